From an optimization exercise on the open Yosys and OpenROAD flow, aimed at small area, a short achievable clock period and few clock cycles per item; shortcuts taken in it are not production practice. Only simulation tests tie the RTL to the original design; equivalence was not proved. Order is by start time. A run may have started before the one above it ended, and the first run may already hold edits. Some runs may be left out. An edit can pass the tests and still lose a function that they never use.

$ cat flow/config.mk
export PLATFORM = sky130hd
export DESIGN_NAME = LCM
export DESIGN_NICKNAME = LCM
export VERILOG_FILES = /design/flow/design.v
export SDC_FILE = /design/flow/constraint.sdc
export NUM_CORES = 4
export LEC_CHECK = 0
export CAP_MARGIN = 20
export CORE_MARGIN = 2
export CORE_UTILIZATION = 40
export SLEW_MARGIN = 20
$ cat flow/constraint.sdc
create_clock -name core_clock -period 240.0 [get_ports {clk}]
set_input_delay 48.0000 -clock core_clock [delete_from_list [all_inputs] [get_ports {clk}]]
set_output_delay 48.0000 -clock core_clock [all_outputs]
set_load 0.01 [all_outputs]
$ cat flow/design.v
module DIV #(
    DATA_WIDTH  = 8                      
)(
    input  [DATA_WIDTH-1:0] numer,       
    input  [DATA_WIDTH-1:0] denom,       
    output [DATA_WIDTH-1:0] quotient,    
    output [DATA_WIDTH-1:0] remain       
);
    reg [DATA_WIDTH*2-1:0] numer_r;
    reg [DATA_WIDTH*2-1:0] denom_r;
    reg quotient_e [DATA_WIDTH];
    always_comb begin
        numer_r = {{DATA_WIDTH{1'b0}},numer};    
        denom_r = denom << DATA_WIDTH;           
    end
    reg [DATA_WIDTH*2-1:0] numer_e [DATA_WIDTH+1];
    reg [DATA_WIDTH*2-1:0] denom_e [DATA_WIDTH+1];
    assign numer_e[0] = numer_r;
    assign denom_e[0] = denom_r >> 1;
    generate
    genvar i;
    for(i=0;i<DATA_WIDTH;i++)
        begin:shift
            always_comb begin
                if( numer_e[i] >= denom_e[i])begin
                    quotient_e[DATA_WIDTH-1-i] = 1'b1;
                    numer_e[i+1] =  numer_e[i]-denom_e[i];
                    denom_e[i+1] = denom_e[i] >> 1;
                end
                else begin
                    quotient_e[DATA_WIDTH-1-i] = 1'b0;
                    numer_e[i+1] =numer_e[i];
                    denom_e[i+1] = denom_e[i] >> 1;
                end
            end
				assign quotient[i] = quotient_e[i];  
        end
    endgenerate
    assign remain = numer_e[DATA_WIDTH];     
endmodule
`timescale 1ns/1ns
module LCM #(
    parameter   DATA_WIDTH = 16          
)(
    input                       clk,     
    input                       rst_n,   
    input                       en,      
    input  [DATA_WIDTH-1:0]     a,       
    input  [DATA_WIDTH-1:0]     b,       
    output                      valid,   
    output [DATA_WIDTH*2-1:0]   gcd,     
    output [DATA_WIDTH*2-1:0]   lcm      
);
    reg en_r1,en_r2;
    always_ff @(posedge clk, negedge rst_n) begin
        if(!rst_n) begin
            en_r1 <= '0;
            en_r2 <= '0;
        end
        else begin
            en_r1 <= en;
            en_r2 <= en_r1;
        end
    end
    wire enable;
    assign enable = en_r1 && ~en_r2;
    reg  [DATA_WIDTH-1:0] numer,denom;
    wire [DATA_WIDTH-1:0]quotient,remain;
    DIV#(
        .DATA_WIDTH(DATA_WIDTH)                      
    )u_DIV(
        .numer,       
        .denom,       
        .quotient,    
        .remain       
    );
    reg [DATA_WIDTH*2-1:0]   gcd_r;
    always_ff @(posedge clk, negedge rst_n) begin
        if(!rst_n) begin
            numer <= '0;
            denom <= '0;   
		end
        else if(valid) begin
            numer <= '0;
            denom <= '0;
        end
        else if(enable) begin
            numer <= a;
            denom <= b;
        end
        else if(remain!='0)begin
            numer <= denom;
            denom <= remain;
        end
        else begin
            gcd_r <= denom;
        end
    end
    assign gcd = (valid)?gcd_r:'0;
    reg valid_r;
    always_ff @(posedge clk, negedge rst_n) begin
        if(!rst_n) begin
            valid_r <= '0;
        end
        else if((remain=='0)&&(denom!='0)&&(valid_r=='0)) begin
            valid_r <= '1;
        end
        else begin
            valid_r <= '0;
        end
    end
    assign valid = valid_r;
    wire [DATA_WIDTH*2-1:0]   lcm_r;
    wire [DATA_WIDTH*2-1:0]   product;
    assign product = a*b;
    DIV#(
        .DATA_WIDTH(DATA_WIDTH*2)                      
    )ulcm_DIV(
        .numer(product),       
        .denom(gcd),       
        .quotient(lcm_r),    
        .remain()       
    );
    assign lcm = (valid)?lcm_r:'0;
endmodule
$ cat flow/run.sh
#!/bin/bash
# synth_recipe.tcl (not shown) runs the flow's synth.tcl, then flattens the netlist and writes it again
# the make line also repeats each setting of config.mk as NAME=value (left out here)
make -C /OpenROAD-flow-scripts/flow DESIGN_CONFIG=/design/flow/config.mk WORK_HOME=/design/flow/orfs CLKGATE_MAP_FILE= SYNTH_SCRIPT=/design/flow/synth_recipe.tcl finish
==> results.json, run 1 <==
{
  "worst-path-buf-inv": 35,
  "cp.arrival_ps": 183630,
  "yosys_most_used_dff": "dfrtp_1",
  "synth_top_area_share_pct": 11.90,
  "crit_required_ps": 192000,
  "finalSetupViolations": 0,
  "ys_top_cells_by_area": "ha_1, xnor2_1, a21oi_1",
  "vias": 92336,
  "synthCells": 11845,
  "period_share_pct": 96.51,
  "finClkSkew_ps": 15.72,
  "worstHoldStart": "en_r1",
  "worstPathMaxFanout": 34,
  "overflow": 0,
  "wire_per_inst_um": 22.58,
  "min_to": "en_r2",
  "r2r_slack_ps": 175390,
  "cp-end-kind": "primary output",
  "die_area_sq_um": 225300,
  "io_buffer_count": 83,
  "endpoint": "lcm[0]",
  "drc": 0,
  "grt_pass1_wl_um": 510100,
  "die-width_um": 474.7,
  "slowest_delay_ps": 690,
  "core_sq_um": 219900,
  "post-place-ws_ps": -866.6,
  "antenna_left": 0,
  "hold_viol": 0,
  "numCtsBuffers": 5,
  "clk_latency_ps": 320,
  "startpoint": "b[12]",
  "status": "timing/DRC/antenna clean",
  "num_rows": 172,
  "r2r_cells": 300,
  "synth.distinct_cells": 225,
  "cp_num_cells": 689,
  "holdCritPathClass": "reg2reg",
  "maxSlewViolCount": 0,
  "h-tree-depth": 2,
  "start_util_pct": 40.29,
  "setup_ws_ps": 8365,
  "cts-hold-fix-buffers": 0,
  "place.gp.congestion": 0.9775,
  "cts_buffer_depth": 2,
  "max_freq_mhz": 4.317,
  "synth_top_area_cell": "ha_1",
  "cts_sinks": 51,
  "criticalPathCategory": "in2out",
  "fin_nets": 12909,
  "grtUsageTotal_pct": 27.92,
  "timing.max_cap.violations": 0,
  "root_buffer": "clkbuf_16",
  "path_clk_slew_ps": 80,
  "syn2layout_area_growth_pct": 4.350,
  "tritoncts": "built",
  "holdPathStages": 0,
  "yosys_warnings": 13,
  "timing.rr.start": "numer[0]",
  "die_h_um": 474.7,
  "synth_edf_count": 16,
  "slowest_stage": "clkdlybuf4s15_1",
  "dr.pass1.iters": 6,
  "cp-start-kind": "primary input",
  "path_common_cell": "a21o_1",
  "viasPerCell": 6.260,
  "drive_gt1_share_pct": 14.09,
  "drt_iter0_markers": 8088,
  "r2r-end": "gcd_r[10]",
  "multi_input_comb_area_sq_um": 81660,
  "cp_top_family": "compound AO/OA/AOI/OAI gates",
  "layout_common_cells": "nor2_1, a21oi_1, nand2_1",
  "layout_commonest_cell": "nor2_1",
  "yosysSeqAreaShare_pct": 1.531,
  "antenna_found_initial": 6,
  "num_antenna_cells": 0,
  "ys_async_sr_fraction_pct": 68.63,
  "worst_pin_slew_ps": 1208,
  "synth_area_sq_um": 88610,
  "relSlewSlack_pct": 18.75,
  "ios": 100,
  "grt_max_degree": 66,
  "grt_pass1_vias": 87485,
  "postSynthAreaPerCell_sq_um": 7.481,
  "finalWirelength_um": 333100,
  "num-fill-cells": 22832,
  "ys_ff_latch": 51,
  "seq_area_sq_um": 1358,
  "hpwl_um": 269000,
  "min_period_ps": 231630
}
==> what timing repair did <==
item,in CTS,in global routing
endpoints found under the setup margin,1,3
buffers inserted,1,97
pin swaps,3,30
gates resized for setup,20,144
cloned,2,14
endpoints found under the hold margin,0,0
==> metal layers <==
| layer | track usage [%] | share of wire, % | vias to the layer above | routed length (um) |
|---|---|---|---|---|
| met5 | 0 | 0.0081 | - | 27 |
| met4 | 8.157 | 3.3 | 4 | 11150 |
| met3 | 2.439 | 5.9 | 585 | 19760 |
| met2 | 46.62 | 46 | 3344 | 152700 |
| met1 | 37.97 | 45 | 44610 | 149500 |
| li1 | - | - | 43793 | - |
==> cell type report <==
cell class | instances | area share [%]
well taps | 2958 | 4.003
flip-flops and latches | 51 | 1.468
inverters | 675 | 2.750
clock inverters | 3 | 0.04871
multi-input cells | 10691 | 88.31
repair buffers | 368 | 3.285
clock buffers | 5 | 0.1353
==> cells by family (layout without fill, tap and decap cells) <==
group	after synthesis	after routing	synth area share, %
multiplexers	299	299	3.706
flip-flops	51	51	1.531
buffers and inverters	1134	1051	7.179
other	1	16	0.004232
XOR/XNOR	1213	1213	12.56
AND/OR/NAND/NOR	4444	4455	27.91
adder cells (fa/ha/maj)	1082	1082	17.30
AO/OA/AOI/OAI	3621	3626	29.81
==> through the flow <==
step | utilization (%) | area, sq um | cells | hold slack, ps | setup TNS, ps
detailed placement | 41.31 | 90870 | 14629 | 460.5 | -866.6
floorplan | - | 88670 | 11860 | 354.6 | 0
finish | 42.04 | 92470 | 14751 | 496.9 | 0
global route | 42.04 | 92470 | 14751 | 487.0 | -317.7
CTS | 41.41 | 91090 | 14640 | 497.7 | 0
global placement | 41.31 | 90860 | 14629 | 459.3 | 0
==> registers in the layout (all words and copies together), names as in the netlist <==
signal / cells
gcd_r: 16
denom: 16
numer: 16
en_r1: 1
en_r2: 1
valid_r: 1
==> cells in the mapped netlist, types with 35 or more instances <==
| library cell | n |
|---|---|
| a211oi_1 | 75 |
| a21boi_0 | 43 |
| a21o_1 | 620 |
| a21o_2 | 54 |
| a21oi_1 | 998 |
| a21oi_2 | 47 |
| a311oi_1 | 66 |
| a31oi_1 | 102 |
| and2_1 | 210 |
| and2_2 | 66 |
| and3_1 | 80 |
| and3_2 | 55 |
| and4_1 | 36 |
| buf_4 | 37 |
| buf_6 | 113 |
| clkbuf_1 | 174 |
| dfrtp_1 | 35 |
| fa_1 | 239 |
| ha_1 | 843 |
| inv_1 | 670 |
| mux2_2 | 161 |
| mux2i_1 | 114 |
| nand2_1 | 931 |
| nand2b_1 | 157 |
| nand3_1 | 313 |
| nand4_1 | 289 |
| nor2_1 | 1058 |
| nor2b_1 | 120 |
| nor3_1 | 226 |
| nor3b_1 | 37 |
| nor4_1 | 130 |
| o2111ai_1 | 55 |
| o211ai_1 | 74 |
| o21a_1 | 46 |
| o21ai_0 | 433 |
| o21ai_1 | 47 |
| o21bai_1 | 122 |
| o31ai_1 | 58 |
| or2_2 | 56 |
| or3_1 | 79 |
| or4_1 | 49 |
| xnor2_1 | 811 |
| xnor2_2 | 37 |
| xor2_1 | 344 |
Testbench counts, summed over its fixed seeds: cycles 18,210, items 1,600.
Power of run 1 is not shown: the default activity estimate is doubtful for this run.
==> inputs of run 2 (changes only) <==
==> flow/design.v (replaced) <==
module DIV #(
    parameter W  = 16,       
    parameter SH = 2         
)(
    input  [W-1:0]   m,
    input  [W-1:0]   x,
    input  [W-1:0]   y,
    input  [2*W-1:0] u,
    input  [2*W-1:0] v,
    output [W-1:0]   xn,
    output [W-1:0]   yn,
    output [2*W-1:0] un,
    output [2*W-1:0] vn
);
    wire xo = |(x & m);
    wire yo = |(y & m);
    wire [W-1:0] bx = ~(y & {W{xo}});      
    wire [W-1:0] by = ~(x & {W{yo}});      
    wire [W:0]   cx, cy;
    wire selx = ~xo | (yo & cx[W]);       
    wire both = xo & yo;
    wire [W-1:0] dx, dy;
    assign cx[0] = 1'b1;
    assign cy[0] = 1'b1;
    wire [2*W-1:0] ug = u & {2*W{both | ~selx}};
    wire [2*W-1:0] vg = v & {2*W{both | selx}};
    wire [2*W:0]   cs;
    wire [2*W-1:0] s;                     
    assign cs[0] = 1'b0;
    genvar i;
    generate
        for (i = 0; i < W; i++) begin : sub
            assign dx[i]   = x[i] ^ bx[i] ^ cx[i];
            assign cx[i+1] = (x[i] & bx[i]) | (cx[i] & (x[i] ^ bx[i]));
            assign dy[i]   = y[i] ^ by[i] ^ cy[i];
            assign cy[i+1] = (y[i] & by[i]) | (cy[i] & (y[i] ^ by[i]));
        end
        for (i = 0; i < 2*W; i++) begin : add
            assign s[i]    = ug[i] ^ vg[i] ^ cs[i];
            assign cs[i+1] = (ug[i] & vg[i]) | (cs[i] & (ug[i] ^ vg[i]));
        end
    endgenerate
    wire tx = (SH > 1) && ~|(dx & (m << 1));
    wire ty = (SH > 1) && ~|(dy & (m << 1));
    assign xn = selx ? (tx ? dx >> 2 : dx >> 1) : x;
    assign yn = selx ? y : (ty ? dy >> 2 : dy >> 1);
    assign un = selx ? (tx ? u << 2 : u << 1) : s;
    assign vn = selx ? s : (ty ? v << 2 : v << 1);
endmodule
module LCM #(
    parameter DATA_WIDTH = 16
)(
    input                       clk,
    input                       rst_n,
    input                       en,
    input  [DATA_WIDTH-1:0]     a,
    input  [DATA_WIDTH-1:0]     b,
    output                      valid,
    output [DATA_WIDTH*2-1:0]   gcd,
    output [DATA_WIDTH*2-1:0]   lcm
);
    localparam W  = DATA_WIDTH;
    localparam NS = 2;               
    reg en_q, busy;
    reg [W-1:0]   x, y;
    reg [2*W-1:0] u, v;
    wire start = en & ~en_q;
    always_ff @(posedge clk, negedge rst_n) begin
        if (!rst_n) begin
            en_q <= 1'b0;
            busy <= 1'b0;
        end else begin
            en_q <= en;
            if (start)      busy <= 1'b1;
            else if (valid) busy <= 1'b0;
        end
    end
    wire [W-1:0] o = x | y;
    wire [W-1:0] m;
    wire [W:0]   seen;               
    assign seen[0] = 1'b0;
    genvar j;
    generate
        for (j = 0; j < W; j++) begin : low
            assign m[j]      = o[j] & ~seen[j];
            assign seen[j+1] = o[j] | seen[j];
        end
    endgenerate
    wire [W-1:0]   xs [NS+1];
    wire [W-1:0]   ys [NS+1];
    wire [2*W-1:0] us [NS+1];
    wire [2*W-1:0] vs [NS+1];
    assign xs[0] = x;
    assign ys[0] = y;
    assign us[0] = u;
    assign vs[0] = v;
    genvar i;
    generate
        for (i = 0; i < NS; i++) begin : step
            DIV #(.W(W)) u_step (
                .m (m),
                .x (xs[i]), .y (ys[i]), .u (us[i]), .v (vs[i]),
                .xn(xs[i+1]), .yn(ys[i+1]), .un(us[i+1]), .vn(vs[i+1])
            );
        end
    endgenerate
    always_ff @(posedge clk) begin
        if (start) begin
            x <= a;
            y <= b;
            u <= {{W{1'b0}}, b};
            v <= '0;
        end else begin
            x <= xs[NS];
            y <= ys[NS];
            u <= us[NS];
            v <= vs[NS];
        end
    end
    assign valid = busy & (~|x | ~|y);
    assign gcd   = {{W{1'b0}}, x | y};
    assign lcm   = v;
endmodule
==> results.json, run 2 <==
{
  "worst_pin_slew_ps": 976.8,
  "num_antenna_cells": 0,
  "num-fill-cells": 2828,
  "die_area_sq_um": 30440,
  "cp.arrival_ps": 2660,
  "layout_commonest_cell": "nand2_1",
  "cp-start-kind": "flip-flop",
  "cp_top_family": "simple AND/OR/NAND/NOR gates",
  "wire_per_inst_um": 22.46,
  "holdCritPathClass": "reg2reg",
  "r2r_slack_ps": 213170,
  "placed_area_sq_um": 12630,
  "cts_resized": 0,
  "slowest_stage": "nor4_1",
  "grt_pass1_wl_um": 64320,
  "cp-end-kind": "primary output",
  "criticalPathCategory": "reg2out",
  "finalSetupViolations": 0,
  "tns_ps": 0,
  "period_share_pct": 21.11,
  "num_rows": 62,
  "cts_buffer_depth": 2,
  "clk_latency_ps": 360,
  "antenna_found_initial": 0,
  "relSlewSlack_pct": 34.52,
  "grtUsageTotal_pct": 26.83,
  "viasPerCell": 6.115,
  "syn2layout_area_growth_pct": 11.21,
  "tritoncts": "built",
  "crit_required_ps": 192000,
  "yosysMostFrequentCell": "nand2_1",
  "grt_pass1_vias": 11291,
  "ys_top_cells_by_area": "fa_1, dfxtp_1, mux2i_1",
  "min_period_ps": 50660,
  "place.gp.congestion": 0.9714,
  "drt_iter0_markers": 1159,
  "cp_cell_sequence": "nor4_1, nand2_1, o21ai_0, and2_1, clkdlybuf4s50_1",
  "numCtsBuffers": 9,
  "ios": 100,
  "finalWirelength_um": 40510,
  "yosys-top-cells-count": "nand2_1, o21ai_0, fa_1",
  "die_h_um": 174.5,
  "overflow": 0,
  "status": "timing/DRC/antenna clean",
  "fin_nets": 1571,
  "path_clk_slew_ps": 70,
  "final_area_sq_um": 12930,
  "hold_viol": 0,
  "worst-path-buf-inv": 1,
  "ys_async_sr_fraction_pct": 2.041,
  "timing.max_cap.violations": 0,
  "hpwl_um": 29940,
  "max_freq_mhz": 19.74,
  "die-width_um": 174.5,
  "hold_slack_ps": 539.0,
  "postSynthAreaPerCell_sq_um": 8.267,
  "synth_area_sq_um": 11620,
  "cts-hold-fix-buffers": 0,
  "synth.distinct_cells": 87,
  "finClkSkew_ps": 10.50,
  "antenna_left": 0,
  "cts_setup_buffers": 0,
  "vias": 11031,
  "maxSlewViolCount": 0,
  "yosys_warnings": 1,
  "synth_top_area_share_pct": 20.32,
  "slowest_delay_ps": 600,
  "core_sq_um": 28630,
  "h-tree-depth": 3,
  "rsz0062_at_grt": "false",
  "largestRegisters": "u: 32 flops, v: 32 flops",
  "cts_sinks": 98,
  "dr.pass1.iters": 6,
  "yosysSeqAreaShare_pct": 16.96,
  "layout_common_cells": "nand2_1, o21ai_0, fa_1",
  "drive_gt1_share_pct": 8.873,
  "synth_top_area_cell": "fa_1",
  "grt_max_degree": 71,
  "synthCells": 1406,
  "drc": 0,
  "root_buffer": "clkbuf_16",
  "yosys_most_used_dff": "dfxtp_1",
  "start_util_pct": 40.61,
  "worstPathMaxFanout": 9,
  "io_buffer_count": 83,
  "ys_ff_latch": 98,
  "synth_edf_count": 0
}
## run 2: cell types whose count changed after synthesis, moves of 284 or more
cell,delta
nand4_1,-284
nor2_1,-970
nand3_1,-300
inv_1,-637
a21o_1,-616
xnor2_1,-809
a21oi_1,-937
o21ai_0,-308
nand2_1,-715
xor2_1,-342
ha_1,-841
## run 2: layout make-up
| type | count | area, sq um | share of cell area (%) |
|---|---|---|---|
| flip-flops and latches | 98 | 1972 | 15.26 |
| well taps | 384 | 480.5 | 3.717 |
| clock buffers | 12 | 256.5 | 1.984 |
| clock inverters | 3 | 40.04 | 0.3097 |
| inverters | 36 | 135.1 | 1.045 |
| multi-input cells | 1170 | 9064 | 70.12 |
| repair buffers | 101 | 978.4 | 7.569 |
## run 2: cells by family after synthesis
family | share of synthesized area [%]
and+or+nand+nor | 21.92
AOI/OAI and AO/OA | 21.55
xor gates and xnor gates | 0.3015
muxes | 12.57
other | 0.06461
buffers and inverters | 6.093
DFF | 16.96
adders and majority gates | 20.54
## run 2: final timing paths
kind                          to   from  depth (start not counted)
max                        valid   x[1]                          5
min                         busy   busy                          2
max reg2reg                v[31]   y[5]                         65
min reg2reg                 busy   busy                          2
max in group asynchronous   busy  rst_n                          1
min in group asynchronous   en_q  rst_n                          1
## run 2: through the flow
step           instances  util, %  setup slack, ps
6_report            1804    45.16           189340
3_3_place_gp        1788    44.05           189500
3_5_place_dp        1789    44.12           189750
2_1_floorplan       1422        -           190700
4_1_cts             1804    45.16           189350
5_1_grt             1804    45.16           189310
## run 2: routing by layer
metal | vias up | track usage (%) | share of wire [%]
met3 | 102 | 2.647 | 6.5
li1 | 5000 | - | -
met2 | 490 | 45.62 | 48
met5 | - | 0 | 0
met4 | 0 | 11.94 | 4.3
met1 | 5439 | 34.56 | 41
## run 2: worst reg2reg max path, delay by kind of cell, from the launching register on
kind	cells	cell delay [ps]
compound gates	2	560
fa+ha+maj	44	19500
buf+inv	4	1280
flops	1	530
simple gates	13	3930
mux	2	920
Testbench counts for the RTL of run 2, summed over its fixed seeds: cycles 13,518, items 1,600.
Power of run 2 is left out: the tool's default activity adds up to more than one toggle a clock period on the data nets, which glitch-free logic cannot reach.
==> inputs of run 3 (changes only) <==
--- a/flow/design.v
+++ b/flow/design.v
@@ -12,21 +12,15 @@
     output [2*W-1:0] un,
     output [2*W-1:0] vn
 );
-    wire xo = |(x & m);
-    wire yo = |(y & m);
-    wire [W-1:0] bx = ~(y & {W{xo}});      
-    wire [W-1:0] by = ~(x & {W{yo}});      
+    wire xo   = |(x & m);
+    wire yo   = |(y & m);
+    wire both = xo & yo;
+    wire [W-1:0] bx = ~(y & {W{both}});
+    wire [W-1:0] by = ~(x & {W{both}});
     wire [W:0]   cx, cy;
-    wire selx = ~xo | (yo & cx[W]);       
-    wire both = xo & yo;
     wire [W-1:0] dx, dy;
     assign cx[0] = 1'b1;
     assign cy[0] = 1'b1;
-    wire [2*W-1:0] ug = u & {2*W{both | ~selx}};
-    wire [2*W-1:0] vg = v & {2*W{both | selx}};
-    wire [2*W:0]   cs;
-    wire [2*W-1:0] s;                     
-    assign cs[0] = 1'b0;
     genvar i;
     generate
         for (i = 0; i < W; i++) begin : sub
@@ -35,17 +29,24 @@
             assign dy[i]   = y[i] ^ by[i] ^ cy[i];
             assign cy[i+1] = (y[i] & by[i]) | (cy[i] & (y[i] ^ by[i]));
         end
+    endgenerate
+    wire swap = xo & (~yo | ~cx[W]);
+    wire [W-1:0]   d = swap ? dy : dx;       
+    wire [2*W-1:0] w = swap ? v : u;         
+    wire t = (SH > 1) && ~|(d & (m << 1));
+    assign xn = t ? d >> 2 : d >> 1;
+    assign un = t ? w << 2 : w << 1;
+    assign yn = swap ? x : y;
+    wire [2*W-1:0] va = v & {2*W{yo}};
+    wire [2*W-1:0] ua = u & {2*W{xo}};
+    wire [2*W:0]   cs;
+    assign cs[0] = 1'b0;
+    generate
         for (i = 0; i < 2*W; i++) begin : add
-            assign s[i]    = ug[i] ^ vg[i] ^ cs[i];
-            assign cs[i+1] = (ug[i] & vg[i]) | (cs[i] & (ug[i] ^ vg[i]));
+            assign vn[i]    = va[i] ^ ua[i] ^ cs[i];
+            assign cs[i+1] = (va[i] & ua[i]) | (cs[i] & (va[i] ^ ua[i]));
         end
     endgenerate
-    wire tx = (SH > 1) && ~|(dx & (m << 1));
-    wire ty = (SH > 1) && ~|(dy & (m << 1));
-    assign xn = selx ? (tx ? dx >> 2 : dx >> 1) : x;
-    assign yn = selx ? y : (ty ? dy >> 2 : dy >> 1);
-    assign un = selx ? (tx ? u << 2 : u << 1) : s;
-    assign vn = selx ? s : (ty ? v << 2 : v << 1);
 endmodule
 module LCM #(
     parameter DATA_WIDTH = 16
@@ -61,20 +62,11 @@
 );
     localparam W  = DATA_WIDTH;
     localparam NS = 2;               
-    reg en_q, busy;
+    reg en_q, busy, valid_r;
     reg [W-1:0]   x, y;
     reg [2*W-1:0] u, v;
     wire start = en & ~en_q;
-    always_ff @(posedge clk, negedge rst_n) begin
-        if (!rst_n) begin
-            en_q <= 1'b0;
-            busy <= 1'b0;
-        end else begin
-            en_q <= en;
-            if (start)      busy <= 1'b1;
-            else if (valid) busy <= 1'b0;
-        end
-    end
+    wire load  = ~busy | valid_r;
     wire [W-1:0] o = x | y;
     wire [W-1:0] m;
     wire [W:0]   seen;               
@@ -104,8 +96,19 @@
             );
         end
     endgenerate
+    always_ff @(posedge clk, negedge rst_n) begin
+        if (!rst_n) begin
+            en_q    <= 1'b0;
+            busy    <= 1'b0;
+            valid_r <= 1'b0;
+        end else begin
+            en_q    <= en;
+            busy    <= start | (busy & ~valid_r);
+            valid_r <= busy & ~valid_r & ~|xs[NS];
+        end
+    end
     always_ff @(posedge clk) begin
-        if (start) begin
+        if (load) begin
             x <= a;
             y <= b;
             u <= {{W{1'b0}}, b};
@@ -117,7 +120,7 @@
             v <= vs[NS];
         end
     end
-    assign valid = busy & (~|x | ~|y);
-    assign gcd   = {{W{1'b0}}, x | y};
+    assign valid = valid_r;
+    assign gcd   = {{W{1'b0}}, y};
     assign lcm   = v;
 endmodule
==> results.json, run 3 <==
{
  "die_area_sq_um": 27880,
  "synth_top_family_by_area": "simple AND/OR/NAND/NOR gates",
  "cts_buffer_depth": 2,
  "antenna_left": 0,
  "postSynthAreaPerCell_sq_um": 7.545,
  "largestRegisters": "u: 32 flops, v: 32 flops",
  "criticalPathCategory": "reg2out",
  "die_h_um": 167.0,
  "synth.distinct_cells": 76,
  "finalSetupViolations": 0,
  "cts_setup_buffers": 0,
  "finalWirelength_um": 34240,
  "worst-path-buf-inv": 1,
  "cts-hold-fix-buffers": 0,
  "ios": 100,
  "grt_pass1_vias": 9724,
  "core_sq_um": 26060,
  "ys_async_sr_fraction_pct": 3.030,
  "layout_common_cells": "nand2_1, nor2_1, fa_1",
  "layout_commonest_cell": "nand2_1",
  "crit_required_ps": 192000,
  "root_buffer": "clkbuf_16",
  "path_clk_slew_ps": 70,
  "endpoint": "gcd[3]",
  "slowest_delay_ps": 620,
  "relSlewSlack_pct": 23.93,
  "drt_iter0_markers": 1137,
  "yosys_most_used_dff": "dfxtp_1",
  "die-width_um": 167.0,
  "finClkSkew_ps": 13.52,
  "io_buffer_count": 83,
  "cts_sinks": 99,
  "max_freq_mhz": 20.18,
  "vias": 10116,
  "r2r-end": "v[31]",
  "hpwl_um": 24970,
  "r2r_cells": 67,
  "wirelength_met1_um": 15720,
  "status": "timing/DRC/antenna clean",
  "startpoint": "y[3]",
  "tns_ps": 0,
  "timing.max_cap.violations": 0,
  "ys_top_cells_by_area": "fa_1, dfxtp_1, nand2_1",
  "holdCritPathClass": "reg2reg",
  "yosysMostFrequentCell": "nand2_1",
  "place.gp.congestion": 0.9339,
  "cts_resized": 0,
  "clk_latency_ps": 370,
  "cp_top_family": "buffers and inverters",
  "syn2layout_area_growth_pct": 12.30,
  "period_share_pct": 20.65,
  "dr_wl_met3_um": 2558,
  "placed_area_sq_um": 11600,
  "synth_top_area_cell": "fa_1",
  "fin_nets": 1588,
  "dr.pass1.iters": 6,
  "synth_compound_area_share_pct": 11.45,
  "viasPerCell": 5.702,
  "multi_input_comb_area_sq_um": 8108,
  "met2_length_um": 15020,
  "num_antenna_cells": 0,
  "wire_per_inst_um": 19.30,
  "rsz0062_at_grt": "false",
  "synth_area_sq_um": 10620,
  "yosys_warnings": 1,
  "grtUsageTotal_pct": 24.54,
  "grt_max_degree": 85,
  "ys_ff_latch": 99,
  "numCtsBuffers": 9,
  "cp-end-kind": "primary output",
  "drc": 0,
  "synth_edf_count": 0,
  "highest_layer": "met4",
  "cp_num_cells": 1,
  "yosys-top-cells-count": "nand2_1, nor2_1, fa_1",
  "timing.rr.start": "y[5]",
  "synth_xor_area_share_pct": 0.4122,
  "worst_pin_slew_ps": 1141,
  "synth_top_area_share_pct": 21.86,
  "num-fill-cells": 2640,
  "yosysSeqAreaShare_pct": 18.80,
  "cp.arrival_ps": 1560,
  "cp-start-kind": "flip-flop",
  "tritoncts": "built",
  "final_area_sq_um": 11930,
  "seq_area_sq_um": 1997,
  "synthMuxAreaShare_pct": 9.329,
  "antenna_found_initial": 1,
  "grt_pass1_wl_um": 54290,
  "yosys.area_share.adder_pct": 22.21,
  "min_period_ps": 49560,
  "overflow": 0,
  "worstPathMaxFanout": 10,
  "hold_viol": 0,
  "start_util_pct": 40.76,
  "cp_cell_sequence": "clkdlybuf4s50_1",
  "num_rows": 59,
  "synthCells": 1408,
  "r2r_slack_ps": 214720,
  "maxSlewViolCount": 0,
  "slowest_stage": "clkdlybuf4s50_1",
  "drive_gt1_share_pct": 4.795,
  "yosys.area_share.simple_pct": 32.05,
  "h-tree-depth": 3
}
## run 3: layout make-up
class,instances,area share [%]
Clock inverter,6,0.6084
Inverter,34,1.070
Sequential cell,99,16.74
Multi-Input combinational cell,1192,67.97
Tap cell,335,3.514
Timing Repair Buffer,98,8.181
Clock buffer,10,1.919
## run 3: worst min path at each step
stage / startpoint / end / slack, ps / cells after the start
floorplan: en_q / busy / 400 / 1
global placement: en_q / busy / 410 / 1
detailed placement: en_q / busy / 440 / 1
CTS: en_q / busy / 460 / 1
global route: en_q / busy / 470 / 1
finish: en_q / busy / 450 / 1
## run 3: cell families after synthesis
logic type      after synthesis
compound gates              182
xor+xnor                      5
fa+ha+maj                   119
buf+inv                     134
flops                        99
mux                          96
other cells                   2
simple gates                771
## run 3: routing by layer
layer / global-route usage (%) / vias up
met4: 8.058 / 0
met2: 36.34 / 422
met1: 36.42 / 4920
met5: 0 / -
met3: 3.921 / 56
li1: - / 4718
## run 3: metrics by stage
step	hold WS (ps)	utilization (%)	setup WS, ps	cells
2_1_floorplan	399.6	-	191470	1425
3_3_place_gp	407.9	44.51	190870	1757
3_5_place_dp	442.8	44.51	190830	1757
4_1_cts	457.7	45.67	190440	1773
5_1_grt	470.1	45.78	190400	1774
6_report	448.2	45.78	190450	1774
Testbench counts for the RTL of run 3, summed over its fixed seeds: cycles 13,518, items 1,600.
Power of run 3 is left out for the same reason.
==> inputs of run 4 (changes only) <==
--- a/flow/design.v
+++ b/flow/design.v
@@ -3,6 +3,7 @@
     parameter SH = 2         
 )(
     input  [W-1:0]   m,
+    input            yo,     
     input  [W-1:0]   x,
     input  [W-1:0]   y,
     input  [2*W-1:0] u,
@@ -13,7 +14,6 @@
     output [2*W-1:0] vn
 );
     wire xo   = |(x & m);
-    wire yo   = |(y & m);
     wire both = xo & yo;
     wire [W-1:0] bx = ~(y & {W{both}});
     wire [W-1:0] by = ~(x & {W{both}});
@@ -37,14 +37,13 @@
     assign xn = t ? d >> 2 : d >> 1;
     assign un = t ? w << 2 : w << 1;
     assign yn = swap ? x : y;
-    wire [2*W-1:0] va = v & {2*W{yo}};
     wire [2*W-1:0] ua = u & {2*W{xo}};
     wire [2*W:0]   cs;
     assign cs[0] = 1'b0;
     generate
         for (i = 0; i < 2*W; i++) begin : add
-            assign vn[i]    = va[i] ^ ua[i] ^ cs[i];
-            assign cs[i+1] = (va[i] & ua[i]) | (cs[i] & (va[i] ^ ua[i]));
+            assign vn[i]    = v[i] ^ ua[i] ^ cs[i];
+            assign cs[i+1] = (v[i] & ua[i]) | (cs[i] & (v[i] ^ ua[i]));
         end
     endgenerate
 endmodule
@@ -91,6 +90,7 @@
         for (i = 0; i < NS; i++) begin : step
             DIV #(.W(W)) u_step (
                 .m (m),
+                .yo(i == 0 ? |(y & m) : 1'b1),
                 .x (xs[i]), .y (ys[i]), .u (us[i]), .v (vs[i]),
                 .xn(xs[i+1]), .yn(ys[i+1]), .un(us[i+1]), .vn(vs[i+1])
             );
--- a/flow/config.mk
+++ b/flow/config.mk
@@ -5,6 +5,7 @@
 export SDC_FILE = /design/flow/constraint.sdc
 export NUM_CORES = 4
 export LEC_CHECK = 0
+export ABC_AREA = 1
 export CAP_MARGIN = 20
 export CORE_MARGIN = 2
 export CORE_UTILIZATION = 40
==> results.json, run 4 <==
{
  "die_h_um": 160.7,
  "syn2layout_area_growth_pct": 12.77,
  "layout_commonest_cell": "nand2_1",
  "grt_pass1_vias": 8904,
  "crit_required_ps": 192000,
  "synth_area_sq_um": 9824,
  "num-fill-cells": 2505,
  "yosysSeqAreaShare_pct": 20.33,
  "cts-hold-fix-buffers": 0,
  "cts_sinks": 99,
  "tns_ps": 0,
  "fin_nets": 1589,
  "io_buffer_count": 83,
  "grtUsageTotal_pct": 22.89,
  "yosysMostFrequentCell": "nand2_1",
  "num_antenna_cells": 0,
  "drc": 0,
  "hold_viol": 0,
  "ios": 100,
  "cts_resized": 0,
  "hpwl_um": 21250,
  "path_clk_slew_ps": 70,
  "postSynthAreaPerCell_sq_um": 7.038,
  "cp_cell_sequence": "clkdlybuf4s50_1",
  "grt_pass1_wl_um": 46900,
  "antenna_found_initial": 0,
  "yosys_most_used_dff": "dfxtp_1",
  "ys_top_cells_by_area": "fa_1, dfxtp_1, nand2_1",
  "cp-start-kind": "flip-flop",
  "synth_top_area_share_pct": 23.64,
  "timing.max_cap.violations": 0,
  "placed_area_sq_um": 10770,
  "die_area_sq_um": 25830,
  "ys_async_sr_fraction_pct": 3.030,
  "dr.pass1.iters": 5,
  "slowest_delay_ps": 600,
  "numCtsBuffers": 9,
  "rsz0062_at_grt": "false",
  "worstPathMaxFanout": 6,
  "finClkSkew_ps": 9.331,
  "cts_setup_buffers": 0,
  "tritoncts": "built",
  "drt_iter0_markers": 667,
  "die-width_um": 160.7,
  "worst-path-buf-inv": 1,
  "maxSlewViolCount": 0,
  "slowest_stage": "clkdlybuf4s50_1",
  "holdCritPathClass": "reg2reg",
  "largestRegisters": "u: 32 flops, v: 32 flops",
  "synth_edf_count": 0,
  "worst_pin_slew_ps": 896.8,
  "max_freq_mhz": 20.22,
  "cp_top_family": "buffers and inverters",
  "cp-end-kind": "primary output",
  "root_buffer": "clkbuf_16",
  "viasPerCell": 5.043,
  "antenna_left": 0,
  "place.gp.congestion": 0.9288,
  "synth_top_area_cell": "fa_1",
  "synthCells": 1396,
  "final_area_sq_um": 11080,
  "status": "timing/DRC/antenna clean",
  "seq_area_sq_um": 1997,
  "num_rows": 57,
  "hold_slack_ps": 446.8,
  "min_period_ps": 49460,
  "synth.distinct_cells": 43,
  "start_util_pct": 40.52,
  "clk_latency_ps": 360,
  "wire_per_inst_um": 16.06,
  "layout_common_cells": "nand2_1, inv_1, nor2_1",
  "finalWirelength_um": 28330,
  "core_sq_um": 24250,
  "yosys_warnings": 1,
  "drive_gt1_share_pct": 5.208,
  "period_share_pct": 20.61,
  "yosys-top-cells-count": "nand2_1, inv_1, nor2_1",
  "criticalPathCategory": "reg2out",
  "h-tree-depth": 3,
  "ys_ff_latch": 99,
  "cts_buffer_depth": 2,
  "grt_max_degree": 78,
  "vias": 8895,
  "overflow": 0,
  "cp.arrival_ps": 1460,
  "finalSetupViolations": 0,
  "relSlewSlack_pct": 40.00,
  "multi_input_comb_area_sq_um": 6823
}
==> run 4: cell count changes in the layout (fill, tap and decap cells not counted), sizes merged, moves of 8 or more <==
cell / previous run / this run
inv: 37 / 168
nand2: 354 / 418
o21ai: 64 / 128
mux2i: 90 / 42
and2: 47 / 0
nor2: 212 / 165
nand3: 83 / 121
a21oi: 36 / 7
nor3: 26 / 5
a31oi: 12 / 0
nand3b: 0 / 9
a211oi: 9 / 1
o221ai: 8 / 0
==> run 4: layout make-up <==
type,instances,share of cell area [%]
inverter,169,5.726
clock buffer,12,2.315
timing repair buffer,93,8.176
sequential,99,18.02
multi-input combinational,1063,61.58
clock inverter,4,0.5195
tap,324,3.659
==> run 4: kinds of logic (layout without fill, tap and decap cells) <==
logic type / count (synthesis) / count (layout) / synth area share [%]
xor gates and xnor gates: 6 / 6 / 0.5349
adders and majority gates: 119 / 119 / 24.02
muxes: 42 / 42 / 4.279
DFF: 99 / 99 / 20.33
and+or+nand+nor: 732 / 732 / 32.03
other: 2 / 19 / 0.07644
AOI/OAI and AO/OA: 145 / 145 / 7.705
buffers and inverters: 251 / 278 / 11.03
==> run 4: metrics by stage <==
step	utilization, %	cells	setup WS (ps)
floorplan	-	1413	191520
global route	45.69	1764	190470
global placement	44.40	1748	190950
finish	45.69	1764	190540
CTS	45.69	1764	190530
detailed placement	44.40	1748	190930
==> run 4: worst paths after layout <==
kind                       start      to  slack [ps]  cells past startpoint
min                         en_q    busy         450                      1
min reg2reg                 en_q    busy         450                      1
max                         y[1]  gcd[1]      190540                      1
min in group asynchronous  rst_n    en_q       47820                      1
max in group asynchronous  rst_n    busy      192040                      1
max reg2reg                 y[2]   v[31]      213970                     79
==> run 4: per-layer routing <==
metal | routed length, um | up-vias | track usage [%]
li1 | - | 4375 | -
met1 | 12560 | 4186 | 30.96
met2 | 13090 | 288 | 37.13
met3 | 1771 | 46 | 3.796
met4 | 909 | 0 | 8.279
met5 | 0 | - | 0
Testbench counts for the RTL of run 4, summed over its fixed seeds: cycles 13,518, items 1,600.
Power of run 4 is left out for the same reason.
==> inputs of run 5 (changes only) <==
--- a/flow/design.v
+++ b/flow/design.v
@@ -60,7 +60,7 @@
     output [DATA_WIDTH*2-1:0]   lcm
 );
     localparam W  = DATA_WIDTH;
-    localparam NS = 2;               
+    localparam NS = 3;               
     reg en_q, busy, valid_r;
     reg [W-1:0]   x, y;
     reg [2*W-1:0] u, v;
==> results.json, run 5 <==
{
  "ys_top_cells_by_area": "fa_1, nand2_1, dfxtp_1",
  "antenna_left": 0,
  "dr.pass1.iters": 5,
  "cts-hold-fix-buffers": 0,
  "cts_sinks": 99,
  "die_h_um": 183.9,
  "die_area_sq_um": 33820,
  "cts_setup_buffers": 0,
  "ios": 100,
  "holdCritPathClass": "reg2reg",
  "syn2layout_area_growth_pct": 9.356,
  "r2r_slack_ps": 203890,
  "root_buffer": "clkbuf_16",
  "tns_ps": 0,
  "status": "timing/DRC/antenna clean",
  "viasPerCell": 5.168,
  "slowest_stage": "clkdlybuf4s50_1",
  "ys_ff_latch": 99,
  "layout_common_cells": "nand2_1, inv_1, nor2_1",
  "grt_max_degree": 75,
  "yosysSeqAreaShare_pct": 15.43,
  "maxSlewViolCount": 0,
  "worstPathMaxFanout": 6,
  "ys_async_sr_fraction_pct": 3.030,
  "cts_buffer_depth": 2,
  "synth_edf_count": 0,
  "clk_latency_ps": 380,
  "finalSetupViolations": 0,
  "fin_nets": 2152,
  "criticalPathCategory": "reg2out",
  "finalWirelength_um": 39640,
  "cp.arrival_ps": 1530,
  "relSlewSlack_pct": 37.00,
  "drive_gt1_share_pct": 4.990,
  "numCtsBuffers": 9,
  "cp_cell_sequence": "clkdlybuf4s50_1",
  "path_clk_slew_ps": 90,
  "synth_top_area_cell": "fa_1",
  "vias": 12129,
  "yosys_most_used_dff": "dfxtp_1",
  "drc": 0,
  "finClkSkew_ps": 15.51,
  "synthCells": 1923,
  "place.gp.congestion": 0.8701,
  "synth_area_sq_um": 12940,
  "num-fill-cells": 3328,
  "start_util_pct": 40.81,
  "h-tree-depth": 3,
  "grt_pass1_wl_um": 63970,
  "slowest_delay_ps": 610,
  "hpwl_um": 30150,
  "max_freq_mhz": 20.19,
  "num_rows": 65,
  "postSynthAreaPerCell_sq_um": 6.732,
  "grtUsageTotal_pct": 24.39,
  "cp-end-kind": "primary output",
  "cts_resized": 0,
  "synth_top_area_share_pct": 26.75,
  "cp_top_family": "buffers and inverters",
  "crit_required_ps": 192000,
  "layout_commonest_cell": "nand2_1",
  "worst-path-buf-inv": 1,
  "core_sq_um": 31720,
  "overflow": 0,
  "yosys-top-cells-count": "nand2_1, inv_1, nor2_1",
  "worst_pin_slew_ps": 937.7,
  "yosysMostFrequentCell": "nand2_1",
  "timing.max_cap.violations": 0,
  "wire_per_inst_um": 16.89,
  "rsz0062_at_grt": "false",
  "period_share_pct": 20.64,
  "yosys_warnings": 1,
  "die-width_um": 183.9,
  "hold_viol": 0,
  "drt_iter0_markers": 747,
  "io_buffer_count": 83,
  "min_period_ps": 49530,
  "largestRegisters": "u: 32 flops, v: 32 flops",
  "cp-start-kind": "flip-flop",
  "grt_pass1_vias": 11949,
  "antenna_found_initial": 1,
  "synth.distinct_cells": 41,
  "tritoncts": "built"
}
## run 5: cell types whose count changed after synthesis, sizes merged, moves of 10 or more
cell,delta
inv,+41
o21ai,+65
fa,+57
nand2,+229
nor2,+49
nand3,+49
mux2i,-13
buf,+13
clkbuf,+15
o21a,+10
## run 5: final cells by class
cell class                 instances  area [sq um]  share of cell area (%)
clock inverter                     6         47.55                  0.3359
multi-input combinational       1518          9624                   67.99
inverter                         213         799.5                   5.648
clock buffer                      10         239.0                   1.688
timing repair buffer              98         943.4                   6.664
antenna                            1         2.502                 0.01768
sequential                        99          1997                   14.11
tap                              402         503.0                   3.553
## run 5: kinds of logic after synthesis
family / share of synthesized area (%)
xor+xnor: 0.5412
buf+inv: 10.78
mux: 2.242
compound gates: 8.854
fa+ha+maj: 27.24
other cells: 0.05802
simple gates: 34.86
flops: 15.43
## run 5: through the flow
stage                     cell area (sq um)  hold slack (ps)  std cells  setup WS [ps]  utilization [%]
after floorplan                       13010            410.3       1940         191520                -
after global placement                13870            422.3       2330         190880            43.72
after detailed placement              13870            424.4       2330         190880            43.72
after CTS                             14150            434.9       2346         190450            44.62
after global routing                  14150            460.5       2346         190420            44.62
final                                 14160            430.9       2347         190470            44.63
## run 5: final timing paths
check,end,cells after the start,from
worst min-delay path,busy,1,en_q
max in group asynchronous,busy,1,rst_n
worst max-delay path,gcd[2],1,y[2]
worst max register to register,v[31],116,y[0]
worst min register to register,busy,1,en_q
min in group asynchronous,valid_r,1,rst_n
## run 5: per-layer routing
layer | track usage, % | up-vias | wire length [um]
met4 | 9.568 | 0 | 1335
met3 | 2.536 | 64 | 1648
met1 | 30.81 | 5783 | 17070
li1 | - | 5966 | -
met2 | 42.78 | 316 | 19580
met5 | 0 | - | 0
Testbench counts for the RTL of run 5, summed over its fixed seeds: cycles 9,814, items 1,600.
Power of run 5 is left out for the same reason.
==> inputs of run 6 (changes only) <==
--- a/flow/design.v
+++ b/flow/design.v
@@ -60,7 +60,7 @@
     output [DATA_WIDTH*2-1:0]   lcm
 );
     localparam W  = DATA_WIDTH;
-    localparam NS = 3;               
+    localparam NS = 4;               
     reg en_q, busy, valid_r;
     reg [W-1:0]   x, y;
     reg [2*W-1:0] u, v;
==> results.json, run 6 <==
{
  "yosys_most_used_dff": "dfxtp_1",
  "die_area_sq_um": 41420,
  "slowest_delay_ps": 640,
  "io_buffer_count": 83,
  "timing.rr.start": "x[0]",
  "setup_ws_ps": 190440,
  "yosys-top-cells-count": "nand2_1, nor2_1, o21ai_0",
  "synth_top_area_cell": "fa_1",
  "worst-path-buf-inv": 1,
  "h-tree-depth": 3,
  "fin_cells": 2959,
  "drc": 0,
  "r2r_slack_ps": 192450,
  "cts_setup_buffers": 0,
  "synth_area_sq_um": 15920,
  "drive_gt1_share_pct": 4.398,
  "postSynthAreaPerCell_sq_um": 6.553,
  "viasPerCell": 5.259,
  "finClkSkew_ps": 18.53,
  "grt_pass1_vias": 15174,
  "period_share_pct": 20.65,
  "min_period_ps": 49560,
  "layout_common_cells": "nand2_1, nor2_1, o21ai_0",
  "startpoint": "y[11]",
  "status": "timing/DRC/antenna clean",
  "worstPathMaxFanout": 6,
  "vias": 15562,
  "numCtsBuffers": 9,
  "synth_edf_count": 0,
  "die_h_um": 203.5,
  "timing.max_cap.violations": 0,
  "synthCells": 2430,
  "yosysSeqAreaShare_pct": 12.54,
  "yosys_warnings": 1,
  "wire_per_inst_um": 18.27,
  "ios": 100,
  "synth_top_area_share_pct": 28.92,
  "antenna_left": 0,
  "hold_viol": 0,
  "finalSetupViolations": 0,
  "cp_top_family": "buffers and inverters",
  "yosysMostFrequentCell": "nand2_1",
  "dr.pass1.iters": 6,
  "start_util_pct": 40.26,
  "grt_max_degree": 76,
  "num-fill-cells": 4194,
  "slowest_stage": "clkdlybuf4s50_1",
  "grtUsageTotal_pct": 27.06,
  "largestRegisters": "u: 32 flops, v: 32 flops",
  "cts-hold-fix-buffers": 0,
  "ys_top_cells_by_area": "fa_1, nand2_1, dfxtp_1",
  "worst_pin_slew_ps": 1044,
  "finalWirelength_um": 54070,
  "fin_nets": 2700,
  "maxSlewViolCount": 0,
  "dp.cells": 2941,
  "overflow": 0,
  "path_clk_slew_ps": 90,
  "core_sq_um": 39550,
  "cp-start-kind": "flip-flop",
  "cts_buffer_depth": 2,
  "ys_ff_latch": 99,
  "fin_util_pct": 43.85,
  "post-place-ws_ps": 190710,
  "hpwl_um": 43290,
  "cp.arrival_ps": 1560,
  "tritoncts": "built",
  "worstHoldStart": "en_q",
  "place.gp.congestion": 0.9774,
  "die-width_um": 203.5,
  "grt_pass1_wl_um": 86010,
  "cp-end-kind": "primary output",
  "holdCritPathClass": "reg2reg",
  "layout_commonest_cell": "nand2_1",
  "cp_cell_sequence": "clkdlybuf4s50_1",
  "syn2layout_area_growth_pct": 8.911,
  "cts_sinks": 99,
  "root_buffer": "clkbuf_16",
  "crit_required_ps": 192000,
  "drt_iter0_markers": 1317,
  "synth.distinct_cells": 41,
  "clk_latency_ps": 410,
  "antenna_found_initial": 2,
  "tns_ps": 0,
  "rsz0062_at_grt": "false",
  "criticalPathCategory": "reg2out",
  "ys_async_sr_fraction_pct": 3.030,
  "relSlewSlack_pct": 30.14,
  "num_rows": 73,
  "max_freq_mhz": 20.18,
  "cts_resized": 0
}
run 6: cell count changes after synthesis, moves of 17 or more:
cell / before / now
nand2_1: 633 / 823
o21ai_0: 177 / 234
nor2_1: 196 / 264
inv_1: 198 / 229
clkbuf_1: 57 / 74
fa_1: 173 / 230
nand3_1: 166 / 214
run 6: stage by stage:
| step | hold WS [ps] | cell area, sq um |
|---|---|---|
| after floorplan | 410.3 | 15990 |
| after global placement | 426.9 | 17000 |
| after detailed placement | 431.4 | 17000 |
| after CTS | 447.7 | 17320 |
| after global routing | 478.3 | 17340 |
| final | 442.3 | 17340 |
run 6: metal layers:
layer  share of wire [%]  global-route usage, %  up-vias  wire, um
li1                    -                      -     7531         -
met1                  43                  35.44     7497     23100
met2                  49                  46.38      460     26410
met3                 5.1                  3.196       74      2747
met4                 3.3                  9.072        0      1808
met5                   0                      0        -         0
run 6: cell families after synthesis:
logic type	after synthesis	synth area share, %
AO/OA/AOI/OAI	298	9.901
flip-flops	99	12.54
multiplexers	28	1.760
other	2	0.04717
AND/OR/NAND/NOR	1369	35.48
XOR/XNOR	12	0.6601
buffers and inverters	385	10.14
adder cells (fa/ha/maj)	237	29.47
run 6: cell type report:
cell class                 instances  area, sq um  share of cell area (%)
multi-input combinational       1963        12410                   71.54
sequential                        99         1997                   11.52
timing repair buffer             108         1031                   5.945
inverter                         247        927.1                   5.346
tap                              525        656.9                   3.788
clock buffer                       9        225.2                   1.299
clock inverter                     7        95.09                  0.5483
antenna                            1        2.502                 0.01443
run 6: worst paths after layout:
| path | to | depth (start not counted) |
|---|---|---|
| setup / recovery | gcd[11] | 1 |
| hold / removal | busy | 1 |
| setup reg to reg | v[31] | 146 |
| hold reg to reg | busy | 1 |
| max in group asynchronous | valid_r | 1 |
| min in group asynchronous | busy | 1 |
Testbench counts for the RTL of run 6, summed over its fixed seeds: cycles 7,949, items 1,600.
Power of run 6 is left out for the same reason.
==> inputs of run 7 (changes only) <==
--- a/flow/design.v
+++ b/flow/design.v
@@ -60,7 +60,7 @@
     output [DATA_WIDTH*2-1:0]   lcm
 );
     localparam W  = DATA_WIDTH;
-    localparam NS = 4;               
+    localparam NS = 3;               
     reg en_q, busy, valid_r;
     reg [W-1:0]   x, y;
     reg [2*W-1:0] u, v;
==> flow/flow/run.sh (new file) <==
#!/bin/bash
# Own layout flow: the standard synthesis, then ABC re-maps the
# combinational logic for area (registers and adder cells untouched), then
# the standard ORFS flow from floorplan to finish, with plain buf_1 port
# buffers. Each tool writes its full output to a log here.
set -euo pipefail
HERE=$(pwd)
R=$HERE/orfs/results/$FLOW_PLATFORM/LCM/base
LIB=$FLOW_HOME/platforms/$FLOW_PLATFORM/lib/sky130_fd_sc_hd__tt_025C_1v80.lib

bash standard.sh synth > log_synth.txt 2>&1

# combinational cells as logic, for ABC to map again
python3 flow/genmap.py "$LIB" comb_map.v > log_genmap.txt 2>&1
DU=$(make -s -C "$FLOW_HOME" DESIGN_CONFIG="$HERE/config.mk" WORK_HOME="$HERE/orfs" print-DONT_USE_CELLS 2>/dev/null | sed -n 's/^DONT_USE_CELLS: //p')
DUARGS=""
for c in $DU; do DUARGS="$DUARGS -dont_use $c"; done
cp "$R/1_2_yosys.v" "$HERE/std_synth.v"
cat > remap.ys <<E2
read_liberty -lib $LIB
read_verilog $HERE/std_synth.v
hierarchy -top $FLOW_TOP
techmap -map $HERE/comb_map.v
techmap
opt -fast
abc -script $HERE/flow/area.abc -liberty $LIB $DUARGS -D 240000
opt_clean -purge
hilomap -singleton -hicell sky130_fd_sc_hd__conb_1 HI -locell sky130_fd_sc_hd__conb_1 LO
splitnets
opt_clean -purge
tee -o $HERE/remap_stat.txt stat -liberty $LIB
check -assert -mapped
write_verilog -noattr -nohex -nodec $HERE/remap.v
E2
yosys -s remap.ys > log_remap.txt 2>&1
cp remap.v "$R/1_2_yosys.v"
touch "$R/1_2_yosys.v"

export BUFFER_PORTS_ARGS="-buffer_cell sky130_fd_sc_hd__buf_1"
bash standard.sh finish > log_finish.txt 2>&1
==> flow/flow/area.abc (new file) <==
strash
dch
map -a
mfs2
&get -n
&st
&dch
&nf -R 1000
&put
mfs2
&get -n
&st
&dch
&nf -R 1000
&put
topo
==> flow/flow/genmap.py (new file) <==
import re,sys
lib=open(sys.argv[1]).read()
# cells kept as they are: adders, tie cells and anything not for logic
keep=['sky130_fd_sc_hd__fa_','sky130_fd_sc_hd__ha_','sky130_fd_sc_hd__conb','sky130_fd_sc_hd__lpflow','sky130_fd_sc_hd__probe']
out=[]
starts=[m for m in re.finditer(r'\n\s*cell\s*\(\s*"?(sky130_fd_sc_hd__\w+)"?\s*\)',lib)]
for k,m in enumerate(starts):
    name=m.group(1)
    body=lib[m.end(): starts[k+1].start() if k+1<len(starts) else len(lib)]
    if re.search(r'\b(ff|latch|statetable)\s*\(',body): continue
    if any(name.startswith(p) for p in keep): continue
    pins=re.findall(r'pin\s*\(\s*"?(\w+)"?\s*\)\s*\{(.*?)\n\s{8}\}',body,re.S)
    ins=[];outs=[]
    for pn,pb in pins:
        d=re.search(r'direction\s*:\s*"?(\w+)',pb)
        if not d: continue
        if d.group(1)=='input': ins.append(pn)
        elif d.group(1)=='output':
            f=re.search(r'function\s*:\s*"([^"]*)"',pb)
            if not f: break
            outs.append((pn,f.group(1)))
    else:
        if not outs: continue
        ex=[]
        for pn,f in outs:
            f=f.replace('!','~').replace('+','|').replace('*','&')
            ex.append(f"  assign {pn} = {f};")
        out.append(f"module {name}({','.join(ins+[o for o,_ in outs])});\n"+''.join(f"  input {i};\n" for i in ins)+''.join(f"  output {o};\n" for o,_ in outs)+'\n'.join(ex)+"\nendmodule\n")
open(sys.argv[2],'w').write('\n'.join(out))
print(len(out))
==> flow/standard.sh (new file) <==
#!/bin/bash
# synth_recipe.tcl (not shown) runs the flow's synth.tcl, then flattens the netlist and writes it again
# the make line also repeats each setting of config.mk as NAME=value (left out here)
make -C /OpenROAD-flow-scripts/flow DESIGN_CONFIG=/design/flow/config.mk WORK_HOME=/design/flow/orfs CLKGATE_MAP_FILE= SYNTH_SCRIPT=/design/flow/synth_recipe.tcl "${@:-finish}"
--- a/flow/config.mk
+++ b/flow/config.mk
@@ -5,7 +5,6 @@
 export SDC_FILE = /design/flow/constraint.sdc
 export NUM_CORES = 4
 export LEC_CHECK = 0
-export ABC_AREA = 1
 export CAP_MARGIN = 20
 export CORE_MARGIN = 2
 export CORE_UTILIZATION = 40
removed: flow/run.sh
==> results.json, run 7 <==
{
  "num_rows": 65,
  "startpoint": "y[8]",
  "h-tree-depth": 3,
  "cp-start-kind": "flip-flop",
  "cp_top_family": "flip-flops",
  "synth_area_sq_um": 12680,
  "min_period_ps": 49210,
  "slowest_delay_ps": 640,
  "overflow": 0,
  "layout_common_cells": "nand2_1, nor2_1, fa_1",
  "dr.pass1.iters": 6,
  "crit_required_ps": 192000,
  "ios": 100,
  "cts_buffer_depth": 2,
  "hpwl_um": 36780,
  "timing.max_cap.violations": 0,
  "grt_pass1_vias": 13768,
  "die-width_um": 182.0,
  "timing.rr.start": "y[0]",
  "max_freq_mhz": 20.32,
  "layout_commonest_cell": "nand2_1",
  "period_share_pct": 20.51,
  "num_antenna_cells": 0,
  "holdPathStages": 1,
  "worstHoldStart": "en_q",
  "numCtsBuffers": 9,
  "drc": 0,
  "status": "timing/DRC/antenna clean",
  "holdCritPathClass": "reg2reg",
  "maxSlewViolCount": 0,
  "vias": 13782,
  "antenna_found_initial": 0,
  "syn2layout_area_growth_pct": 11.62,
  "cts_resized": 0,
  "path_clk_slew_ps": 70,
  "io_buffer_count": 83,
  "cp_num_cells": 1,
  "die_h_um": 182.0,
  "drive_gt1_share_pct": 3.268,
  "cp_cell_sequence": "buf_1",
  "wire_per_inst_um": 22.34,
  "worstPathMaxFanout": 9,
  "tritoncts": "built",
  "cts_sinks": 99,
  "fin_util_pct": 45.08,
  "die_area_sq_um": 33140,
  "cts_setup_buffers": 0,
  "finalSetupViolations": 0,
  "cp-end-kind": "primary output",
  "cts-hold-fix-buffers": 0,
  "criticalPathCategory": "reg2out",
  "relSlewSlack_pct": 28.91,
  "postSynthAreaPerCell_sq_um": 7.511,
  "yosys_warnings": 1,
  "worst_pin_slew_ps": 1055,
  "drt_iter0_markers": 1279,
  "slowest_stage": "dfxtp_1",
  "dp.cells": 2222,
  "synthCells": 1688,
  "grt_pass1_wl_um": 77100,
  "viasPerCell": 6.158,
  "rsz0062_at_grt": "false",
  "finClkSkew_ps": 16.25,
  "worst-path-buf-inv": 1,
  "hold_viol": 0,
  "place.gp.congestion": 0.9727,
  "fin_nets": 2044,
  "antenna_left": 0,
  "grtUsageTotal_pct": 30.21,
  "r2r_cells": 95,
  "finalWirelength_um": 50000,
  "fin_cells": 2238,
  "root_buffer": "clkbuf_16",
  "grt_max_degree": 105,
  "core_sq_um": 31390,
  "largestRegisters": "u: 32 flops, v: 32 flops",
  "tns_ps": 0,
  "cp.arrival_ps": 1210,
  "start_util_pct": 40.39,
  "clk_latency_ps": 370
}
run 7: per-stage QoR:
step | hold slack, ps | instance area [sq um] | setup slack (ps)
after floorplan | 410.3 | 12740 | 191520
after global placement | 417.5 | 13870 | 191200
after detailed placement | 430.8 | 13870 | 191190
after CTS | 440.7 | 14150 | 190800
after global routing | 446.9 | 14150 | 190760
final | 437.8 | 14150 | 190790
run 7: layout make-up:
class                   count  area [sq um]
repair buffers            115         551.8
flip-flops and latches     99          1997
clock inverters             5         37.54
clock buffers              11         242.7
well taps                 402         503.0
fillers                  3241         17240
multi-input cells        1485         10360
inverters                 121         454.2
run 7: per-layer routing:
metal / vias up / part of all wire, % / global-route usage [%]
met5: - / 0 / 0
met4: 0 / 4.9 / 14.19
met3: 150 / 7.5 / 4.011
met2: 677 / 48 / 51.37
met1: 6733 / 40 / 38.10
li1: 6222 / - / -
run 7: final timing paths:
kind	to	slack [ps]
setup / recovery	gcd[8]	190790
hold / removal	busy	440
setup reg to reg	v[31]	202720
hold reg to reg	busy	440
max in group asynchronous	valid_r	192380
min in group asynchronous	en_q	47440
Testbench counts for the RTL of run 7, summed over its fixed seeds: cycles 9,814, items 1,600.
Power of run 7 is left out for the same reason.
==> inputs of run 8 (changes only) <==
--- a/flow/design.v
+++ b/flow/design.v
@@ -60,7 +60,7 @@
     output [DATA_WIDTH*2-1:0]   lcm
 );
     localparam W  = DATA_WIDTH;
-    localparam NS = 3;               
+    localparam NS = 4;               
     reg en_q, busy, valid_r;
     reg [W-1:0]   x, y;
     reg [2*W-1:0] u, v;
--- a/flow/config.mk
+++ b/flow/config.mk
@@ -5,6 +5,7 @@
 export SDC_FILE = /design/flow/constraint.sdc
 export NUM_CORES = 4
 export LEC_CHECK = 0
+export ABC_AREA = 1
 export CAP_MARGIN = 20
 export CORE_MARGIN = 2
 export CORE_UTILIZATION = 40
==> results.json, run 8 <==
{
  "die-width_um": 189.0,
  "drt_iter0_markers": 954,
  "seq_area_sq_um": 1997,
  "vias": 12119,
  "finalWirelength_um": 44940,
  "cp-start-kind": "flip-flop",
  "tns_ps": 0,
  "path_clk_slew_ps": 80,
  "synthCells": 1553,
  "hold_viol": 0,
  "ios": 100,
  "syn2layout_area_growth_pct": 11.10,
  "min_period_ps": 50730,
  "synth_area_sq_um": 13680,
  "timing.rr.start": "y[0]",
  "die_h_um": 189.0,
  "crit_required_ps": 240310,
  "drc": 0,
  "core_sq_um": 33620,
  "num-fill-cells": 3363,
  "root_buffer": "clkbuf_16",
  "cts_setup_buffers": 0,
  "wire_per_inst_um": 20.98,
  "viasPerCell": 5.658,
  "start_util_pct": 40.71,
  "num_antenna_cells": 0,
  "multi_input_comb_area_sq_um": 11520,
  "criticalPathCategory": "reg2reg",
  "worst-path-buf-inv": 12,
  "fin_nets": 1961,
  "max_freq_mhz": 19.71,
  "holdCritPathClass": "reg2reg",
  "die_area_sq_um": 35710,
  "relSlewSlack_pct": 35.14,
  "layout_common_cells": "nand2_1, fa_1, nor2_1",
  "status": "timing/DRC/antenna clean",
  "grt_max_degree": 78,
  "cp-end-kind": "flip-flop",
  "finClkSkew_ps": 19.74,
  "cp_top_family": "adder cells",
  "cts_buffer_depth": 2,
  "cp.arrival_ps": 51050,
  "drive_gt1_share_pct": 3.070,
  "finalSetupViolations": 0,
  "io_buffer_count": 83,
  "rsz0062_at_grt": "false",
  "hpwl_um": 36630,
  "overflow": 0,
  "antenna_found_initial": 0,
  "dr.pass1.iters": 8,
  "grtUsageTotal_pct": 26.09,
  "cts_sinks": 99,
  "clk_latency_ps": 390,
  "worstPathMaxFanout": 59,
  "maxSlewViolCount": 0,
  "yosys_warnings": 1,
  "timing.max_cap.violations": 0,
  "worstHoldStart": "en_q",
  "num_rows": 67,
  "postSynthAreaPerCell_sq_um": 8.812,
  "period_share_pct": 21.14,
  "cts_resized": 0,
  "cts-hold-fix-buffers": 0,
  "largestRegisters": "u: 32 flops, v: 32 flops",
  "path_common_cell": "fa_1",
  "slowest_stage": "o21ai_0",
  "antenna_left": 0,
  "h-tree-depth": 3,
  "tritoncts": "built",
  "grt_pass1_vias": 12494,
  "startpoint": "y[0]",
  "worst_pin_slew_ps": 962.7,
  "slowest_delay_ps": 820,
  "place.gp.congestion": 1.008,
  "numCtsBuffers": 9,
  "layout_commonest_cell": "nand2_1",
  "grt_pass1_wl_um": 71790
}
## run 8: routing by layer
| metal | wire length [um] | GRT usage (%) | vias to the layer above |
|---|---|---|---|
| li1 | - | - | 5594 |
| met4 | 1652 | 9.075 | 0 |
| met2 | 21420 | 43.35 | 451 |
| met3 | 2931 | 5.042 | 96 |
| met5 | 0 | 0 | - |
| met1 | 18940 | 33.98 | 5978 |
## run 8: worst reg2reg max path, delay by kind of cell, from the launching register on
family / cells / cell delay (ps)
buffers and inverters: 12 / 3310
flip-flops: 1 / 340
XOR/XNOR: 5 / 810
AND/OR/NAND/NOR: 37 / 8480
multiplexers: 4 / 1410
AO/OA/AOI/OAI: 18 / 4430
adder cells (fa/ha/maj): 74 / 31890
## run 8: final cells by class
type,instances,share of cell area (%)
multi-input cells,1392,75.77
flip-flops and latches,99,13.13
well taps,448,3.687
repair buffers,108,3.366
inverters,79,1.950
clock buffers,11,1.662
clock inverters,5,0.4279
## run 8: final timing paths
path,end,slack [ps],depth (start not counted)
max,v[31],189270,150
min,busy,430,1
max reg2reg,v[31],189270,150
min reg2reg,busy,430,1
max in group asynchronous,busy,192360,1
min in group asynchronous,en_q,47440,1
## run 8: stage by stage
stage	utilization (%)	hold slack, ps	cells	setup slack, ps	cell area [sq um]
floorplan	-	399.6	1570	183820	13750
global placement	44.22	408.5	2125	190280	14870
detailed placement	44.22	423.8	2125	189420	14870
CTS	45.17	435.2	2141	189350	15180
global route	45.23	434.6	2142	186160	15200
finish	45.23	429.4	2142	189270	15200
Testbench counts for the RTL of run 8, summed over its fixed seeds: cycles 7,949, items 1,600.
Power of run 8 is left out for the same reason.
==> inputs of run 9 (changes only) <==
--- a/flow/design.v
+++ b/flow/design.v
@@ -60,7 +60,7 @@
     output [DATA_WIDTH*2-1:0]   lcm
 );
     localparam W  = DATA_WIDTH;
-    localparam NS = 4;               
+    localparam NS = 3;               
     reg en_q, busy, valid_r;
     reg [W-1:0]   x, y;
     reg [2*W-1:0] u, v;
==> results.json, run 9 <==
{
  "grt_pass1_vias": 11646,
  "postSynthAreaPerCell_sq_um": 7.635,
  "slowest_stage": "dfxtp_1",
  "dr.pass1.iters": 5,
  "status": "timing/DRC/antenna clean",
  "numCtsBuffers": 9,
  "layout_common_cells": "nand2_1, nor2_1, fa_1",
  "worst_pin_slew_ps": 1112,
  "slowest_delay_ps": 530,
  "die_area_sq_um": 31350,
  "crit_required_ps": 192000,
  "grt_pass1_wl_um": 64410,
  "drt_iter0_markers": 956,
  "r2r_cells": 104,
  "relSlewSlack_pct": 25.21,
  "cts_sinks": 99,
  "worstHoldStart": "en_q",
  "cts_buffer_depth": 2,
  "core_sq_um": 29560,
  "setup_ws_ps": 190900,
  "io_buffer_count": 83,
  "timing.max_cap.violations": 0,
  "finClkSkew_ps": 12.83,
  "timing.rr.start": "x[1]",
  "die-width_um": 177.1,
  "maxSlewViolCount": 0,
  "num-fill-cells": 3098,
  "grtUsageTotal_pct": 26.77,
  "worstPathMaxFanout": 8,
  "max_freq_mhz": 20.36,
  "cp_num_cells": 1,
  "hold_slack_ps": 450.2,
  "rsz0062_at_grt": "false",
  "worst-path-buf-inv": 1,
  "tns_ps": 0,
  "wire_per_inst_um": 19.05,
  "start_util_pct": 40.52,
  "cp_cell_sequence": "buf_1",
  "period_share_pct": 20.46,
  "num_antenna_cells": 0,
  "drive_gt1_share_pct": 3.444,
  "viasPerCell": 5.632,
  "r2r_slack_ps": 203620,
  "antenna_left": 0,
  "holdPathStages": 1,
  "die_h_um": 177.1,
  "holdCritPathClass": "reg2reg",
  "overflow": 0,
  "cp-end-kind": "primary output",
  "cts_resized": 0,
  "root_buffer": "clkbuf_16",
  "ios": 100,
  "layout_commonest_cell": "nand2_1",
  "min_period_ps": 49100,
  "finalWirelength_um": 40070,
  "hold_viol": 0,
  "place.gp.congestion": 0.9647,
  "post-place-ws_ps": 191290,
  "synth_area_sq_um": 11980,
  "cp-start-kind": "flip-flop",
  "synthCells": 1569,
  "r2r-end": "v[31]",
  "drc": 0,
  "vias": 11844,
  "h-tree-depth": 3,
  "fin_util_pct": 45.69,
  "num_rows": 63,
  "path_clk_slew_ps": 80,
  "antenna_found_initial": 1,
  "tritoncts": "built",
  "criticalPathCategory": "reg2out",
  "fin_nets": 1921,
  "cts_setup_buffers": 0,
  "cp.arrival_ps": 1100,
  "syn2layout_area_growth_pct": 12.74,
  "cts-hold-fix-buffers": 0,
  "cp_top_family": "flip-flops",
  "hpwl_um": 31260,
  "finalSetupViolations": 0,
  "largestRegisters": "u: 32 flops, v: 32 flops",
  "grt_max_degree": 84,
  "clk_latency_ps": 380,
  "yosys_warnings": 1,
  "min_to": "busy"
}
run 9: cell type report:
type                            count  area [sq um]  area share (%)
Clock buffer                       10         239.0           1.769
Clock inverter                      6         93.84          0.6948
Inverter                           95         356.6           2.640
Multi-Input combinational cell   1392          9809           72.63
Sequential cell                    99          1997           14.79
Tap cell                          390         488.0           3.613
Timing Repair Buffer              111         521.8           3.863
run 9: how the worst max path moves through the flow:
stage | from | end | slack [ps]
2_1_floorplan | y[4] | gcd[4] | 191500
4_1_cts | y[10] | gcd[10] | 190880
5_1_grt | y[4] | gcd[4] | 190840
3_5_place_dp | y[10] | gcd[10] | 191290
6_report | y[10] | gcd[10] | 190900
3_3_place_gp | y[10] | gcd[10] | 191310
run 9: through the flow:
step,cell area [sq um],std cells
3_5_place_dp,13160,2087
3_3_place_gp,13160,2087
2_1_floorplan,12040,1586
6_report,13510,2103
4_1_cts,13490,2103
5_1_grt,13510,2103
run 9: routing by layer:
layer | vias up | track usage, % | wire length (um)
met3 | 70 | 3.222 | 2307
met1 | 5756 | 35.36 | 17330
met2 | 429 | 45.20 | 19090
met5 | - | 0 | 0
met4 | 0 | 9.401 | 1333
li1 | 5589 | - | -
Testbench counts for the RTL of run 9, summed over its fixed seeds: cycles 9,814, items 1,600.
Power of run 9 is left out for the same reason.
==> inputs of run 10 (changes only) <==
--- a/flow/design.v
+++ b/flow/design.v
@@ -3,6 +3,7 @@
     parameter SH = 2         
 )(
     input  [W-1:0]   m,
+    input            xo,     
     input            yo,     
     input  [W-1:0]   x,
     input  [W-1:0]   y,
@@ -11,9 +12,9 @@
     output [W-1:0]   xn,
     output [W-1:0]   yn,
     output [2*W-1:0] un,
-    output [2*W-1:0] vn
+    output [2*W-1:0] vn,
+    output           xon     
 );
-    wire xo   = |(x & m);
     wire both = xo & yo;
     wire [W-1:0] bx = ~(y & {W{both}});
     wire [W-1:0] by = ~(x & {W{both}});
@@ -34,7 +35,8 @@
     wire [W-1:0]   d = swap ? dy : dx;       
     wire [2*W-1:0] w = swap ? v : u;         
     wire t = (SH > 1) && ~|(d & (m << 1));
-    assign xn = t ? d >> 2 : d >> 1;
+    assign xn  = t ? d >> 2 : d >> 1;
+    assign xon = (SH > 1) ? (~t | |(d & (m << 2))) : |(d & (m << 1));
     assign un = t ? w << 2 : w << 1;
     assign yn = swap ? x : y;
     wire [2*W-1:0] ua = u & {2*W{xo}};
@@ -60,7 +62,7 @@
     output [DATA_WIDTH*2-1:0]   lcm
 );
     localparam W  = DATA_WIDTH;
-    localparam NS = 3;               
+    localparam NS = 4;               
     reg en_q, busy, valid_r;
     reg [W-1:0]   x, y;
     reg [2*W-1:0] u, v;
@@ -81,18 +83,22 @@
     wire [W-1:0]   ys [NS+1];
     wire [2*W-1:0] us [NS+1];
     wire [2*W-1:0] vs [NS+1];
+    wire           xos[NS+1];
     assign xs[0] = x;
     assign ys[0] = y;
     assign us[0] = u;
     assign vs[0] = v;
+    assign xos[0] = |(x & m);
     genvar i;
     generate
         for (i = 0; i < NS; i++) begin : step
             DIV #(.W(W)) u_step (
                 .m (m),
+                .xo(xos[i]),
                 .yo(i == 0 ? |(y & m) : 1'b1),
                 .x (xs[i]), .y (ys[i]), .u (us[i]), .v (vs[i]),
-                .xn(xs[i+1]), .yn(ys[i+1]), .un(us[i+1]), .vn(vs[i+1])
+                .xn(xs[i+1]), .yn(ys[i+1]), .un(us[i+1]), .vn(vs[i+1]),
+                .xon(xos[i+1])
             );
         end
     endgenerate
==> flow/flow/run.sh (replaced) <==
#!/bin/bash
# Own layout flow: the standard synthesis, then ABC maps the
# combinational logic again for area with a few scripts (registers and
# adder cells untouched) and keeps the smallest result, then the standard
# ORFS flow from floorplan to finish, with buf_1 port buffers.
# Each tool writes its full output to a log file here.
set -euo pipefail
HERE=$(pwd)
R=$HERE/orfs/results/$FLOW_PLATFORM/LCM/base
LIB=$FLOW_HOME/platforms/$FLOW_PLATFORM/lib/sky130_fd_sc_hd__tt_025C_1v80.lib

bash standard.sh synth > log_synth.txt 2>&1
cp "$R/1_2_yosys.v" "$HERE/std_synth.v"

# combinational cells as logic, for ABC to map again
python3 flow/genmap.py "$LIB" comb_map.v > log_genmap.txt 2>&1
DU=$(make -s -C "$FLOW_HOME" DESIGN_CONFIG="$HERE/config.mk" WORK_HOME="$HERE/orfs" print-DONT_USE_CELLS 2>/dev/null | sed -n 's/^DONT_USE_CELLS: //p')
DUARGS=""
for c in $DU; do DUARGS="$DUARGS -dont_use $c"; done

remap() {  # remap SCRIPT: writes remap_SCRIPT.v and remap_SCRIPT.area
  local s=$1
  cat > remap_$s.ys <<E2
read_liberty -lib $LIB
read_verilog $HERE/std_synth.v
hierarchy -top $FLOW_TOP
techmap -map $HERE/comb_map.v
techmap
opt -fast
abc -script $HERE/flow/$s.abc -liberty $LIB $DUARGS -D 240000
opt_clean -purge
hilomap -singleton -hicell sky130_fd_sc_hd__conb_1 HI -locell sky130_fd_sc_hd__conb_1 LO
splitnets
opt_clean -purge
tee -o $HERE/remap_$s.stat stat -liberty $LIB
check -assert -mapped
write_verilog -noattr -nohex -nodec $HERE/remap_$s.v
E2
  if yosys -s remap_$s.ys > log_remap_$s.txt 2>&1; then
    sed -n "s/.*Chip area for module '.$FLOW_TOP': *//p" remap_$s.stat > remap_$s.area
  fi
}
for s in a4 b1 b3 c4 c5; do remap $s & done
wait
best=""; besta=""
for s in a4 b1 b3 c4 c5; do
  [[ -s remap_$s.area ]] || continue
  a=$(cat remap_$s.area)
  if [[ -z "$best" ]] || awk -v a="$a" -v b="$besta" 'BEGIN{exit !(a<b)}'; then best=$s; besta=$a; fi
done
echo "best remap: $best $besta" | tee log_remap_choice.txt
if [[ -n "$best" ]]; then
  cp remap_$best.v "$R/1_2_yosys.v"
  touch "$R/1_2_yosys.v"
fi

export BUFFER_PORTS_ARGS="-buffer_cell sky130_fd_sc_hd__buf_1"
bash standard.sh finish > log_finish.txt 2>&1
==> flow/flow/a4.abc (new file) <==
strash
dch
map -a
mfs2
&get -n
&st
&dch
&nf -R 1000
&put
mfs2
&get -n
&st
&dch
&nf -R 1000
&put
topo
==> flow/flow/b1.abc (new file) <==
strash
dch
map -a
mfs2
&get -n
&st
&dch
&nf -R 1000
&put
mfs2
&get -n
&st
&dch
&nf -R 1000
&put
mfs2
&get -n
&st
&dch
&nf -R 1000
&put
topo
==> flow/flow/b3.abc (new file) <==
strash
dc2
dch -f
map -a
mfs2 -a
strash
dch -f
map -a
mfs2 -a
&get -n
&st
&dch -f
&nf -R 1000
&put
topo
==> flow/flow/c3.abc (new file) <==
strash
&get -n
&st
&deepsyn -T 120
&put
dch
map -a
mfs2
&get -n
&st
&dch
&nf -R 1000
&put
mfs2
&get -n
&st
&dch
&nf -R 1000
&put
topo
==> flow/flow/c4.abc (new file) <==
strash
dch
amap
mfs2
&get -n
&st
&dch
&nf -R 1000
&put
mfs2
&get -n
&st
&dch
&nf -R 1000
&put
topo
==> flow/flow/c5.abc (new file) <==
strash
ifraig
dc2
dch
map -a
mfs2 -W 4 -M 5000
&get -n
&st
&dch
&nf -R 1000
&put
mfs2 -W 4 -M 5000
&get -n
&st
&dch
&nf -R 1000
&put
topo
removed: flow/flow/area.abc
==> results.json, run 10 <==
{
  "status": "timing/DRC/antenna clean",
  "cp.arrival_ps": 1160,
  "core_sq_um": 33620,
  "place.gp.congestion": 0.9513,
  "antenna_found_initial": 2,
  "hpwl_um": 32300,
  "cts_sinks": 99,
  "cp-start-kind": "flip-flop",
  "use_met3_pct": 4.153,
  "dr.pass1.iters": 5,
  "wire_per_inst_um": 19.51,
  "rsz0062_at_grt": "false",
  "tns_ps": 0,
  "maxSlewViolCount": 0,
  "cts-hold-fix-buffers": 0,
  "hold_viol": 0,
  "slowest_delay_ps": 580,
  "cts_buffer_depth": 2,
  "postSynthAreaPerCell_sq_um": 9.178,
  "synthCells": 1488,
  "die-width_um": 188.8,
  "relSlewSlack_pct": 23.76,
  "grt_max_degree": 69,
  "root_buffer": "clkbuf_16",
  "layout_common_cells": "fa_1, nand2_1, mux2i_1",
  "min_period_ps": 49160,
  "finClkSkew_ps": 9.669,
  "path_clk_slew_ps": 80,
  "gr-max-usage-layer": "met2",
  "cp_top_family": "flip-flops",
  "num_rows": 67,
  "cp_cell_sequence": "buf_1",
  "layout_commonest_cell": "fa_1",
  "setup_ws_ps": 190840,
  "cp-end-kind": "primary output",
  "drive_gt1_share_pct": 2.954,
  "grtUsageTotal_pct": 24.01,
  "fin_nets": 1892,
  "period_share_pct": 20.48,
  "largestRegisters": "u: 32 flops, v: 32 flops",
  "h-tree-depth": 3,
  "cts_setup_buffers": 0,
  "worstPathMaxFanout": 8,
  "numCtsBuffers": 9,
  "post-place-ws_ps": 191240,
  "synth_area_sq_um": 13660,
  "max_freq_mhz": 20.34,
  "syn2layout_area_growth_pct": 11.14,
  "overflow": 0,
  "vias": 11551,
  "timing.max_cap.violations": 0,
  "holdCritPathClass": "reg2reg",
  "slowest_stage": "dfxtp_1",
  "io_buffer_count": 83,
  "clk_latency_ps": 390,
  "finalSetupViolations": 0,
  "worst-path-buf-inv": 1,
  "finalWirelength_um": 40490,
  "drt_iter0_markers": 782,
  "crit_required_ps": 192000,
  "ios": 100,
  "antenna_left": 0,
  "yosys_warnings": 1,
  "die_h_um": 188.8,
  "grt_pass1_vias": 11964,
  "tritoncts": "built",
  "die_area_sq_um": 35640,
  "viasPerCell": 5.567,
  "grtUsageMet2_pct": 39.55,
  "drc": 0,
  "criticalPathCategory": "reg2out",
  "start_util_pct": 40.63,
  "cts_resized": 0,
  "worst_pin_slew_ps": 1132,
  "grt_pass1_wl_um": 66530,
  "met1_usage_pct": 32.11
}
## run 10: changes by cell type in the layout (fill, tap and decap cells not counted), moves of 33 or more
cell      previous run  this run
nand2_1            372       223
mux2i_1             58       219
nand3_1             70        10
o211ai_1            43        10
fa_1               173       230
o21ai_0            171        70
mux2_1               3        52
## run 10: worst paths after layout
path	startpoint	endpoint	slack, ps	cells after the start
min	en_q	busy	440	1
max reg2reg	y[0]	v[31]	192680	131
max	y[9]	gcd[9]	190840	1
max in group asynchronous	rst_n	busy	192310	1
min reg2reg	en_q	busy	440	1
min in group asynchronous	rst_n	valid_r	47460	1
## run 10: final cells by class
cell class                 count  area (sq um)
inverter                      74         277.8
tap                          448         560.5
clock buffer                  10         229.0
sequential                    99          1997
timing repair buffer         104         469.2
multi-input combinational   1332         11500
antenna                        2         5.005
clock inverter                 6         136.4
fill                        3377         18440
## run 10: stage by stage
step | hold WS, ps | cell area, sq um | util [%] | instances
CTS | 442.1 | 15170 | 45.14 | 2073
global placement | 423.4 | 14800 | 44.03 | 2057
floorplan | 410.3 | 13720 | - | 1505
detailed placement | 430.6 | 14810 | 44.05 | 2057
global route | 457.1 | 15170 | 45.14 | 2073
finish | 439.8 | 15180 | 45.15 | 2075
## run 10: layer usage
layer | part of all wire (%) | wire length (um) | vias up
met4 | 2.7 | 1113 | 0
met3 | 5.7 | 2318 | 53
met5 | 0 | 0 | -
met1 | 44 | 17840 | 5744
li1 | - | - | 5404
met2 | 47 | 19220 | 350
Testbench counts for the RTL of run 10, summed over its fixed seeds: cycles 7,949, items 1,600.
Power of run 10 is left out for the same reason.
==> inputs of run 11 (changes only) <==
--- a/flow/config.mk
+++ b/flow/config.mk
@@ -9,4 +9,5 @@
 export CAP_MARGIN = 20
 export CORE_MARGIN = 2
 export CORE_UTILIZATION = 40
+export CTS_BUF_LIST = sky130_fd_sc_hd__clkbuf_8
 export SLEW_MARGIN = 20
==> results.json, run 11 <==
{
  "grt_max_degree": 69,
  "drive_gt1_share_pct": 2.954,
  "drt_iter0_markers": 904,
  "cp-end-kind": "primary output",
  "cts_sinks": 99,
  "die-width_um": 188.8,
  "finClkSkew_ps": 12.49,
  "core_sq_um": 33620,
  "viasPerCell": 5.576,
  "h-tree-depth": 3,
  "criticalPathCategory": "reg2out",
  "worst-path-buf-inv": 1,
  "ios": 100,
  "timing.max_cap.violations": 0,
  "cp.arrival_ps": 1210,
  "cts-hold-fix-buffers": 0,
  "dr.pass1.iters": 6,
  "maxSlewViolCount": 0,
  "finalWirelength_um": 40550,
  "min_period_ps": 49210,
  "num_rows": 67,
  "grt_pass1_vias": 11968,
  "die_area_sq_um": 35640,
  "finalSetupViolations": 0,
  "tns_ps": 0,
  "vias": 11575,
  "cp_top_family": "flip-flops",
  "tritoncts": "built",
  "cts_resized": 0,
  "crit_required_ps": 192000,
  "setup_ws_ps": 190790,
  "grt_pass1_wl_um": 66410,
  "overflow": 0,
  "worstPathMaxFanout": 8,
  "place.gp.congestion": 0.9513,
  "syn2layout_area_growth_pct": 10.42,
  "max_freq_mhz": 20.32,
  "layout_commonest_cell": "fa_1",
  "largestRegisters": "u: 32 flops, v: 32 flops",
  "numCtsBuffers": 9,
  "drc": 0,
  "post-place-ws_ps": 191240,
  "period_share_pct": 20.50,
  "io_buffer_count": 83,
  "path_clk_slew_ps": 110,
  "postSynthAreaPerCell_sq_um": 9.178,
  "wire_per_inst_um": 19.53,
  "num-fill-cells": 3388,
  "status": "timing/DRC/antenna clean",
  "cp_cell_sequence": "buf_1",
  "holdCritPathClass": "reg2reg",
  "cts_buffer_depth": 2,
  "synth_area_sq_um": 13660,
  "cp-start-kind": "flip-flop",
  "hpwl_um": 32300,
  "slowest_stage": "dfxtp_1",
  "start_util_pct": 40.63,
  "layout_common_cells": "fa_1, nand2_1, mux2i_1",
  "synthCells": 1488,
  "hold_viol": 0,
  "die_h_um": 188.8,
  "clk_latency_ps": 440,
  "worst_pin_slew_ps": 1102,
  "relSlewSlack_pct": 25.79,
  "antenna_found_initial": 3,
  "rsz0062_at_grt": "false",
  "cts_setup_buffers": 0,
  "grtUsageTotal_pct": 23.93,
  "slowest_delay_ps": 570,
  "fin_nets": 1892,
  "antenna_left": 0,
  "root_buffer": "clkbuf_8",
  "yosys_warnings": 1
}
[run 11: final cells by class]
type	count	area (sq um)	share of cell area, %
clock inverters	7	140.1	0.9293
diodes	3	7.507	0.04978
flip-flops and latches	99	1997	13.24
inverters	74	277.8	1.842
well taps	448	560.5	3.717
clock buffers	9	123.9	0.8214
multi-input cells	1332	11500	76.29
repair buffers	104	469.2	3.112
[run 11: final timing paths]
kind	startpoint	depth (start not counted)	slack, ps	endpoint
min reg2reg	en_q	1	440	busy
max	y[9]	1	190790	gcd[9]
max in group asynchronous	rst_n	1	192370	busy
min in group asynchronous	rst_n	1	47400	valid_r
min	en_q	1	440	busy
max reg2reg	y[0]	132	192590	v[31]
[run 11: layer usage]
metal / part of all wire, % / track usage [%]
met1: 44 / 32.09
met2: 47 / 39.32
met3: 6.1 / 4.507
met4: 2.8 / 7.181
met5: 0 / 0
[run 11: per-stage QoR]
| stage | area (sq um) | utilization (%) | hold slack, ps | instances |
|---|---|---|---|---|
| after floorplan | 13720 | - | 410.3 | 1505 |
| after global routing | 15070 | 44.84 | 462.2 | 2074 |
| after global placement | 14800 | 44.03 | 423.4 | 2057 |
| final | 15080 | 44.86 | 443.8 | 2076 |
| after detailed placement | 14810 | 44.05 | 430.6 | 2057 |
| after CTS | 15070 | 44.84 | 448.3 | 2073 |
[run 11: worst register-to-register path: cells and delay by family, from the launching register on]
kind,cells,cell delay (ps)
AO/OA/AOI/OAI,10,2410
buffers and inverters,11,3030
flip-flops,1,370
adder cells (fa/ha/maj),74,31610
AND/OR/NAND/NOR,29,8070
multiplexers,3,1060
XOR/XNOR,5,820
Power of run 11 is left out for the same reason.
==> inputs of run 12 (changes only) <==
--- a/flow/config.mk
+++ b/flow/config.mk
@@ -6,8 +6,8 @@
 export NUM_CORES = 4
 export LEC_CHECK = 0
 export ABC_AREA = 1
-export CAP_MARGIN = 20
+export CAP_MARGIN = 5
 export CORE_MARGIN = 2
-export CORE_UTILIZATION = 40
+export CORE_UTILIZATION = 60
 export CTS_BUF_LIST = sky130_fd_sc_hd__clkbuf_8
-export SLEW_MARGIN = 20
+export SLEW_MARGIN = 5
==> results.json, run 12 <==
{
  "place.gp.congestion": 0.9369,
  "hpwl_um": 30420,
  "status": "timing/DRC/antenna clean",
  "cts_resized": 0,
  "cts_setup_buffers": 0,
  "wire_per_inst_um": 20.08,
  "seq_area_sq_um": 1997,
  "fin_nets": 1889,
  "rsz0062_at_grt": "false",
  "die-width_um": 154.9,
  "timing.rr.start": "y[1]",
  "viasPerCell": 6.074,
  "path_clk_slew_ps": 120,
  "synthCells": 1488,
  "root_buffer": "clkbuf_8",
  "cts_sinks": 99,
  "r2r_cells": 132,
  "drive_gt1_share_pct": 2.836,
  "postSynthAreaPerCell_sq_um": 9.178,
  "overflow": 0,
  "drt_iter0_markers": 910,
  "layout_common_cells": "fa_1, nand2_1, mux2i_1",
  "cts_buffer_depth": 2,
  "min_period_ps": 49150,
  "grt_pass1_wl_um": 63620,
  "die_area_sq_um": 23980,
  "clk_latency_ps": 420,
  "antenna_left": 0,
  "cp_top_family": "flip-flops",
  "num_rows": 55,
  "synth_area_sq_um": 13660,
  "worst_pin_slew_ps": 1065,
  "syn2layout_area_growth_pct": 8.081,
  "cts-hold-fix-buffers": 0,
  "relSlewSlack_pct": 28.36,
  "maxSlewViolCount": 0,
  "startpoint": "y[4]",
  "core_sq_um": 22500,
  "multi_input_comb_area_sq_um": 11500,
  "layout_commonest_cell": "fa_1",
  "cp.arrival_ps": 1150,
  "finalWirelength_um": 38290,
  "r2r_slack_ps": 192720,
  "max_freq_mhz": 20.35,
  "num_antenna_cells": 0,
  "holdPathStages": 1,
  "timing.max_cap.violations": 0,
  "yosys_warnings": 1,
  "antenna_found_initial": 0,
  "min_to": "busy",
  "grtUsageTotal_pct": 33.84,
  "criticalPathCategory": "reg2out",
  "worst-path-buf-inv": 1,
  "largestRegisters": "u: 32 flops, v: 32 flops",
  "period_share_pct": 20.48,
  "start_util_pct": 60.69,
  "finalSetupViolations": 0,
  "numCtsBuffers": 9,
  "cp-start-kind": "flip-flop",
  "vias": 11584,
  "dr.pass1.iters": 6,
  "crit_required_ps": 192000,
  "hold_viol": 0,
  "tritoncts": "built",
  "io_buffer_count": 83,
  "holdCritPathClass": "reg2reg",
  "worstPathMaxFanout": 9,
  "cp-end-kind": "primary output",
  "die_h_um": 154.9,
  "slowest_delay_ps": 540,
  "drc": 0,
  "finClkSkew_ps": 25.25,
  "worstHoldStart": "en_q",
  "tns_ps": 0,
  "grt_max_degree": 58,
  "h-tree-depth": 3,
  "cp_num_cells": 1,
  "ios": 100,
  "num-fill-cells": 2016,
  "r2r-end": "v[31]",
  "slowest_stage": "dfxtp_1",
  "grt_pass1_vias": 12007,
  "cp_cell_sequence": "buf_1"
}
## run 12: cell types whose count changed in the layout (fill, tap and decap cells not counted), sizes merged
cell,before,now
inv,2,3
clkinv,74,76
diode,3,0
clkinvlp,1,2
buf,104,101
bufinv,4,0
## run 12: metrics by stage
step	setup WS [ps]	util, %	cell area [sq um]	instances	hold slack (ps)
after floorplan	182940	-	13720	1505	410.3
after global placement	191320	64.79	14580	1891	420.4
after detailed placement	191320	64.79	14580	1891	425.1
after CTS	190840	65.59	14760	1907	457.6
after global routing	190150	65.59	14760	1907	508.1
final	190850	65.59	14760	1907	459.0
## run 12: per-layer routing
| layer | wire (um) | up-vias | global-route usage [%] |
|---|---|---|---|
| li1 | - | 5391 | - |
| met1 | 15550 | 5747 | 44.42 |
| met2 | 19130 | 381 | 57.69 |
| met3 | 2324 | 65 | 4.457 |
| met4 | 1286 | 0 | 12.57 |
| met5 | 0 | - | 0 |
## run 12: how the worst max path moves through the flow
stage / end
global placement: gcd[4]
finish: gcd[4]
detailed placement: gcd[4]
global route: v[31]
floorplan: v[31]
CTS: gcd[4]
## run 12: layout make-up
cell class,instances,share of cell area [%]
Clock inverter,7,0.3899
Timing Repair Buffer,101,3.026
Multi-Input combinational cell,1332,77.92
Sequential cell,99,13.53
Tap cell,285,2.416
Clock buffer,9,0.8392
Inverter,74,1.882
Power of run 12 is left out for the same reason.
==> inputs of run 13 (changes only) <==
--- a/flow/config.mk
+++ b/flow/config.mk
@@ -9,5 +9,4 @@
 export CAP_MARGIN = 5
 export CORE_MARGIN = 2
 export CORE_UTILIZATION = 60
-export CTS_BUF_LIST = sky130_fd_sc_hd__clkbuf_8
 export SLEW_MARGIN = 5
==> results.json, run 13 <==
{
  "cts_sinks": 99,
  "antenna_left": 0,
  "finalSetupViolations": 0,
  "start_util_pct": 60.69,
  "cts_resized": 0,
  "grt_pass1_wl_um": 63720,
  "die_area_sq_um": 23980,
  "cts_setup_buffers": 0,
  "io_buffer_count": 83,
  "die-width_um": 154.9,
  "die_h_um": 154.9,
  "num_antenna_cells": 0,
  "grt_max_degree": 58,
  "slowest_delay_ps": 520,
  "min_period_ps": 49080,
  "max_freq_mhz": 20.37,
  "grtUsageTotal_pct": 33.82,
  "finalWirelength_um": 38400,
  "numCtsBuffers": 9,
  "grt_pass1_vias": 12045,
  "cp-start-kind": "flip-flop",
  "tns_ps": 0,
  "drc": 0,
  "synth_area_sq_um": 13660,
  "drt_iter0_markers": 859,
  "overflow": 0,
  "clk_latency_ps": 370,
  "tritoncts": "built",
  "cp_num_cells": 1,
  "r2r_cells": 132,
  "status": "timing/DRC/antenna clean",
  "timing.max_cap.violations": 0,
  "cts-hold-fix-buffers": 0,
  "num_rows": 55,
  "cp-end-kind": "primary output",
  "fin_nets": 1889,
  "worst-path-buf-inv": 1,
  "h-tree-depth": 3,
  "core_sq_um": 22500,
  "worstPathMaxFanout": 9,
  "holdPathStages": 1,
  "period_share_pct": 20.45,
  "hold_viol": 0,
  "r2r_slack_ps": 192630,
  "relSlewSlack_pct": 26.76,
  "layout_common_cells": "fa_1, nand2_1, mux2i_1",
  "place.gp.congestion": 0.9369,
  "drive_gt1_share_pct": 2.836,
  "maxSlewViolCount": 0,
  "ios": 100,
  "criticalPathCategory": "reg2out",
  "synthCells": 1488,
  "dr.pass1.iters": 6,
  "vias": 11659,
  "hpwl_um": 30420,
  "cp_top_family": "flip-flops",
  "cp_cell_sequence": "buf_1",
  "postSynthAreaPerCell_sq_um": 9.178,
  "slowest_stage": "dfxtp_1",
  "wire_per_inst_um": 20.13,
  "syn2layout_area_growth_pct": 8.823,
  "worst_pin_slew_ps": 1089,
  "cp.arrival_ps": 1080,
  "largestRegisters": "u: 32 flops, v: 32 flops",
  "antenna_found_initial": 0,
  "finClkSkew_ps": 14.17,
  "crit_required_ps": 192000,
  "path_clk_slew_ps": 80,
  "holdCritPathClass": "reg2reg",
  "root_buffer": "clkbuf_16",
  "viasPerCell": 6.114,
  "cts_buffer_depth": 2,
  "yosys_warnings": 1,
  "rsz0062_at_grt": "false",
  "layout_commonest_cell": "fa_1"
}
==> run 13: through the flow <==
| stage | cell area, sq um | cells | util (%) | worst slack [ps] | hold slack [ps] |
|---|---|---|---|---|---|
| 6_report | 14860 | 1907 | 66.04 | 190920 | 453.9 |
| 5_1_grt | 14860 | 1907 | 66.04 | 190180 | 502.9 |
| 4_1_cts | 14860 | 1907 | 66.04 | 190910 | 452.1 |
| 3_5_place_dp | 14580 | 1891 | 64.79 | 191320 | 425.1 |
| 3_3_place_gp | 14580 | 1891 | 64.79 | 191320 | 420.4 |
| 2_1_floorplan | 13720 | 1505 | - | 182940 | 410.3 |
==> run 13: per-layer routing <==
layer  global-route usage [%]  wire length, um
met1                    44.62            15520
met2                    58.01            19230
met3                    4.401             2383
met4                    11.38             1267
met5                        0                0
==> run 13: worst paths after layout <==
check,from,endpoint
min reg2reg,en_q,busy
min,en_q,busy
max in group asynchronous,rst_n,valid_r
max reg2reg,y[1],v[31]
min in group asynchronous,rst_n,busy
max,y[4],gcd[4]
==> run 13: worst reg2reg max path: cells and delay by family, from the launching register on <==
kind | cells | cell delay [ps]
AOI/OAI and AO/OA | 9 | 1480
buffers and inverters | 11 | 3470
xor gates and xnor gates | 5 | 820
DFF | 1 | 400
and+or+nand+nor | 30 | 8130
adders and majority gates | 74 | 31600
muxes | 3 | 1410
==> run 13: layout make-up <==
cell class	instances	area (sq um)
fillers	1996	7641
flip-flops and latches	99	1997
inverters	74	277.8
well taps	285	356.6
clock inverters	7	57.56
multi-input cells	1332	11500
repair buffers	101	446.7
clock buffers	9	225.2
Power of run 13 is left out for the same reason.
==> inputs of run 14 (changes only) <==
--- a/flow/config.mk
+++ b/flow/config.mk
@@ -9,4 +9,6 @@
 export CAP_MARGIN = 5
 export CORE_MARGIN = 2
 export CORE_UTILIZATION = 60
+export CTS_BUF_LIST = sky130_fd_sc_hd__clkbuf_8
+export CTS_CLUSTER_SIZE = 12
 export SLEW_MARGIN = 5
==> results.json, run 14 <==
{
  "status": "timing/DRC/antenna clean",
  "antenna_found_initial": 0,
  "h-tree-depth": 3,
  "holdPathStages": 1,
  "root_buffer": "clkbuf_8",
  "crit_required_ps": 192000,
  "start_util_pct": 60.69,
  "layout_common_cells": "fa_1, nand2_1, mux2i_1",
  "io_buffer_count": 83,
  "cts-hold-fix-buffers": 0,
  "finClkSkew_ps": 25.25,
  "die_area_sq_um": 23980,
  "cts_setup_buffers": 0,
  "cts_sinks": 99,
  "postSynthAreaPerCell_sq_um": 9.178,
  "synth_area_sq_um": 13660,
  "cp-start-kind": "flip-flop",
  "core_sq_um": 22500,
  "num_rows": 55,
  "dr.pass1.iters": 6,
  "path_clk_slew_ps": 120,
  "largestRegisters": "u: 32 flops, v: 32 flops",
  "maxSlewViolCount": 0,
  "worst-path-buf-inv": 1,
  "tns_ps": 0,
  "vias": 11584,
  "place.gp.congestion": 0.9369,
  "grt_pass1_wl_um": 63620,
  "overflow": 0,
  "wire_per_inst_um": 20.08,
  "grtUsageTotal_pct": 33.84,
  "drt_iter0_markers": 910,
  "hpwl_um": 30420,
  "num_antenna_cells": 0,
  "grt_max_degree": 58,
  "criticalPathCategory": "reg2out",
  "relSlewSlack_pct": 28.36,
  "antenna_left": 0,
  "rsz0062_at_grt": "false",
  "cts_buffer_depth": 2,
  "cp_num_cells": 1,
  "drive_gt1_share_pct": 2.836,
  "cp.arrival_ps": 1150,
  "die_h_um": 154.9,
  "r2r_cells": 132,
  "cp_top_family": "flip-flops",
  "cts_resized": 0,
  "synthCells": 1488,
  "cp-end-kind": "primary output",
  "finalWirelength_um": 38290,
  "worstPathMaxFanout": 9,
  "viasPerCell": 6.074,
  "die-width_um": 154.9,
  "slowest_stage": "dfxtp_1",
  "fin_nets": 1889,
  "layout_commonest_cell": "fa_1",
  "clk_latency_ps": 420,
  "drc": 0,
  "yosys_warnings": 1,
  "ios": 100,
  "min_period_ps": 49150,
  "finalSetupViolations": 0,
  "holdCritPathClass": "reg2reg",
  "slowest_delay_ps": 540,
  "period_share_pct": 20.48,
  "worst_pin_slew_ps": 1065,
  "numCtsBuffers": 9,
  "tritoncts": "built",
  "max_freq_mhz": 20.35,
  "timing.max_cap.violations": 0,
  "num-fill-cells": 2016,
  "grt_pass1_vias": 12007,
  "hold_viol": 0,
  "cp_cell_sequence": "buf_1",
  "syn2layout_area_growth_pct": 8.081
}
[run 14: final cells by class]
cell class	instances	area, sq um	area share, %
well taps	285	356.6	2.416
inverters	74	277.8	1.882
repair buffers	101	446.7	3.026
flip-flops and latches	99	1997	13.53
multi-input cells	1332	11500	77.92
clock inverters	7	57.56	0.3899
clock buffers	9	123.9	0.8392
[run 14: metal layers]
metal | track usage [%] | routed length [um] | up-vias
met1 | 44.42 | 15550 | 5747
met5 | 0 | 0 | -
li1 | - | - | 5391
met3 | 4.457 | 2324 | 65
met2 | 57.69 | 19130 | 381
met4 | 12.57 | 1286 | 0
[run 14: worst paths after layout]
kind                       startpoint      end  slack [ps]
max                              y[4]   gcd[4]      190850
min reg2reg                      en_q     busy         460
max in group asynchronous       rst_n  valid_r      192490
min in group asynchronous       rst_n     busy       47360
min                              en_q     busy         460
max reg2reg                      y[1]    v[31]      192720
[run 14: metrics by stage]
| step | setup slack, ps | area, sq um | hold slack (ps) | util [%] | std cells |
|---|---|---|---|---|---|
| finish | 190850 | 14760 | 459.0 | 65.59 | 1907 |
| global route | 190150 | 14760 | 508.1 | 65.59 | 1907 |
| CTS | 190840 | 14760 | 457.6 | 65.59 | 1907 |
| detailed placement | 191320 | 14580 | 425.1 | 64.79 | 1891 |
| global placement | 191320 | 14580 | 420.4 | 64.79 | 1891 |
| floorplan | 182940 | 13720 | 410.3 | - | 1505 |
Power of run 14 is left out for the same reason.
==> inputs of run 15 (changes only) <==
--- a/flow/design.v
+++ b/flow/design.v
@@ -1,6 +1,7 @@
 module DIV #(
     parameter W  = 16,       
-    parameter SH = 2         
+    parameter SH = 2,        
+    parameter FIRST = 1      
 )(
     input  [W-1:0]   m,
     input            xo,     
@@ -16,8 +17,8 @@
     output           xon     
 );
     wire both = xo & yo;
-    wire [W-1:0] bx = ~(y & {W{both}});
-    wire [W-1:0] by = ~(x & {W{both}});
+    wire [W-1:0] bx = ~(y & {W{xo}});
+    wire [W-1:0] by = ~(x & {W{FIRST ? both : 1'b1}});
     wire [W:0]   cx, cy;
     wire [W-1:0] dx, dy;
     assign cx[0] = 1'b1;
@@ -92,7 +93,7 @@
     genvar i;
     generate
         for (i = 0; i < NS; i++) begin : step
-            DIV #(.W(W)) u_step (
+            DIV #(.W(W), .FIRST(i == 0)) u_step (
                 .m (m),
                 .xo(xos[i]),
                 .yo(i == 0 ? |(y & m) : 1'b1),
--- a/flow/config.mk
+++ b/flow/config.mk
@@ -9,6 +9,4 @@
 export CAP_MARGIN = 5
 export CORE_MARGIN = 2
 export CORE_UTILIZATION = 60
-export CTS_BUF_LIST = sky130_fd_sc_hd__clkbuf_8
-export CTS_CLUSTER_SIZE = 12
 export SLEW_MARGIN = 5
==> results.json, run 15 <==
{
  "cts_setup_buffers": 0,
  "cts_sinks": 99,
  "rsz0062_at_grt": "false",
  "die-width_um": 154.5,
  "grt_pass1_wl_um": 63670,
  "cp.arrival_ps": 1110,
  "grt_max_degree": 84,
  "period_share_pct": 20.46,
  "antenna_found_initial": 0,
  "cts_buffer_depth": 2,
  "timing.rr.start": "y[0]",
  "num_antenna_cells": 0,
  "wire_per_inst_um": 20.06,
  "r2r_cells": 133,
  "r2r_slack_ps": 192190,
  "vias": 11806,
  "die_area_sq_um": 23880,
  "min_to": "busy",
  "r2r-end": "v[31]",
  "antenna_left": 0,
  "worstPathMaxFanout": 7,
  "synthCells": 1511,
  "layout_common_cells": "nand2_1, fa_1, mux2i_1",
  "core_sq_um": 22430,
  "timing.max_cap.violations": 0,
  "cp_cell_sequence": "buf_1",
  "num_rows": 55,
  "setup_ws_ps": 190890,
  "status": "timing/DRC/antenna clean",
  "die_h_um": 154.5,
  "postSynthAreaPerCell_sq_um": 8.999,
  "holdPathStages": 1,
  "maxSlewViolCount": 0,
  "slowest_delay_ps": 520,
  "finalWirelength_um": 38770,
  "slowest_stage": "dfxtp_1",
  "overflow": 0,
  "tritoncts": "built",
  "holdCritPathClass": "reg2reg",
  "cts_resized": 0,
  "start_util_pct": 60.61,
  "dp.cells": 1917,
  "hpwl_um": 30780,
  "drt_iter0_markers": 858,
  "h-tree-depth": 3,
  "place.gp.congestion": 0.9545,
  "placed_area_sq_um": 14580,
  "cp-end-kind": "primary output",
  "cts-hold-fix-buffers": 0,
  "worst_pin_slew_ps": 1360,
  "syn2layout_area_growth_pct": 9.717,
  "largestRegisters": "u: 32 flops, v: 32 flops",
  "viasPerCell": 6.108,
  "cp_top_family": "flip-flops",
  "worst-path-buf-inv": 1,
  "fin_cells": 1933,
  "path_clk_slew_ps": 70,
  "dr.pass1.iters": 7,
  "drc": 0,
  "min_period_ps": 49110,
  "finalSetupViolations": 0,
  "fin_nets": 1916,
  "io_buffer_count": 83,
  "ios": 100,
  "hold_viol": 0,
  "finClkSkew_ps": 7.904,
  "drive_gt1_share_pct": 3.034,
  "criticalPathCategory": "reg2out",
  "grtUsageTotal_pct": 34.08,
  "clk_latency_ps": 360,
  "tns_ps": 0,
  "grt_pass1_vias": 12057,
  "yosys_warnings": 1,
  "crit_required_ps": 192000,
  "cp-start-kind": "flip-flop",
  "numCtsBuffers": 9,
  "root_buffer": "clkbuf_16",
  "final_area_sq_um": 14920,
  "synth_area_sq_um": 13600,
  "relSlewSlack_pct": 8.396,
  "max_freq_mhz": 20.36,
  "worstHoldStart": "en_q",
  "layout_commonest_cell": "nand2_1",
  "post-place-ws_ps": 191280
}
-- run 15: worst max path at each step --
stage          startpoint       to  slack [ps]  cells past startpoint
2_1_floorplan        y[0]  valid_r      174100                    116
3_3_place_gp        y[14]  gcd[14]      191300                      1
3_5_place_dp        y[14]  gcd[14]      191280                      1
4_1_cts             y[14]  gcd[14]      190890                      1
5_1_grt              y[0]    v[31]      189580                    133
6_report            y[14]  gcd[14]      190890                      1
-- run 15: layout make-up --
type                            instances  area (sq um)
Tap cell                              285         356.6
Inverter                               83         311.5
Clock inverter                          6         112.6
Fill cell                            1964          7515
Clock buffer                            9         225.2
Sequential cell                        99          1997
Multi-Input combinational cell       1346         11440
Timing Repair Buffer                  105         474.2
-- run 15: per-layer routing --
layer / share of wire, % / track usage [%] / vias to the layer above / routed length, um
met1: 40 / 44.24 / 5855 / 15620
met3: 6.5 / 5.212 / 74 / 2506
met2: 50 / 58.63 / 433 / 19260
li1: - / - / 5444 / -
met4: 3.6 / 11.64 / 0 / 1387
met5: 0 / 0 / - / 0
-- run 15: per-stage QoR --
stage	util, %	hold slack (ps)
floorplan	-	399.6
global placement	64.97	405.8
detailed placement	64.97	416.4
CTS	66.48	425.9
global route	66.50	457.6
finish	66.50	420.7
Testbench counts for the RTL of run 15, summed over its fixed seeds: cycles 7,949, items 1,600.
Power of run 15 is left out for the same reason.
==> inputs of run 16 (changes only) <==
--- a/flow/flow/run.sh
+++ b/flow/flow/run.sh
@@ -18,6 +18,7 @@
 DUARGS=""
 for c in $DU; do DUARGS="$DUARGS -dont_use $c"; done
 
+SCRIPTS="c4 e2 b4 e1 e5 b3"
 remap() {  # remap SCRIPT: writes remap_SCRIPT.v and remap_SCRIPT.area
   local s=$1
   cat > remap_$s.ys <<E2
@@ -40,10 +41,10 @@
     sed -n "s/.*Chip area for module '.$FLOW_TOP': *//p" remap_$s.stat > remap_$s.area
   fi
 }
-for s in a4 b1 b3 c4 c5; do remap $s & done
+for s in $SCRIPTS; do remap $s & done
 wait
 best=""; besta=""
-for s in a4 b1 b3 c4 c5; do
+for s in $SCRIPTS; do
   [[ -s remap_$s.area ]] || continue
   a=$(cat remap_$s.area)
   if [[ -z "$best" ]] || awk -v a="$a" -v b="$besta" 'BEGIN{exit !(a<b)}'; then best=$s; besta=$a; fi
==> flow/flow/b4.abc (new file) <==
strash
&get -n
&st
&dch
&nf -p -R 1000
&put
mfs2
&get -n
&st
&dch
&nf -p -R 1000
&put
topo
==> flow/flow/e1.abc (new file) <==
strash
dch
amap
mfs2
&get -n
&st
&dch
&nf -R 1000
&put
mfs2
&get -n
&st
&dch
&nf -R 1000
&put
mfs2
&get -n
&st
&dch
&nf -R 1000
&put
topo
==> flow/flow/e2.abc (new file) <==
strash
dch -f
amap
mfs2
&get -n
&st
&dch -f
&nf -R 1000
&put
mfs2
&get -n
&st
&dch -f
&nf -R 1000
&put
topo
==> flow/flow/e5.abc (new file) <==
strash
&get -n
&st
&dc2
&put
dch
amap
mfs2
&get -n
&st
&dch
&nf -R 1000
&put
mfs2
&get -n
&st
&dch
&nf -R 1000
&put
topo
removed: flow/flow/a4.abc
removed: flow/flow/b1.abc
removed: flow/flow/c3.abc
removed: flow/flow/c5.abc
==> results.json, run 16 <==
{
  "max_freq_mhz": 20.36,
  "drive_gt1_share_pct": 3.034,
  "status": "timing/DRC/antenna clean",
  "h-tree-depth": 3,
  "r2r_cells": 133,
  "gr-max-usage-layer": "met2",
  "crit_required_ps": 192000,
  "grtUsageTotal_pct": 34.08,
  "syn2layout_area_growth_pct": 9.717,
  "overflow": 0,
  "cts-hold-fix-buffers": 0,
  "numCtsBuffers": 9,
  "period_share_pct": 20.46,
  "layout_common_cells": "nand2_1, fa_1, mux2i_1",
  "die_area_sq_um": 23880,
  "r2r-end": "v[31]",
  "tns_ps": 0,
  "die_h_um": 154.5,
  "drc": 0,
  "vias": 11806,
  "met1_usage_pct": 44.24,
  "die-width_um": 154.5,
  "synthCells": 1511,
  "start_util_pct": 60.61,
  "path_clk_slew_ps": 70,
  "slowest_delay_ps": 520,
  "yosys_warnings": 1,
  "postSynthAreaPerCell_sq_um": 8.999,
  "grt_pass1_wl_um": 63670,
  "cp.arrival_ps": 1110,
  "rsz0062_at_grt": "false",
  "maxSlewViolCount": 0,
  "timing.max_cap.violations": 0,
  "hold_viol": 0,
  "ios": 100,
  "largestRegisters": "u: 32 flops, v: 32 flops",
  "drt_iter0_markers": 858,
  "antenna_left": 0,
  "root_buffer": "clkbuf_16",
  "wire_per_inst_um": 20.06,
  "antenna_found_initial": 0,
  "grt_pass1_vias": 12057,
  "finalWirelength_um": 38770,
  "grtUsageMet2_pct": 58.63,
  "min_to": "busy",
  "num_antenna_cells": 0,
  "criticalPathCategory": "reg2out",
  "io_buffer_count": 83,
  "cp-start-kind": "flip-flop",
  "tritoncts": "built",
  "finClkSkew_ps": 7.904,
  "grt_max_degree": 84,
  "min_period_ps": 49110,
  "synth_area_sq_um": 13600,
  "num_rows": 55,
  "cp_cell_sequence": "buf_1",
  "hpwl_um": 30780,
  "cts_buffer_depth": 2,
  "cts_sinks": 99,
  "clk_latency_ps": 360,
  "cts_resized": 0,
  "place.gp.congestion": 0.9545,
  "holdCritPathClass": "reg2reg",
  "relSlewSlack_pct": 8.396,
  "cts_setup_buffers": 0,
  "worstPathMaxFanout": 7,
  "timing.rr.start": "y[0]",
  "worst_pin_slew_ps": 1360,
  "cp_top_family": "flip-flops",
  "fin_nets": 1916,
  "core_sq_um": 22430,
  "worst-path-buf-inv": 1,
  "layout_commonest_cell": "nand2_1",
  "r2r_slack_ps": 192190,
  "finalSetupViolations": 0,
  "worstHoldStart": "en_q",
  "slowest_stage": "dfxtp_1",
  "holdPathStages": 1,
  "cp-end-kind": "primary output",
  "dr.pass1.iters": 7,
  "viasPerCell": 6.108,
  "use_met3_pct": 5.212
}
-- run 16: how the worst max path moves through the flow --
stage	start	end	slack, ps	cells after the start
floorplan	y[0]	valid_r	174100	116
global placement	y[14]	gcd[14]	191300	1
detailed placement	y[14]	gcd[14]	191280	1
CTS	y[14]	gcd[14]	190890	1
global route	y[0]	v[31]	189580	133
finish	y[14]	gcd[14]	190890	1
-- run 16: routing by layer --
metal / up-vias / share of wire [%]
li1: 5444 / -
met1: 5855 / 40
met2: 433 / 50
met3: 74 / 6.5
met4: 0 / 3.6
met5: - / 0
-- run 16: cell type report --
cell class | instances | area (sq um)
fillers | 1964 | 7515
inverters | 83 | 311.5
multi-input cells | 1346 | 11440
clock buffers | 9 | 225.2
repair buffers | 105 | 474.2
well taps | 285 | 356.6
flip-flops and latches | 99 | 1997
clock inverters | 6 | 112.6
-- run 16: through the flow --
| step | instance area [sq um] | util (%) | hold slack [ps] | setup slack [ps] | std cells |
|---|---|---|---|---|---|
| 4_1_cts | 14910 | 66.48 | 425.9 | 190890 | 1932 |
| 6_report | 14920 | 66.50 | 420.7 | 190890 | 1933 |
| 5_1_grt | 14920 | 66.50 | 457.6 | 189580 | 1933 |
| 3_3_place_gp | 14580 | 64.97 | 405.8 | 191300 | 1917 |
| 2_1_floorplan | 13660 | - | 399.6 | 174100 | 1528 |
| 3_5_place_dp | 14580 | 64.97 | 416.4 | 191280 | 1917 |
Power of run 16 is left out for the same reason.
==> inputs of run 17 (changes only) <==
--- a/flow/config.mk
+++ b/flow/config.mk
@@ -8,5 +8,6 @@
 export ABC_AREA = 1
 export CAP_MARGIN = 5
 export CORE_MARGIN = 2
-export CORE_UTILIZATION = 60
+export CORE_UTILIZATION = 40
+export CTS_BUF_LIST = sky130_fd_sc_hd__clkbuf_8
 export SLEW_MARGIN = 5
==> results.json, run 17 <==
{
  "max_freq_mhz": 20.36,
  "worstPathMaxFanout": 7,
  "hpwl_um": 31940,
  "tns_ps": 0,
  "dp.cells": 2080,
  "synthCells": 1511,
  "use_met3_pct": 3.967,
  "rsz0062_at_grt": "false",
  "maxSlewViolCount": 0,
  "cts_resized": 0,
  "met1_usage_pct": 30.56,
  "path_clk_slew_ps": 120,
  "cts_setup_buffers": 0,
  "fin_util_pct": 44.75,
  "worst-path-buf-inv": 1,
  "die_h_um": 188.4,
  "period_share_pct": 20.47,
  "clk_latency_ps": 450,
  "finalWirelength_um": 41060,
  "yosys_warnings": 1,
  "cp-end-kind": "primary output",
  "syn2layout_area_growth_pct": 10.35,
  "num_rows": 67,
  "fin_cells": 2096,
  "antenna_found_initial": 0,
  "worst_pin_slew_ps": 1232,
  "status": "timing/DRC/antenna clean",
  "die_area_sq_um": 35490,
  "finClkSkew_ps": 18.64,
  "dr.pass1.iters": 5,
  "min_period_ps": 49120,
  "viasPerCell": 5.589,
  "grtUsageTotal_pct": 24.14,
  "cts-hold-fix-buffers": 0,
  "cts_buffer_depth": 2,
  "core_sq_um": 33530,
  "drc": 0,
  "root_buffer": "clkbuf_8",
  "hold_viol": 0,
  "num_antenna_cells": 0,
  "cp-start-kind": "flip-flop",
  "setup_ws_ps": 190880,
  "grt_pass1_vias": 12507,
  "grt_max_degree": 61,
  "wire_per_inst_um": 19.59,
  "vias": 11714,
  "slowest_stage": "dfxtp_1",
  "place.gp.congestion": 0.8647,
  "postSynthAreaPerCell_sq_um": 8.999,
  "grt_pass1_wl_um": 66830,
  "finalSetupViolations": 0,
  "antenna_left": 0,
  "cp.arrival_ps": 1120,
  "start_util_pct": 40.55,
  "layout_common_cells": "nand2_1, fa_1, mux2i_1",
  "synth_area_sq_um": 13600,
  "grtUsageMet2_pct": 42.11,
  "drt_iter0_markers": 723,
  "timing.max_cap.violations": 0,
  "crit_required_ps": 192000,
  "cp_top_family": "flip-flops",
  "fin_nets": 1915,
  "tritoncts": "built",
  "io_buffer_count": 83,
  "largestRegisters": "u: 32 flops, v: 32 flops",
  "gr-max-usage-layer": "met2",
  "relSlewSlack_pct": 17.03,
  "die-width_um": 188.4,
  "layout_commonest_cell": "nand2_1",
  "criticalPathCategory": "reg2out",
  "overflow": 0,
  "drive_gt1_share_pct": 2.973,
  "ios": 100,
  "post-place-ws_ps": 191340,
  "h-tree-depth": 3,
  "numCtsBuffers": 9,
  "slowest_delay_ps": 490,
  "holdCritPathClass": "reg2reg",
  "cts_sinks": 99,
  "cp_cell_sequence": "buf_1"
}
## run 17: final cells by class
class	instances	area, sq um
multi-input combinational	1346	11440
clock inverter	6	93.84
fill	3418	18530
tap	448	560.5
inverter	83	311.5
sequential	99	1997
timing repair buffer	104	469.2
clock buffer	10	137.6
## run 17: worst reg2reg max path: cells and delay by family (launching register included)
| kind | cells | cell delay [ps] |
|---|---|---|
| buffers and inverters | 13 | 3970 |
| AND/OR/NAND/NOR | 28 | 9430 |
| multiplexers | 2 | 880 |
| XOR/XNOR | 5 | 770 |
| AO/OA/AOI/OAI | 9 | 2320 |
| flip-flops | 1 | 370 |
| adder cells (fa/ha/maj) | 72 | 29610 |
## run 17: final timing paths
check                           cells past startpoint   from  slack, ps      end
min in group asynchronous                           1  rst_n      47330     en_q
max in group asynchronous                           1  rst_n     192500     busy
worst min register to register                      1   en_q        440     busy
worst max register to register                    129   y[0]     192630    v[31]
worst max-delay path                                1  y[12]     190880  gcd[12]
worst min-delay path                                1   en_q        440     busy
## run 17: per-stage QoR
step                      hold slack (ps)  area, sq um
after floorplan                     399.6        13660
after global placement              405.2        14770
after detailed placement            422.4        14770
after CTS                           449.6        15010
after global routing                451.4        15010
final                               444.7        15010
## run 17: metal layers
metal,share of wire (%),wire (um)
met1,42,17370
met3,4.9,2003
met4,2.8,1155
met5,0,0
met2,50,20540
Power of run 17 is left out for the same reason.
==> inputs of run 18 (changes only) <==
--- a/flow/flow/run.sh
+++ b/flow/flow/run.sh
@@ -18,7 +18,6 @@
 DUARGS=""
 for c in $DU; do DUARGS="$DUARGS -dont_use $c"; done
 
-SCRIPTS="c4 e2 b4 e1 e5 b3"
 remap() {  # remap SCRIPT: writes remap_SCRIPT.v and remap_SCRIPT.area
   local s=$1
   cat > remap_$s.ys <<E2
@@ -41,10 +40,10 @@
     sed -n "s/.*Chip area for module '.$FLOW_TOP': *//p" remap_$s.stat > remap_$s.area
   fi
 }
-for s in $SCRIPTS; do remap $s & done
+for s in a4 b1 b3 c4 c5; do remap $s & done
 wait
 best=""; besta=""
-for s in $SCRIPTS; do
+for s in a4 b1 b3 c4 c5; do
   [[ -s remap_$s.area ]] || continue
   a=$(cat remap_$s.area)
   if [[ -z "$best" ]] || awk -v a="$a" -v b="$besta" 'BEGIN{exit !(a<b)}'; then best=$s; besta=$a; fi
==> flow/flow/a4.abc (new file) <==
strash
dch
map -a
mfs2
&get -n
&st
&dch
&nf -R 1000
&put
mfs2
&get -n
&st
&dch
&nf -R 1000
&put
topo
==> flow/flow/b1.abc (new file) <==
strash
dch
map -a
mfs2
&get -n
&st
&dch
&nf -R 1000
&put
mfs2
&get -n
&st
&dch
&nf -R 1000
&put
mfs2
&get -n
&st
&dch
&nf -R 1000
&put
topo
==> flow/flow/c3.abc (new file) <==
strash
&get -n
&st
&deepsyn -T 120
&put
dch
map -a
mfs2
&get -n
&st
&dch
&nf -R 1000
&put
mfs2
&get -n
&st
&dch
&nf -R 1000
&put
topo
==> flow/flow/c5.abc (new file) <==
strash
ifraig
dc2
dch
map -a
mfs2 -W 4 -M 5000
&get -n
&st
&dch
&nf -R 1000
&put
mfs2 -W 4 -M 5000
&get -n
&st
&dch
&nf -R 1000
&put
topo
--- a/flow/config.mk
+++ b/flow/config.mk
@@ -8,6 +8,7 @@
 export ABC_AREA = 1
 export CAP_MARGIN = 5
 export CORE_MARGIN = 2
-export CORE_UTILIZATION = 40
-export CTS_BUF_LIST = sky130_fd_sc_hd__clkbuf_8
+export CORE_UTILIZATION = 60
+export CTS_CLUSTER_DIAMETER = 100
+export CTS_CLUSTER_SIZE = 30
 export SLEW_MARGIN = 5
removed: flow/flow/b4.abc
removed: flow/flow/e1.abc
removed: flow/flow/e2.abc
removed: flow/flow/e5.abc
==> results.json, run 18 <==
{
  "fin_cells": 1933,
  "start_util_pct": 60.61,
  "relSlewSlack_pct": 8.396,
  "dr.pass1.iters": 7,
  "max_freq_mhz": 20.36,
  "status": "timing/DRC/antenna clean",
  "min_period_ps": 49110,
  "cts_setup_buffers": 0,
  "io_buffer_count": 83,
  "ios": 100,
  "overflow": 0,
  "slowest_delay_ps": 520,
  "crit_required_ps": 192000,
  "dp.cells": 1917,
  "layout_common_cells": "nand2_1, fa_1, mux2i_1",
  "num_antenna_cells": 0,
  "drc": 0,
  "cts_buffer_depth": 2,
  "yosys_warnings": 1,
  "die_h_um": 154.5,
  "synth_area_sq_um": 13600,
  "antenna_found_initial": 0,
  "place.gp.congestion": 0.9545,
  "hold_viol": 0,
  "worst_pin_slew_ps": 1360,
  "worstPathMaxFanout": 7,
  "antenna_left": 0,
  "largestRegisters": "u: 32 flops, v: 32 flops",
  "grt_pass1_vias": 12057,
  "cts_sinks": 99,
  "cp_top_family": "flip-flops",
  "clk_latency_ps": 360,
  "cp_cell_sequence": "buf_1",
  "root_buffer": "clkbuf_16",
  "tns_ps": 0,
  "die-width_um": 154.5,
  "grt_max_degree": 84,
  "final_area_sq_um": 14920,
  "tritoncts": "built",
  "path_clk_slew_ps": 70,
  "grtUsageTotal_pct": 34.08,
  "wire_per_inst_um": 20.06,
  "worst-path-buf-inv": 1,
  "viasPerCell": 6.108,
  "finalWirelength_um": 38770,
  "slowest_stage": "dfxtp_1",
  "cts_resized": 0,
  "core_sq_um": 22430,
  "num-fill-cells": 1964,
  "fin_nets": 1916,
  "cp-start-kind": "flip-flop",
  "grt_pass1_wl_um": 63670,
  "rsz0062_at_grt": "false",
  "h-tree-depth": 3,
  "finalSetupViolations": 0,
  "timing.max_cap.violations": 0,
  "finClkSkew_ps": 7.904,
  "cp-end-kind": "primary output",
  "numCtsBuffers": 9,
  "cts-hold-fix-buffers": 0,
  "cp.arrival_ps": 1110,
  "holdCritPathClass": "reg2reg",
  "hpwl_um": 30780,
  "vias": 11806,
  "placed_area_sq_um": 14580,
  "layout_commonest_cell": "nand2_1",
  "period_share_pct": 20.46,
  "drt_iter0_markers": 858,
  "syn2layout_area_growth_pct": 9.717,
  "drive_gt1_share_pct": 3.034,
  "num_rows": 55,
  "postSynthAreaPerCell_sq_um": 8.999,
  "die_area_sq_um": 23880,
  "synthCells": 1511,
  "maxSlewViolCount": 0,
  "criticalPathCategory": "reg2out"
}
==> run 18: worst register-to-register path, delay by kind of cell (launching register included) <==
kind	cells	cell delay, ps
multiplexers	1	570
buffers and inverters	15	4540
XOR/XNOR	5	840
AND/OR/NAND/NOR	30	9680
flip-flops	1	350
adder cells (fa/ha/maj)	72	29210
AO/OA/AOI/OAI	10	2540
==> run 18: layout make-up <==
cell class / instances / area [sq um] / area share (%)
Clock inverter: 6 / 112.6 / 0.7548
Clock buffer: 9 / 225.2 / 1.510
Multi-Input combinational cell: 1346 / 11440 / 76.69
Inverter: 83 / 311.5 / 2.088
Tap cell: 285 / 356.6 / 2.390
Sequential cell: 99 / 1997 / 13.38
Timing Repair Buffer: 105 / 474.2 / 3.178
==> run 18: path summary, 6_finish.rpt <==
check,depth (start not counted),startpoint,slack [ps],endpoint
worst min-delay path,1,en_q,420,busy
worst max register to register,133,y[0],192190,v[31]
max in group asynchronous,1,rst_n,192410,busy
worst min register to register,1,en_q,420,busy
worst max-delay path,1,y[14],190890,gcd[14]
min in group asynchronous,1,rst_n,47440,en_q
==> run 18: metal layers <==
metal,routed length [um],vias up,global-route usage (%),share of wire [%]
li1,-,5444,-,-
met1,15620,5855,44.24,40
met2,19260,433,58.63,50
met3,2506,74,5.212,6.5
met4,1387,0,11.64,3.6
met5,0,-,0,0
==> run 18: per-stage QoR <==
| stage | setup slack [ps] | utilization (%) | hold slack [ps] |
|---|---|---|---|
| global route | 189580 | 66.50 | 457.6 |
| floorplan | 174100 | - | 399.6 |
| global placement | 191300 | 64.97 | 405.8 |
| finish | 190890 | 66.50 | 420.7 |
| CTS | 190890 | 66.48 | 425.9 |
| detailed placement | 191280 | 64.97 | 416.4 |
Power of run 18 is left out for the same reason.
==> inputs of run 19 (changes only) <==
--- a/flow/config.mk
+++ b/flow/config.mk
@@ -9,6 +9,7 @@
 export CAP_MARGIN = 5
 export CORE_MARGIN = 2
 export CORE_UTILIZATION = 60
-export CTS_CLUSTER_DIAMETER = 100
-export CTS_CLUSTER_SIZE = 30
+export CTS_BUF_LIST = sky130_fd_sc_hd__clkbuf_16
+export CTS_CLUSTER_DIAMETER = 200
+export CTS_CLUSTER_SIZE = 50
 export SLEW_MARGIN = 5
==> results.json, run 19 <==
{
  "fin_util_pct": 66.50,
  "slowest_delay_ps": 520,
  "grtUsageTotal_pct": 34.08,
  "worst_pin_slew_ps": 1360,
  "grt_pass1_wl_um": 63670,
  "postSynthAreaPerCell_sq_um": 8.999,
  "grt_pass1_vias": 12057,
  "tns_ps": 0,
  "ios": 100,
  "die_area_sq_um": 23880,
  "yosys_warnings": 1,
  "layout_common_cells": "nand2_1, fa_1, mux2i_1",
  "r2r_cells": 133,
  "cp_num_cells": 1,
  "relSlewSlack_pct": 8.396,
  "finClkSkew_ps": 7.904,
  "cts_setup_buffers": 0,
  "drt_iter0_markers": 858,
  "worstHoldStart": "en_q",
  "num-fill-cells": 1964,
  "synth_area_sq_um": 13600,
  "syn2layout_area_growth_pct": 9.717,
  "period_share_pct": 20.46,
  "largestRegisters": "u: 32 flops, v: 32 flops",
  "worstPathMaxFanout": 7,
  "wire_per_inst_um": 20.06,
  "cp_cell_sequence": "buf_1",
  "num_rows": 55,
  "hold_viol": 0,
  "max_freq_mhz": 20.36,
  "grt_max_degree": 84,
  "synthCells": 1511,
  "vias": 11806,
  "cp-end-kind": "primary output",
  "maxSlewViolCount": 0,
  "cts_resized": 0,
  "core_sq_um": 22430,
  "overflow": 0,
  "holdPathStages": 1,
  "worst-path-buf-inv": 1,
  "numCtsBuffers": 9,
  "h-tree-depth": 3,
  "cts_sinks": 99,
  "finalWirelength_um": 38770,
  "cts-hold-fix-buffers": 0,
  "cp-start-kind": "flip-flop",
  "dr.pass1.iters": 7,
  "holdCritPathClass": "reg2reg",
  "viasPerCell": 6.108,
  "hpwl_um": 30780,
  "root_buffer": "clkbuf_16",
  "clk_latency_ps": 360,
  "antenna_left": 0,
  "die_h_um": 154.5,
  "drc": 0,
  "timing.max_cap.violations": 0,
  "slowest_stage": "dfxtp_1",
  "fin_nets": 1916,
  "cp.arrival_ps": 1110,
  "num_antenna_cells": 0,
  "cts_buffer_depth": 2,
  "cp_top_family": "flip-flops",
  "rsz0062_at_grt": "false",
  "startpoint": "y[14]",
  "drive_gt1_share_pct": 3.034,
  "finalSetupViolations": 0,
  "place.gp.congestion": 0.9545,
  "min_period_ps": 49110,
  "status": "timing/DRC/antenna clean",
  "die-width_um": 154.5,
  "timing.rr.start": "y[0]",
  "start_util_pct": 60.61,
  "path_clk_slew_ps": 70,
  "layout_commonest_cell": "nand2_1",
  "io_buffer_count": 83,
  "crit_required_ps": 192000,
  "antenna_found_initial": 0,
  "tritoncts": "built",
  "criticalPathCategory": "reg2out"
}
## run 19: worst paths after layout
kind	end	slack, ps
worst min-delay path	busy	420
min in group asynchronous	en_q	47440
max in group asynchronous	busy	192410
worst max-delay path	gcd[14]	190890
worst max register to register	v[31]	192190
worst min register to register	busy	420
## run 19: layer usage
layer,global-route usage (%),wire (um),vias up
li1,-,-,5444
met5,0,0,-
met4,11.64,1387,0
met1,44.24,15620,5855
met2,58.63,19260,433
met3,5.212,2506,74
## run 19: metrics by stage
| step | area (sq um) | hold slack (ps) | setup WS, ps | instances |
|---|---|---|---|---|
| 3_3_place_gp | 14580 | 405.8 | 191300 | 1917 |
| 6_report | 14920 | 420.7 | 190890 | 1933 |
| 2_1_floorplan | 13660 | 399.6 | 174100 | 1528 |
| 4_1_cts | 14910 | 425.9 | 190890 | 1932 |
| 5_1_grt | 14920 | 457.6 | 189580 | 1933 |
| 3_5_place_dp | 14580 | 416.4 | 191280 | 1917 |
## run 19: layout make-up
| type | instances | area (sq um) | share of cell area (%) |
|---|---|---|---|
| clock buffers | 9 | 225.2 | 1.510 |
| clock inverters | 6 | 112.6 | 0.7548 |
| inverters | 83 | 311.5 | 2.088 |
| multi-input cells | 1346 | 11440 | 76.69 |
| flip-flops and latches | 99 | 1997 | 13.38 |
| well taps | 285 | 356.6 | 2.390 |
| repair buffers | 105 | 474.2 | 3.178 |
Power of run 19 is left out for the same reason.
==> inputs of run 20 (changes only) <==
==> flow/config.mk (replaced) <==
export PLATFORM = sky130hd
export DESIGN_NAME = LCM
export DESIGN_NICKNAME = LCM
export VERILOG_FILES = /design/flow/design.v
export SDC_FILE = /design/flow/constraint.sdc
export NUM_CORES = 4
export LEC_CHECK = 0
export ABC_AREA = 1
export CAP_MARGIN = 0
export CORE_MARGIN = 2
export CORE_UTILIZATION = 60
export SLEW_MARGIN = 0
==> results.json, run 20 <==
{
  "cts_buffer_depth": 2,
  "finalWirelength_um": 38830,
  "cts_sinks": 99,
  "hpwl_um": 30780,
  "viasPerCell": 6.064,
  "antenna_left": 0,
  "setup_ws_ps": 190890,
  "num_antenna_cells": 0,
  "placed_area_sq_um": 14580,
  "cp_num_cells": 1,
  "hold_viol": 0,
  "post-place-ws_ps": 191280,
  "finClkSkew_ps": 8.587,
  "layout_common_cells": "nand2_1, fa_1, mux2i_1",
  "period_share_pct": 20.46,
  "cp.arrival_ps": 1110,
  "drc": 0,
  "tns_ps": 0,
  "layout_commonest_cell": "nand2_1",
  "clk_latency_ps": 360,
  "h-tree-depth": 3,
  "vias": 11715,
  "synthCells": 1511,
  "syn2layout_area_growth_pct": 9.680,
  "relSlewSlack_pct": 8.884,
  "drt_iter0_markers": 866,
  "postSynthAreaPerCell_sq_um": 8.999,
  "r2r_cells": 133,
  "die_h_um": 154.5,
  "wire_per_inst_um": 20.10,
  "path_clk_slew_ps": 80,
  "grt_pass1_vias": 12057,
  "cts-hold-fix-buffers": 0,
  "slowest_stage": "dfxtp_1",
  "holdCritPathClass": "reg2reg",
  "tritoncts": "built",
  "start_util_pct": 60.61,
  "num-fill-cells": 1964,
  "num_rows": 55,
  "worstPathMaxFanout": 7,
  "maxSlewViolCount": 0,
  "ios": 100,
  "fin_nets": 1915,
  "timing.max_cap.violations": 0,
  "status": "timing/DRC/antenna clean",
  "die_area_sq_um": 23880,
  "criticalPathCategory": "reg2out",
  "grt_max_degree": 84,
  "holdPathStages": 1,
  "antenna_found_initial": 0,
  "die-width_um": 154.5,
  "core_sq_um": 22430,
  "worst-path-buf-inv": 1,
  "dr.pass1.iters": 5,
  "grt_pass1_wl_um": 63670,
  "cts_resized": 0,
  "synth_area_sq_um": 13600,
  "grtUsageTotal_pct": 34.08,
  "final_area_sq_um": 14910,
  "cp-end-kind": "primary output",
  "crit_required_ps": 192000,
  "cp_cell_sequence": "buf_1",
  "numCtsBuffers": 9,
  "overflow": 0,
  "min_period_ps": 49110,
  "finalSetupViolations": 0,
  "cp-start-kind": "flip-flop",
  "worst_pin_slew_ps": 1352,
  "io_buffer_count": 83,
  "root_buffer": "clkbuf_16",
  "slowest_delay_ps": 520,
  "cts_setup_buffers": 0,
  "max_freq_mhz": 20.36,
  "yosys_warnings": 1,
  "largestRegisters": "u: 32 flops, v: 32 flops",
  "drive_gt1_share_pct": 2.975,
  "cp_top_family": "flip-flops",
  "rsz0062_at_grt": "false",
  "place.gp.congestion": 0.9545,
  "r2r_slack_ps": 192190
}
run 20: per-layer routing:
layer	GRT usage, %	share of wire [%]	vias up
met3	5.212	6.3	61
met1	44.24	41	5831
met4	11.64	3.4	0
li1	-	-	5440
met5	0	0	-
met2	58.63	50	383
run 20: final timing paths:
| path | startpoint | end |
|---|---|---|
| worst min-delay path | en_q | busy |
| worst max-delay path | y[14] | gcd[14] |
| max in group asynchronous | rst_n | busy |
| min in group asynchronous | rst_n | busy |
| worst max register to register | y[0] | v[31] |
| worst min register to register | en_q | busy |
run 20: layout make-up:
type / count / area [sq um] / area share, %
Multi-Input combinational cell: 1346 / 11440 / 76.72
Sequential cell: 99 / 1997 / 13.39
Timing Repair Buffer: 104 / 469.2 / 3.146
Tap cell: 285 / 356.6 / 2.391
Inverter: 83 / 311.5 / 2.089
Clock buffer: 9 / 225.2 / 1.510
Clock inverter: 6 / 112.6 / 0.7550
run 20: stage by stage:
step                hold slack [ps]  instances  utilization [%]
floorplan                     399.6       1528                -
global placement              405.8       1917            64.97
detailed placement            416.4       1917            64.97
CTS                           425.9       1932            66.48
global route                  457.6       1932            66.48
finish                        420.5       1932            66.48
Power of run 20 is left out for the same reason.
==> inputs of run 21 (changes only) <==
--- a/flow/config.mk
+++ b/flow/config.mk
@@ -6,7 +6,8 @@
 export NUM_CORES = 4
 export LEC_CHECK = 0
 export ABC_AREA = 1
-export CAP_MARGIN = 0
+export CAP_MARGIN = 5
 export CORE_MARGIN = 2
-export CORE_UTILIZATION = 60
-export SLEW_MARGIN = 0
+export CORE_UTILIZATION = 75
+export PLACE_DENSITY = 0.8
+export SLEW_MARGIN = 5
==> results.json, run 21 <==
{
  "status": "timing/DRC/antenna clean",
  "cp_cell_sequence": "buf_1",
  "finalWirelength_um": 38050,
  "grtUsageTotal_pct": 41.11,
  "multi_input_comb_area_sq_um": 11430,
  "r2r_cells": 134,
  "cp-end-kind": "primary output",
  "numCtsBuffers": 9,
  "cts-hold-fix-buffers": 0,
  "finClkSkew_ps": 7.354,
  "die_area_sq_um": 19220,
  "hpwl_um": 29510,
  "worstHoldStart": "en_q",
  "layout_common_cells": "nand2_1, fa_1, mux2i_1",
  "start_util_pct": 75.96,
  "hold_viol": 0,
  "tns_ps": 0,
  "largestRegisters": "u: 32 flops, v: 32 flops",
  "setup_ws_ps": 190950,
  "worst-path-buf-inv": 1,
  "layout_commonest_cell": "nand2_1",
  "rsz0062_at_grt": "false",
  "cp-start-kind": "flip-flop",
  "syn2layout_area_growth_pct": 8.870,
  "seq_area_sq_um": 1997,
  "fin_nets": 1918,
  "die_h_um": 138.7,
  "r2r_slack_ps": 192920,
  "worstPathMaxFanout": 8,
  "vias": 12217,
  "slowest_stage": "dfxtp_1",
  "drt_iter0_markers": 1201,
  "dr.pass1.iters": 6,
  "timing.rr.start": "y[0]",
  "root_buffer": "clkbuf_16",
  "maxSlewViolCount": 0,
  "grt_max_degree": 75,
  "yosys_warnings": 1,
  "clk_latency_ps": 370,
  "timing.max_cap.violations": 0,
  "min_to": "busy",
  "worst_pin_slew_ps": 1167,
  "cts_setup_buffers": 0,
  "num_antenna_cells": 0,
  "relSlewSlack_pct": 21.37,
  "tritoncts": "built",
  "cp_top_family": "flip-flops",
  "drc": 0,
  "grt_pass1_wl_um": 63050,
  "post-place-ws_ps": 191360,
  "core_sq_um": 17900,
  "num_rows": 49,
  "ios": 100,
  "postSynthAreaPerCell_sq_um": 8.999,
  "period_share_pct": 20.44,
  "synthCells": 1511,
  "h-tree-depth": 3,
  "cts_buffer_depth": 2,
  "antenna_left": 0,
  "holdCritPathClass": "reg2reg",
  "min_period_ps": 49050,
  "io_buffer_count": 83,
  "overflow": 0,
  "slowest_delay_ps": 500,
  "drive_gt1_share_pct": 3.089,
  "die-width_um": 138.7,
  "max_freq_mhz": 20.39,
  "num-fill-cells": 1216,
  "dp.cells": 1864,
  "fin_cells": 1880,
  "place.gp.congestion": 0.9962,
  "r2r-end": "v[31]",
  "synth_area_sq_um": 13600,
  "criticalPathCategory": "reg2out",
  "cts_resized": 0,
  "antenna_found_initial": 0,
  "wire_per_inst_um": 20.24,
  "viasPerCell": 6.498,
  "finalSetupViolations": 0,
  "cp.arrival_ps": 1050,
  "cts_sinks": 99,
  "holdPathStages": 1,
  "grt_pass1_vias": 12577,
  "crit_required_ps": 192000,
  "path_clk_slew_ps": 80
}
-- run 21: worst max-delay path by stage --
| stage | end | start | slack [ps] | cells past startpoint |
|---|---|---|---|---|
| 2_1_floorplan | valid_r | y[0] | 174100 | 116 |
| 3_3_place_gp | gcd[12] | y[12] | 191370 | 1 |
| 3_5_place_dp | gcd[8] | y[8] | 191360 | 1 |
| 4_1_cts | gcd[8] | y[8] | 190960 | 1 |
| 5_1_grt | v[31] | y[0] | 190820 | 135 |
| 6_report | gcd[8] | y[8] | 190950 | 1 |
-- run 21: routing by layer --
metal	part of all wire (%)	GRT usage, %	up-vias
met5	0	0	-
met4	6.6	24.77	0
met3	8.1	6.077	179
li1	-	-	5450
met1	37	51.44	5894
met2	49	68.32	694
-- run 21: layout make-up --
cell class / count / area share [%]
inverters: 83 / 2.104
clock inverters: 7 / 0.4141
multi-input cells: 1346 / 77.21
flip-flops and latches: 99 / 13.49
well taps: 229 / 1.935
repair buffers: 107 / 3.322
clock buffers: 9 / 1.521
-- run 21: through the flow --
step / hold WS, ps / util [%] / cell area (sq um)
finish: 440.6 / 82.70 / 14800
global route: 455.8 / 82.70 / 14800
CTS: 441.5 / 82.70 / 14800
detailed placement: 418.0 / 81.09 / 14520
global placement: 415.9 / 81.09 / 14520
floorplan: 399.6 / - / 13660
Power of run 21 is left out for the same reason.

==> re-timing with driven ports <==
In the flow no input, the clock included, has a driving cell. The finished layouts below were timed again as built, in two steps. Step 1: set_driving_cell puts a clkbuf_16 on clk and a buf_2 on each other input, an assumption about the parent block. Step 2 moves the port delays by t, midway between the first and last clock arrival at a register: inputs arrive t later, outputs are due t later. That takes back most of the time a late clock gives input paths. Three values: ideal, step 1, step 2; two values: the first two.
run | shift t [ns] | setup WS [ns] | latest minus earliest clock arrival (ns) | slew at the worst register clock pin (ns) | worst data-port slew with drivers (ns)
run 1 | 0.360 | 8.365 / 8.333 / 8.333 | 0.016 / 0.016 | 0.08 / 0.08 | 0.05
run 2 | 0.399 | 189.341 / 189.293 / 189.692 | 0.011 / 0.010 | 0.07 / 0.07 | 0.04
run 3 | 0.412 | 190.445 / 190.397 / 190.809 | 0.014 / 0.014 | 0.08 / 0.08 | 0.04
run 4 | 0.398 | 190.544 / 190.500 / 190.898 | 0.010 / 0.010 | 0.08 / 0.08 | 0.06
run 5 | 0.430 | 190.468 / 190.414 / 190.844 | 0.016 / 0.016 | 0.09 / 0.09 | 0.07
run 6 | 0.452 | 190.440 / 190.385 / 190.625 | 0.018 / 0.019 | 0.09 / 0.09 | 0.04
run 7 | 0.411 | 190.786 / 190.738 / 191.149 | 0.016 / 0.016 | 0.09 / 0.09 | 0.04
run 8 | 0.425 | 189.267 / 189.267 / 189.267 | 0.020 / 0.020 | 0.08 / 0.08 | 0.04
run 9 | 0.421 | 190.896 / 190.845 / 191.267 | 0.013 / 0.013 | 0.08 / 0.08 | 0.04
run 10 | 0.432 | 190.840 / 190.790 / 191.222 | 0.010 / 0.009 | 0.08 / 0.08 | 0.06
run 11 | 0.484 | 190.789 / 190.742 / 191.226 | 0.012 / 0.012 | 0.11 / 0.11 | 0.06
run 12 | 0.454 | 190.849 / 190.804 / 191.257 | 0.025 / 0.025 | 0.12 / 0.12 | 0.05
run 13 | 0.414 | 190.920 / 190.868 / 191.282 | 0.014 / 0.014 | 0.08 / 0.08 | 0.05
run 14 | 0.454 | 190.849 / 190.804 / 191.257 | 0.025 / 0.025 | 0.12 / 0.12 | 0.05
run 15 | 0.405 | 190.891 / 190.839 / 191.244 | 0.008 / 0.008 | 0.08 / 0.08 | 0.05
run 16 | 0.405 | 190.891 / 190.839 / 191.244 | 0.008 / 0.008 | 0.08 / 0.08 | 0.05
run 17 | 0.485 | 190.883 / 190.834 / 191.319 | 0.019 / 0.019 | 0.12 / 0.12 | 0.04
run 18 | 0.405 | 190.891 / 190.839 / 191.244 | 0.008 / 0.008 | 0.08 / 0.08 | 0.05
run 19 | 0.405 | 190.891 / 190.839 / 191.244 | 0.008 / 0.008 | 0.08 / 0.08 | 0.05
run 20 | 0.406 | 190.889 / 190.838 / 191.244 | 0.009 / 0.008 | 0.08 / 0.08 | 0.05
run 21 | 0.413 | 190.946 / 190.896 / 191.309 | 0.008 / 0.007 | 0.08 / 0.08 | 0.05
After both steps every run listed still meets setup and hold. The setup slack of run 1, which loses most, moves by -0.032 ns with the drivers and by -0.032 ns with both steps.
